Source: an optimization exercise on an open RTL-to-GDS flow (aim: small area, a short achievable clock period and few clock cycles). Production flows keep margins and buffers that such runs may drop. Only simulation tests tie the RTL to the original design; equivalence was not proved. The runs stand in the order in which they began. Some may have run side by side, so a run need not build on the results above it, and the first need not be the original design. Some runs may be left out. An edit can pass the tests and still lose a function that they never use. Power and IR drop assume default switching activity.

<file path="design.v">
module alu #(
    parameter DATA_WIDTH = 32
)(
    input  logic [DATA_WIDTH-1:0]    aluOp1_i,       
    input  logic [DATA_WIDTH-1:0]    aluOp2_i,       
    input  logic [3:0]               aluCtrl_i,      
    output logic [DATA_WIDTH-1:0]    sum_o,          
    output logic                     eq_o            
);
always_comb 
    case (aluCtrl_i)
        4'b0000: sum_o = aluOp1_i + aluOp2_i;               
        4'b0001: sum_o = aluOp1_i - aluOp2_i;               
        4'b0010: sum_o = aluOp1_i & aluOp2_i;               
        4'b0011: sum_o = aluOp1_i | aluOp2_i;               
        4'b0100: sum_o = aluOp1_i << aluOp2_i[4:0];         
        4'b0101: sum_o = ($signed(aluOp1_i) < $signed(aluOp2_i)) ? {{DATA_WIDTH-1{1'b0}}, 1'b1} : {DATA_WIDTH{1'b0}};   
        4'b0110: sum_o = aluOp1_i >> aluOp2_i[4:0];         
        4'b0111: sum_o = (aluOp1_i < aluOp2_i) ? {{DATA_WIDTH-1{1'b0}}, 1'b1} : {DATA_WIDTH{1'b0}};   
        4'b1000: sum_o = $signed(aluOp1_i) >>> aluOp2_i[4:0];  
        4'b1001: sum_o = aluOp1_i ^ aluOp2_i;               
        default: sum_o = 0;
    endcase    
assign eq_o = (sum_o == 0) ? 1'b1 : 1'b0;            
endmodule
module alu_decoder( 
    input  logic [2:0]    funct3_i,
    input  logic          funct7_i,
    input  logic[1:0]    alu_op,
    input  logic[6:0]     op_i,
    output logic[3:0]     alu_control_o    
    );
 always_comb
    case (alu_op)   
        2'b00: alu_control_o = 4'b0000;   
        2'b01: 
            case(funct3_i[2:1])
            2'b00: alu_control_o = 4'b0001;  
            2'b10: alu_control_o = 4'b0101;  
            default: alu_control_o = 4'b0111;  
            endcase
        2'b10:
            case(funct3_i)
              3'b000:
                if (op_i[5]==1 & funct7_i==1) 
                alu_control_o = 4'b0001;   
                else alu_control_o=4'b0000;   
              3'b010: alu_control_o=4'b0101;   
              3'b011: alu_control_o=4'b0111;   
              3'b110: alu_control_o=4'b0011;   
              3'b111: alu_control_o=4'b0010;   
              3'b001: alu_control_o=4'b0100;  
              3'b101: if(funct7_i == 0) alu_control_o = 4'b0110;  
              else alu_control_o = 4'b1000;  
              3'b100: alu_control_o = 4'b1001;  
              default: alu_control_o = 4'b0000; 
            endcase
        default: alu_control_o = 4'b0000;
    endcase
endmodule
module maindecoder(
    input logic [6:0]   op_i,
    input logic [2:0]   funct3_i,
    input logic     zero,
    input logic     lt,
    output logic[1:0]    result_src,
    output logic    mem_write,
    output logic    alu_src,
    output logic    alu_a_pc,
    output logic[2:0]   imm_src,
    output logic    reg_write,
    output logic[1:0]  alu_op,
    output logic    pc_src,
    output logic    branch,
    output logic[1:0]    jump
);
always_comb
case(op_i)
    default: begin
                reg_write = 1'b0;  
                imm_src = 3'b000;
                alu_src = 1'b0;
                alu_a_pc = 1'b0;
                mem_write = 1'b0;
                result_src = 2'b00;
                branch = 1'b0;
                alu_op = 2'b00;
                jump = 2'b00;
            end
    7'b0000011: begin 
                reg_write = 1'b1;
                imm_src = 3'b000;
                alu_src = 1'b1;
                alu_a_pc = 1'b0;
                mem_write = 1'b0;
                result_src = 2'b01;
                branch = 1'b0;
                alu_op = 2'b00;
                jump = 2'b00;
    end
    7'b0010011: begin 
                reg_write = 1'b1;
                imm_src = 3'b000;
                alu_src = 1'b1;
                alu_a_pc = 1'b0;
                mem_write = 1'b0;
                result_src = 2'b00;
                branch = 1'b0;
                alu_op = 2'b10;
                jump = 2'b00;
    end
    7'b0100011: begin  
                reg_write = 1'b0;
                imm_src = 3'b001;
                alu_src = 1'b1;
                alu_a_pc = 1'b0;
                mem_write = 1'b1;
                result_src = 2'b00;
                branch = 1'b0;
                alu_op = 2'b00;
                jump = 2'b00;
    end 
    7'b0110011: begin  
                reg_write = 1'b1;
                imm_src = 3'b000;
                alu_src = 1'b0;
                alu_a_pc = 1'b0;
                mem_write = 1'b0;
                result_src = 2'b00;
                branch = 1'b0;
                alu_op = 2'b10;
                jump = 2'b00;
    end 
    7'b1100011: begin  
                reg_write = 1'b0;
                imm_src = 3'b010;
                alu_src = 1'b0;
                alu_a_pc = 1'b0;
                mem_write = 1'b0;
                result_src = 2'b00;
                branch = 1'b1;
                alu_op = 2'b01;
                jump = 2'b00;
    end 
    7'b0110111: begin 
                reg_write = 1'b1;
                imm_src = 3'b100;
                alu_src = 1'b1; 
                alu_a_pc = 1'b0;
                mem_write = 1'b0; 
                result_src = 2'b11; 
                branch = 1'b0; 
                alu_op = 2'b00;
                jump = 2'b00;
    end 
    7'b0010111: begin 
                reg_write = 1'b1;
                imm_src = 3'b100;
                alu_src = 1'b1; 
                alu_a_pc = 1'b1;
                mem_write = 1'b0; 
                result_src = 2'b00; 
                branch = 1'b0; 
                alu_op = 2'b00;
                jump = 2'b00;
    end 
    7'b1101111: begin  
                reg_write = 1'b1;
                imm_src = 3'b011;
                alu_src = 1'b0;  
                alu_a_pc = 1'b0;
                mem_write = 1'b0;  
                result_src = 2'b10;  
                branch = 1'b0;  
                alu_op = 2'b00; 
                jump = 2'b01;
    end
    7'b1100111: begin  
                reg_write = 1'b1;
                imm_src = 3'b000;
                alu_src = 1'b1;
                alu_a_pc = 1'b0;
                mem_write = 1'b0;
                result_src = 2'b10; 
                branch = 1'b0;  
                alu_op = 2'b00;
                jump = 2'b10;
    end 
endcase
assign pc_src = branch & (funct3_i[0] ^ (funct3_i[2] ? lt : zero));
endmodule
module controlunit(
    input logic [31:0] instr,
    input logic zero,
    input logic lt,
    output logic [1:0] result_src,
    output logic mem_write,
    output logic alu_src,
    output logic alu_a_pc,
    output logic[2:0] imm_src,
    output logic reg_write,
    output logic  pc_src,
    output logic[3:0]  alu_control_o,
    output logic[1:0]  jump
);
logic [6:0] op_i;
logic [2:0] funct3_i;
logic funct7_i;
assign op_i = instr[6:0];
assign funct3_i = instr[14:12];
assign funct7_i = instr[30];
logic [1:0] alu_op;
logic branch;
maindecoder maindecoder(
    .op_i(op_i),
    .funct3_i(funct3_i),
    .zero(zero),
    .lt(lt),
    .branch(branch),
    .jump(jump),
    .result_src(result_src),
    .mem_write(mem_write),
    .alu_src(alu_src),
    .alu_a_pc(alu_a_pc),
    .imm_src(imm_src),
    .reg_write(reg_write),
    .alu_op(alu_op),
    .pc_src(pc_src)
);
alu_decoder aludecoder
(
    .op_i(op_i),
    .funct3_i(funct3_i),
    .funct7_i(funct7_i),
    .alu_op(alu_op),
    .alu_control_o(alu_control_o)
);
endmodule
module sign_extend #(
    parameter DATA_WIDTH = 32
)(
    input   [DATA_WIDTH-1:7] instr,
    input   [2:0]       imm_src,
    output reg [DATA_WIDTH-1:0] imm_ext 
);
    always_comb begin  
        case (imm_src)
            3'b000 : imm_ext = {{20{instr[31]}}, instr[31:20]};  
            3'b001 : imm_ext = {{20{instr[31]}}, instr[31:25], instr[11:7]};  
            3'b010 : imm_ext = {{20{instr[31]}}, instr[7], instr[30:25], instr[11:8], 1'b0};  
            3'b011 : imm_ext = {{12{instr[31]}}, instr[19:12], instr[20], instr[30:21], 1'b0};  
            3'b100 : imm_ext = {instr[31:12], 12'b0};  
            default : imm_ext = {{20{instr[31]}}, instr[31:20]}; 
        endcase
    end
endmodule 
module reg_file #(
    parameter ADDR_WDTH = 5,
    parameter DATA_WDTH = 32
)(
    input                     clk_i,
    input [ADDR_WDTH - 1 : 0] ad1_i,
    input [ADDR_WDTH - 1 : 0] ad2_i,
    input [ADDR_WDTH - 1 : 0] ad3_i,
    input                     we3_i,
    input [DATA_WDTH - 1 : 0] wd3_i,
    output [DATA_WDTH - 1 : 0]rd1_o,
    output [DATA_WDTH - 1 : 0]rd2_o
);
    logic [DATA_WDTH-1:0] reg_data [32];     
    always_ff @ (posedge clk_i) begin
        if (we3_i) reg_data[ad3_i] <= wd3_i;
    end
    assign rd1_o = (ad1_i != 0) ? reg_data[ad1_i] : {DATA_WDTH{1'b0}};
    assign rd2_o = (ad2_i != 0) ? reg_data[ad2_i] : {DATA_WDTH{1'b0}};
endmodule
module alu_top #(
    parameter ADDR_WIDTH = 5,
    parameter DATA_WIDTH = 32
)(
    input logic                     clk_i,            
    input logic [ADDR_WIDTH-1:0]    rs1_i,            
    input logic [ADDR_WIDTH-1:0]    rs2_i,            
    input logic [ADDR_WIDTH-1:0]    rd_i,             
    input logic                     reg_write_i,      
    input logic [DATA_WIDTH-1:0]    imm_op_i,         
    input logic                     alu_src_i,        
    input logic                     alu_a_pc_i,       
    input logic [3:0]               alu_ctrl_i,       
    input logic [1:0]               result_src_i,     
    input logic [DATA_WIDTH-1:0]    pc_i,             
    input logic [DATA_WIDTH-1:0]    pc_plus4_i,       
    input logic [DATA_WIDTH-1:0]    read_data_i,      
    output logic [DATA_WIDTH-1:0]   alu_result_o,     
    output logic [DATA_WIDTH-1:0]   write_data_o,     
    output logic                    eq_o              
);
logic [DATA_WIDTH-1:0] alu_op1;    
logic [DATA_WIDTH-1:0] alu_op2;    
logic [DATA_WIDTH-1:0] reg_op1;    
logic [DATA_WIDTH-1:0] reg_op2;    
logic [DATA_WIDTH-1:0] result;     
reg_file regfile (
    .clk_i (clk_i),
    .ad1_i (rs1_i),
    .ad2_i (rs2_i),
    .ad3_i (rd_i),
    .we3_i (reg_write_i),  
    .wd3_i (result),  
    .rd1_o (reg_op1),
    .rd2_o (reg_op2)
);
assign alu_op1 = alu_a_pc_i ? pc_i : reg_op1;  
assign alu_op2 = alu_src_i ? imm_op_i : reg_op2;  
assign write_data_o = reg_op2;
alu alu (
    .aluOp1_i (alu_op1),
    .aluOp2_i (alu_op2),
    .aluCtrl_i (alu_ctrl_i),
    .sum_o (alu_result_o),
    .eq_o (eq_o)
);
always_comb
    case (result_src_i)
        2'b00: result = alu_result_o;
        2'b01: result = read_data_i;
        2'b10: result = pc_plus4_i;
        default: result = imm_op_i;
    endcase
endmodule
module pc_reg #(
    parameter PC_WIDTH = 32
)(
    input  logic         clk,
    input  logic         rst,
    input  logic [PC_WIDTH-1:0]  next_pc,
    output logic [PC_WIDTH-1:0]  pc
);
always_ff @ (posedge clk, posedge rst) begin
    if (rst) pc<= {PC_WIDTH{1'b0}};
    else pc<= next_pc;
end
endmodule
module pc_top #(
    parameter PC_WIDTH = 32
)(
    input logic [31:0] imm_op,
    input logic clk,
    input logic rst,
    input logic pc_src,
    input logic [1:0] jump,
    input logic [PC_WIDTH-1:0] jalr_pc,  
    output logic [PC_WIDTH-1:0] pc_plus4,
    output logic [PC_WIDTH-1:0] pc_target,
    output logic [PC_WIDTH-1:0] pc
);
logic [PC_WIDTH-1:0] next_pc;
logic pc_jump;  
assign pc_jump = jump[0] | pc_src;
assign pc_plus4 = pc + 32'h4;
assign pc_target = pc + imm_op;
always_comb begin
    if (jump[1]) next_pc = {jalr_pc[PC_WIDTH-1:1], 1'b0};  
    else begin
        next_pc = pc_jump ? pc_target : pc_plus4 ; 
    end
end
pc_reg pc_reg (
    .next_pc(next_pc),
    .clk(clk),
    .rst(rst),
    .pc(pc)
);
endmodule
module top #(
    parameter ADDR_WIDTH = 5,   
              DATA_WIDTH = 32
)(
    input  logic                  clk,      
    input  logic                  rst,
    output logic [DATA_WIDTH-1:0] imem_addr_o,
    input  logic [DATA_WIDTH-1:0] imem_data_i,
    output logic [DATA_WIDTH-1:0] dmem_addr_o,
    output logic [DATA_WIDTH-1:0] dmem_wdata_o,
    output logic                  dmem_we_o,
    input  logic [DATA_WIDTH-1:0] dmem_rdata_i
);
    logic [ADDR_WIDTH-1:0] rs1; 
    logic [ADDR_WIDTH-1:0] rs2; 
    logic [ADDR_WIDTH-1:0] rd;
    logic reg_write;  
    logic alu_src; 
    logic alu_a_pc;
    logic eq; 
    logic pc_src; 
    logic [1:0] result_src;
    logic mem_write;
    logic [1:0] jump;
    logic [DATA_WIDTH-1:0] alu_out;
    logic [DATA_WIDTH-1:0] write_data;
    logic [3:0] alu_ctrl;
    logic [DATA_WIDTH-1:0] imm_op;
    logic [2:0] imm_src;
    logic [DATA_WIDTH-1:0] pc;
    logic [DATA_WIDTH-1:0] pc_plus4;
    logic [DATA_WIDTH-1:0] pc_target;
    logic [DATA_WIDTH-1:0] instr;
    assign instr = imem_data_i;
    assign imem_addr_o = pc;
    assign rs1 = instr[19:15];
    assign rs2 = instr[24:20];
    assign rd  = instr[11:7];
    assign dmem_addr_o  = alu_out;
    assign dmem_wdata_o = write_data;
    assign dmem_we_o    = mem_write;
    alu_top #(.ADDR_WIDTH(ADDR_WIDTH), .DATA_WIDTH(DATA_WIDTH)) alu_regfile (
        .clk_i(clk),
        .rs1_i(rs1),
        .rs2_i(rs2),
        .rd_i(rd),
        .reg_write_i(reg_write),
        .imm_op_i(imm_op),
        .alu_src_i(alu_src),
        .alu_a_pc_i(alu_a_pc),
        .alu_ctrl_i(alu_ctrl),
        .result_src_i(result_src),
        .pc_i(pc),
        .pc_plus4_i(pc_plus4),
        .read_data_i(dmem_rdata_i),
        .alu_result_o(alu_out),
        .write_data_o(write_data),
        .eq_o(eq)
    );
    controlunit control_unit (
        .instr(instr),
        .zero(eq),
        .lt(alu_out[0]),
        .result_src(result_src),
        .mem_write(mem_write),
        .alu_src(alu_src),
        .alu_a_pc(alu_a_pc),
        .imm_src(imm_src),
        .reg_write(reg_write),
        .pc_src(pc_src),
        .alu_control_o(alu_ctrl),
        .jump(jump)
    );
    sign_extend sign_extend (
        .instr(instr[31:7]),
        .imm_src(imm_src),
        .imm_ext(imm_op)
    );
    pc_top pc_module (
        .imm_op(imm_op),
        .clk(clk),
        .rst(rst),
        .pc_src(pc_src),
        .jump(jump),
        .jalr_pc(alu_out),
        .pc_plus4(pc_plus4),
        .pc_target(pc_target),
        .pc(pc)
    );
endmodule
</file>
<file path="run.sh">
#!/bin/bash
# synth_recipe.tcl (not shown) runs the flow's synth.tcl, then flattens the netlist and writes it again
# the make line also repeats each setting of config.mk as NAME=value (left out here)
make -C /OpenROAD-flow-scripts/flow DESIGN_CONFIG=/design/flow/config.mk WORK_HOME=/design/flow/orfs CLKGATE_MAP_FILE= SYNTH_SCRIPT=/design/flow/synth_recipe.tcl finish
</file>
<file path="config.mk">
export PLATFORM = sky130hd
export DESIGN_NAME = top
export DESIGN_NICKNAME = top
export VERILOG_FILES = /design/flow/design.v
export SDC_FILE = /design/flow/constraint.sdc
export NUM_CORES = 4
export LEC_CHECK = 0
export CAP_MARGIN = 20
export CORE_MARGIN = 2
export CORE_UTILIZATION = 40
export SLEW_MARGIN = 20
</file>
<file path="constraint.sdc">
create_clock -name core_clock -period 12.0 [get_ports {clk}]
set_input_delay 2.4000 -clock core_clock [delete_from_list [all_inputs] [get_ports {clk}]]
set_output_delay 2.4000 -clock core_clock [all_outputs]
set_load 0.01 [all_outputs]
</file>
==> results.cfg, run 1 <==
[synthesis]
synth_edf_count = 1024
ys_types = 106
synthFlopType = edfxtp_1
syn_area_sq_um = 61700
ys_seq_area_share_pct = 51.2
async_flop_share_pct = 3.03
synth_cells = 4443
synth_area_leaders = edfxtp_1 50%, mux4_2 18%, mux2i_1 3.7%
synth_top_area_share_pct = 49.9
avgSynthCellArea_sq_um = 13.9
yosys_warnings = 8
synth_seq_cells = 1056
yosysTopAreaCell = edfxtp_1

[timing]
slew_viol_final = 0
setup_viol = 0
max_slew_margin_pct = 20.2
finalHoldViolCount = 0
postLayoutSetupSlackWorst_ns = 0.260
fmax_mhz = 85.2
fin_skew_ns = 0.0522
worst_pin_slew_ns = 1.18
rsz0062_at_grt = false
min_period_over_period_pct = 97.8
fin_crit_ns = 11.74

[grt]
antenna_found_initial = 11
grt_pass1_vias = 45400
track_usage_pct = 33.0
grt_max_degree = 95
grt_pass1_wl_mm = 362
grt_overflow_total = 0

[clock_tree]
htreeDepth = 3
clock-sinks = 1056
cts_root_buf = clkbuf_16
clk_path_buf_depth = 3
cts_buffers = 107
clkTransAtPathRegs_ns = 0.07
cts_tree = built
insertion_delay_ns = 0.77

[worst_hold_path]
min_from = pc_module.pc_reg.pc[1]
min_path_type = reg -> reg

[power_and_ir_drop]
power.share.switching_pct = 34.5
p_clk_share_pct = 28.9
power.density_nw_per_um2 = 168
pwr-share-seq_pct = 39.6
p_int_mw = 7.85
vdd_ir_drop_max_v = 0.000120
p_switching_mw = 4.14
p_leak_nw = 24.4
combPwrFrac_pct = 31.5
power_mw = 12.0

[route]
first_iter_violations = 6629
drc_errors = 0
ant_nets = 0
wire_per_inst_microns = 38.4
num_vias = 46800
routed_wl_mm = 264
dr.pass1.iters = 8
via_per_inst = 6.81

[job]
cap_violations = 0

[floorplan]
dieArea_sq_um = 157000
start_util_pct = 40.2
dieHeight_microns = 397
fp.dieW_microns = 397
coreArea_sq_um = 154000
ios = 163
rows = 144

[place]
hpwl_mm = 178
dp_slack_ns = 0.197
dp.cells = 6661
io_buffers = 162
gp_congestion = 1.02

[final_layout]
mostFrequentLayoutCell = edfxtp_1
fillers = 13500
final_cells = 6864
nets = 4926
drive_above_1_share_pct = 25.3
mostFrequentLayoutCells = 1024 x edfxtp_1, 489 x mux4_2, 321 x buf_4
multi_input_area_sq_um = 28500
largest_register_ffs = 1024
syn2layout_area_growth_pct = 15.7
regArea_sq_um = 31600

[setup_path]
critPathCaptureType = output port
crit_chain = buf_8, buf_12, mux4_2, nor2b_1, a211oi_1, o41ai_2, buf_4, fa_1, a211oi_1, buf_4, o21ai_0, a31oi_1, o21bai_1, a31oi_2, o21ai_0, a311oi_1, o21bai_1, a31o_2, a211o_1, a2111oi_0, nand3b_1, clkdlybuf4s50_1
path_max_fanout = 34
critical_path_arrival_ns = 9.34
path_class = in -> out
worstSetupStartpointType = input pin
worstReg2RegStart = alu_regfile.regfile.reg_data[19][6]
crit_required_ns = 9.60
critical-path-max-stage-delay_ns = 0.57
crit_path_start = imem_data_i[15]
cp_slowest_cell = clkdlybuf4s50_1

[run_status]
status = no timing/DRC/antenna violations
[per-layer routing]
layer  part of all wire (%)  vias up  GRT usage, %
met5                  0.013        -             0
met4                    6.0        4          17.0
met3                     11      672          8.68
met2                     45     3199          50.9
met1                     37    24200          42.9
li1                       -    18700             -
[power by group through the flow]
| stage | Sequential, mW | Clock [mW] | Combinational (mW) |
|---|---|---|---|
| floorplan | 4.76 | 0 | 1.95 |
| global placement | 4.82 | 0 | 3.63 |
| detailed placement | 4.82 | 0 | 3.65 |
| CTS | 4.74 | 3.50 | 3.66 |
| global route | 4.75 | 3.63 | 3.94 |
| finish | 4.75 | 3.47 | 3.77 |
[logic make-up (layout without fill, tap and decap cells)]
| group | Yosys count | after routing | synth area share, % |
|---|---|---|---|
| other cells | 0 | 4 | 0 |
| mux | 779 | 779 | 22.7 |
| simple gates | 865 | 865 | 6.63 |
| xor+xnor | 61 | 61 | 0.866 |
| compound gates | 1054 | 1054 | 12.3 |
| flops | 1056 | 1056 | 51.2 |
| buf+inv | 494 | 867 | 3.56 |
| fa+ha+maj | 134 | 134 | 2.76 |
[worst max-delay path: cells and delay by family]
family / cells / cell delay [ns]
buf+inv: 5 / 1.55
fa+ha+maj: 1 / 0.42
mux: 1 / 0.53
simple gates: 2 / 0.39
compound gates: 13 / 3.91
[path summary, 6_finish.rpt]
check                                     endpoint  slack, ns  cells after the start
min in group asynchronous  pc_module.pc_reg.pc[19]       2.09                      3
max                                 dmem_addr_o[0]       0.26                     22
min                         pc_module.pc_reg.pc[1]       0.74                      2
max in group asynchronous   pc_module.pc_reg.pc[3]       9.45                      3
min reg2reg                 pc_module.pc_reg.pc[1]       0.74                      2
max reg2reg                pc_module.pc_reg.pc[24]       2.89                     30
[what timing repair did]
| item | CTS | global route |
|---|---|---|
| endpoints found under the setup margin | 0 | 5 |
| endpoints found under the hold margin | 0 | 0 |
| setup buffers | 0 | 0 |
| gates resized for setup | 0 | 4 |
| hold buffers | 0 | 0 |
[layout make-up]
| class | count | share of cell area [%] |
|---|---|---|
| timing repair buffer | 506 | 6.32 |
| sequential | 1056 | 44.2 |
| multi-input combinational | 2893 | 40.0 |
| clock buffer | 128 | 3.95 |
| clock inverter | 71 | 1.09 |
| tap | 2044 | 3.58 |
| antenna | 4 | 0.0140 |
| inverter | 162 | 0.854 |
[synthesized netlist by cell type, types with 66 or more instances]
cell	instances
edfxtp_1	1024
mux4_2	489
nand2_1	258
nor2_1	249
mux2i_1	228
a21oi_1	217
clkbuf_1	168
inv_1	148
ha_1	131
o21ai_0	127
a22oi_1	83
nor3_1	74
a211oi_1	72
buf_1	66
nand3_1	66
[metrics by stage]
stage               utilization [%]  instance area [sq um]  TNS, ns  hold WS, ns
finish                         46.5                  71300        0        0.743
global route                   46.5                  71300        0        0.769
CTS                            46.4                  71300        0        0.749
detailed placement             44.1                  67700        0        0.743
global placement               44.1                  67700   -0.343        0.733
floorplan                         -                  61700        0        0.667
Testbench counts, summed over its fixed seeds: cycles 23,777.
==> run 2, diff against run 1 <==
==> design.v (replaced) <==
module alu (
    input  logic [31:0] a_i,
    input  logic [31:0] b_i,
    input  logic [2:0]  f3_i,         
    input  logic        sub_i,        
    input  logic        sra_i,        
    input  logic        cmp_signed_i,
    output logic [31:0] sum_o,        
    output logic [31:0] res_o,
    output logic        eq_o,
    output logic        lt_o
);
    logic [32:0] aext, bext, sum33;
    assign aext  = {cmp_signed_i & a_i[31], a_i};
    assign bext  = {cmp_signed_i & b_i[31], b_i};
    assign sum33 = aext + (sub_i ? ~bext : bext) + {32'd0, sub_i};
    assign sum_o = sum33[31:0];
    assign lt_o  = sum33[32];
    assign eq_o  = (a_i == b_i);
    logic [31:0] sh_in, sh_out, a_rev, sh_rev;
    logic        left;
    assign left = ~f3_i[2];
    always_comb
        for (int i = 0; i < 32; i++) begin
            a_rev[i]  = a_i[31-i];
            sh_rev[i] = sh_out[31-i];
        end
    assign sh_in = left ? a_rev : a_i;
    logic signed [32:0] sh_ext;
    assign sh_ext = $signed({sra_i & f3_i[2] & a_i[31], sh_in}) >>> b_i[4:0];
    assign sh_out = sh_ext[31:0];
    always_comb
        case (f3_i)
            3'b000:  res_o = sum_o;
            3'b001:  res_o = sh_rev;
            3'b010,
            3'b011:  res_o = {31'd0, lt_o};
            3'b100:  res_o = a_i ^ b_i;
            3'b101:  res_o = sh_out;
            3'b110:  res_o = a_i | b_i;
            default: res_o = a_i & b_i;
        endcase
endmodule
module reg_file (
    input  logic        clk_i,
    input  logic [4:0]  ad1_i,
    input  logic [4:0]  ad2_i,
    input  logic [4:0]  ad3_i,
    input  logic        we3_i,
    input  logic [31:0] wd3_i,
    output logic [31:0] rd1_o,
    output logic [31:0] rd2_o
);
    logic [31:0] regs [1:31];
    always_ff @(posedge clk_i)
        if (we3_i) regs[ad3_i] <= wd3_i;
    assign rd1_o = (ad1_i != 5'd0) ? regs[ad1_i] : 32'd0;
    assign rd2_o = (ad2_i != 5'd0) ? regs[ad2_i] : 32'd0;
endmodule
module top #(
    parameter ADDR_WIDTH = 5,
              DATA_WIDTH = 32
)(
    input  logic                  clk,
    input  logic                  rst,
    output logic [DATA_WIDTH-1:0] imem_addr_o,
    input  logic [DATA_WIDTH-1:0] imem_data_i,
    output logic [DATA_WIDTH-1:0] dmem_addr_o,
    output logic [DATA_WIDTH-1:0] dmem_wdata_o,
    output logic                  dmem_we_o,
    input  logic [DATA_WIDTH-1:0] dmem_rdata_i
);
    logic [31:0] pc_f;
    logic [31:0] instr_d, pc_d;
    logic        valid_d;
    logic [31:0] a_e, b_e, t_e;
    logic [4:0]  rd_e;
    logic [2:0]  f3_e;
    logic        we_e, load_e, store_e, br_e, jalr_e, pred_e;
    logic        sub_e, sra_e, cmps_e, selt_e;
    logic        fa_m_e, fa_w_e, fb_m_e, fb_w_e, ft_m_e, ft_w_e;
    logic [31:0] res_m, sd_m;
    logic [4:0]  rd_m;
    logic        we_m, load_m, store_m;
    logic [31:0] wd_w;
    logic [4:0]  rd_w;
    logic        we_w;
    logic [6:0] op_d;
    logic [4:0] rd_d, rs1_d, rs2_d;
    logic [2:0] f3_d;
    assign op_d  = instr_d[6:0];
    assign rd_d  = instr_d[11:7];
    assign f3_d  = instr_d[14:12];
    assign rs1_d = instr_d[19:15];
    assign rs2_d = instr_d[24:20];
    logic is_lui, is_auipc, is_jal, is_jalr, is_br, is_load, is_store, is_opimm, is_op;
    assign is_br    =  op_d[6] & ~op_d[2];
    assign is_jalr  =  op_d[6] &  op_d[2] & ~op_d[3];
    assign is_jal   =  op_d[6] &  op_d[3];
    assign is_lui   = ~op_d[6] &  op_d[2] &  op_d[5];
    assign is_auipc = ~op_d[6] &  op_d[2] & ~op_d[5];
    assign is_op    = ~op_d[6] & ~op_d[2] &  op_d[4] &  op_d[5];
    assign is_opimm = ~op_d[6] & ~op_d[2] &  op_d[4] & ~op_d[5];
    assign is_store = ~op_d[6] & ~op_d[2] & ~op_d[4] &  op_d[5];
    assign is_load  = ~op_d[6] & ~op_d[2] & ~op_d[4] & ~op_d[5];
    logic uses1_d, uses2_d, we_d;
    assign uses1_d = ~(is_lui | is_auipc | is_jal);
    assign uses2_d = is_op | is_br | is_store;
    assign we_d    = ~(is_br | is_store) & (rd_d != 5'd0);
    logic [31:0] imm_i, imm_s, imm_b, imm_u, imm_j;
    assign imm_i = {{20{instr_d[31]}}, instr_d[31:20]};
    assign imm_s = {{20{instr_d[31]}}, instr_d[31:25], instr_d[11:7]};
    assign imm_b = {{20{instr_d[31]}}, instr_d[7], instr_d[30:25], instr_d[11:8], 1'b0};
    assign imm_u = {instr_d[31:12], 12'b0};
    assign imm_j = {{12{instr_d[31]}}, instr_d[19:12], instr_d[20], instr_d[30:21], 1'b0};
    logic [31:0] pc_imm, pc_4, rel_imm;
    assign rel_imm = is_br ? imm_b : (is_jal ? imm_j : imm_u);
    assign pc_imm  = pc_d + rel_imm;
    assign pc_4    = pc_d + 32'd4;
    logic [31:0] rf1, rf2, rv1, rv2;
    reg_file regfile (
        .clk_i (clk),
        .ad1_i (rs1_d),
        .ad2_i (rs2_d),
        .ad3_i (rd_w),
        .we3_i (we_w),
        .wd3_i (wd_w),
        .rd1_o (rf1),
        .rd2_o (rf2)
    );
    assign rv1 = (we_w && rd_w == rs1_d) ? wd_w : rf1;
    assign rv2 = (we_w && rd_w == rs2_d) ? wd_w : rf2;
    logic back_d, stall, id_redirect, ex_redirect;
    logic [31:0] ex_target;
    assign back_d      = is_br & instr_d[31];
    assign stall       = valid_d & load_e &
                         ((uses1_d & rs1_d == rd_e) | (uses2_d & rs2_d == rd_e));
    assign id_redirect = valid_d & (is_jal | back_d);
    assign imem_addr_o = pc_f;
    always_ff @(posedge clk, posedge rst)
        if (rst) begin
            pc_f    <= 32'd0;
            valid_d <= 1'b0;
        end else if (ex_redirect) begin
            pc_f    <= ex_target;
            valid_d <= 1'b0;
        end else if (!stall) begin
            pc_f    <= id_redirect ? pc_imm : pc_f + 32'd4;
            valid_d <= ~id_redirect;
        end
    always_ff @(posedge clk)
        if (!stall) begin
            instr_d <= imem_data_i;
            pc_d    <= pc_f;
        end
    logic issue;
    assign issue = valid_d & ~stall & ~ex_redirect;
    always_ff @(posedge clk, posedge rst)
        if (rst) begin
            we_e    <= 1'b0;
            load_e  <= 1'b0;
            store_e <= 1'b0;
            br_e    <= 1'b0;
            jalr_e  <= 1'b0;
        end else begin
            we_e    <= issue & we_d;
            load_e  <= issue & is_load & (rd_d != 5'd0);
            store_e <= issue & is_store;
            br_e    <= issue & is_br;
            jalr_e  <= issue & is_jalr;
        end
    always_ff @(posedge clk) begin
        rd_e   <= rd_d;
        pred_e <= instr_d[31];
        a_e    <= rv1;
        b_e    <= (is_op | is_br) ? rv2 : (is_store ? imm_s : imm_i);
        if (is_store)                 t_e <= rv2;
        else if (is_lui)              t_e <= imm_u;
        else if (is_jal | is_jalr | back_d) t_e <= pc_4;
        else                          t_e <= pc_imm;
        f3_e   <= (is_op | is_opimm) ? f3_d : 3'b000;
        sub_e  <= is_br | ((is_op | is_opimm) & f3_d[2:1] == 2'b01) |
                  (is_op & f3_d == 3'b000 & instr_d[30]);
        sra_e  <= instr_d[30];
        cmps_e <= is_br ? ~f3_d[1] : ~f3_d[0];
        selt_e <= is_lui | is_auipc | is_jal | is_jalr;
        if (is_br) f3_e <= f3_d;
        fa_m_e <= we_e & (rs1_d == rd_e);
        fa_w_e <= we_m & (rs1_d == rd_m);
        fb_m_e <= (is_op | is_br) & we_e & (rs2_d == rd_e);
        fb_w_e <= (is_op | is_br) & we_m & (rs2_d == rd_m);
        ft_m_e <= is_store & we_e & (rs2_d == rd_e);
        ft_w_e <= is_store & we_m & (rs2_d == rd_m);
    end
    logic [31:0] a, b, t, sum, alu_res;
    logic eq, lt, taken;
    assign a = fa_m_e ? res_m : (fa_w_e ? wd_w : a_e);
    assign b = fb_m_e ? res_m : (fb_w_e ? wd_w : b_e);
    assign t = ft_m_e ? res_m : (ft_w_e ? wd_w : t_e);
    alu alu (
        .a_i          (a),
        .b_i          (b),
        .f3_i         (f3_e),
        .sub_i        (sub_e),
        .sra_i        (sra_e),
        .cmp_signed_i (cmps_e),
        .sum_o        (sum),
        .res_o        (alu_res),
        .eq_o         (eq),
        .lt_o         (lt)
    );
    assign taken       = f3_e[0] ^ (f3_e[2] ? lt : eq);
    assign ex_redirect = jalr_e | (br_e & (taken ^ pred_e));
    assign ex_target   = jalr_e ? {sum[31:1], 1'b0} : t_e;
    always_ff @(posedge clk, posedge rst)
        if (rst) begin
            we_m    <= 1'b0;
            store_m <= 1'b0;
        end else begin
            we_m    <= we_e;
            store_m <= store_e;
        end
    always_ff @(posedge clk) begin
        res_m  <= selt_e ? t_e : alu_res;
        sd_m   <= t;
        rd_m   <= rd_e;
        load_m <= load_e;
    end
    assign dmem_addr_o  = res_m;
    assign dmem_wdata_o = sd_m;
    assign dmem_we_o    = store_m;
    always_ff @(posedge clk, posedge rst)
        if (rst) we_w <= 1'b0;
        else     we_w <= we_m;
    always_ff @(posedge clk) begin
        wd_w <= load_m ? dmem_rdata_i : res_m;
        rd_w <= rd_m;
    end
endmodule
==> run 2 against run 1 <==
  * Still clean on timing, DRC and antenna
  * Routed wire length decreased by 3.0%
  * Register-to-register slack improved by 3.1 ns
  * Clock power increased by 25%
  * Clock-buffer cell count increased by 61
  * Sequential power increased by 37%
  * Design area increased by 11%
  * Synthesized area increased by 14%
  * Clock skew increased by 0.0073 ns
  * Die area increased by 14%
  * Setup slack improved by 5.7 ns
  * Global-route usage decreased by 4.9 points
  * Critical path type is now reg -> reg
  * Largest power group unchanged
  * Highest routed layer unchanged
==> results.cfg, run 2 <==
[timing]
max_slew_margin_pct = 14.4
min_period_over_period_pct = 49.9
worst_pin_slew_ns = 1.27
slew_viol_final = 0
setup-tns-final_ns = 0
setup_viol = 0
finalHoldViolCount = 0
fmax_mhz = 167
rsz0062_at_grt = false
fin_skew_ns = 0.0595
fin_crit_ns = 5.99

[synthesis]
synth_edf_count = 1054
async_flop_share_pct = 3.09
synth.most_common_cell = edfxtp_1
synth_top_area_share_pct = 45.1
synth_cells = 5134
ys_types = 91
ys_top_cells_by_count = 1054 x edfxtp_1, 577 x mux4_2, 364 x nand2_1
yosys_warnings = 3
synthFlopType = edfxtp_1
ys_seq_area_share_pct = 53.2
synth_area_leaders = edfxtp_1 45%, mux4_2 19%, dfxtp_1 6.6%
avgSynthCellArea_sq_um = 13.7
synth_seq_cells = 1327
syn_area_sq_um = 70200
yosysTopAreaCell = edfxtp_1

[setup_path]
crit_required_ns = 12.65
critPathCaptureType = register
r2r-end = res_m[20]
ff2ff_path_depth = 16
worstReg2RegStart = fb_m_e
path_max_fanout = 50
worstSetupStartpointType = register
path_class = reg -> reg
reg2reg_slack_ns = 6.01
critical_path_arrival_ns = 6.64

[power_and_ir_drop]
power_mw = 15.0
power.density_nw_per_um2 = 190
vdd_ir_drop_max_v = 0.000135
p_leak_nw = 26.6

[floorplan]
dieArea_sq_um = 179000
fp.dieW_microns = 423
rows = 153
start_util_pct = 40.3
ios = 163
dieHeight_microns = 423
coreArea_sq_um = 174000

[worst_hold_path]
min_path_type = reg -> reg
holdPathEnd = rd_m[3]
min_from = rd_e[3]
worstHoldPathCells = 0

[route]
drc_errors = 0
via_per_inst = 6.46
first_iter_violations = 6445
ant_nets = 0
wire_per_inst_microns = 33.6
dr.pass1.iters = 6
routed_wl_mm = 256
num_vias = 49200

[place]
io_buffers = 160
gp_congestion = 1.01
dp.cells = 7365
hpwl_mm = 166

[clock_tree]
postCtsSetupRepairBufs = 0
insertion_delay_ns = 0.79
htreeDepth = 4
clock-sinks = 1327
clk_path_buf_depth = 3
cts_resized = 0
cts_tree = built
cts_root_buf = clkbuf_16
cts_buffers = 142
clkTransAtPathRegs_ns = 0.06
holdBufCountCts = 0

[final_layout]
nets = 5379
final_cells = 7619
drive_above_1_share_pct = 20.5
mostFrequentLayoutCell = edfxtp_1
utilization_pct = 45.4
syn2layout_area_growth_pct = 12.7
largest_register_ffs = 992
multi_input_area_sq_um = 31200
fillers = 15400
mostFrequentLayoutCells = 1054 x edfxtp_1, 577 x mux4_2, 364 x nand2_1
regArea_sq_um = 37400
largest-register = regfile.regs

[grt]
grt_pass1_wl_mm = 359
track_usage_pct = 28.1
grt_overflow_total = 0
grt_pass1_vias = 47700
antenna_found_initial = 18
grt_max_degree = 128

[job]
cap_violations = 0

[run_status]
status = no timing/DRC/antenna violations
[run 2: cell count changes after synthesis, sizes merged, moves of 100 or more]
cell	change
a21oi	+100
clkbuf	+100
dfxtp	+232
nand2	+105
nor2	+106
o21ai	+114
[run 2: cell families after synthesis]
logic type | count (synthesis) | synth area share, %
AOI/OAI and AO/OA | 1055 | 9.49
xor gates and xnor gates | 160 | 2.02
adders and majority gates | 129 | 2.32
buffers and inverters | 493 | 2.78
DFF | 1327 | 53.2
muxes | 918 | 23.5
and+or+nand+nor | 1052 | 6.67
[run 2: per-layer routing]
| layer | up-vias | global-route usage [%] | wire length, microns |
|---|---|---|---|
| li1 | 20400 | - | - |
| met1 | 25500 | 37.2 | 98600 |
| met2 | 2703 | 44.0 | 118000 |
| met3 | 599 | 5.42 | 23800 |
| met4 | 6 | 14.3 | 15100 |
| met5 | - | 0 | 40 |
[run 2: layout make-up]
type / count / area share, %
Timing Repair Buffer: 299 / 3.44
Sequential cell: 1327 / 47.3
Inverter: 100 / 0.479
Antenna cell: 1 / 0.00316
Clock buffer: 189 / 4.90
Tap cell: 2325 / 3.68
Clock inverter: 64 / 0.799
Multi-Input combinational cell: 3314 / 39.4
[run 2: worst max-delay path by stage]
stage / cells after the start / end / slack, ns / startpoint
after floorplan: 19 / pc_f[3] / 7.41 / fb_w_e
after global placement: 16 / res_m[20] / 6.28 / fb_m_e
after detailed placement: 17 / pc_f[3] / 6.31 / fb_m_e
after CTS: 16 / res_m[20] / 6.22 / fb_m_e
after global routing: 16 / res_m[16] / 5.84 / fb_m_e
final: 16 / res_m[20] / 6.01 / fb_m_e
[run 2: stage by stage]
step / hold WS [ns] / area, sq um / worst slack (ns)
final: 0.398 / 79100 / 6.01
after global routing: 0.407 / 79100 / 5.84
after CTS: 0.398 / 79100 / 6.22
after detailed placement: 0.385 / 74600 / 6.31
after global placement: 0.388 / 74600 / 6.28
after floorplan: 0.331 / 70200 / 7.41
[run 2: worst max-delay path, cell delays in order, from the launching register on]
cell	delay, ns
dfxtp_2	0.51
buf_4	0.53
nor2b_1	0.35
a21oi_4	0.04
buf_4	0.26
inv_4	0.52
a21oi_1	0.20
fa_1	0.50
nand2b_1	0.19
a211o_1	0.32
a2111oi_0	0.70
or2_2	0.28
a31oi_1	0.13
o21bai_1	0.21
xor2_1	0.61
a211oi_1	0.16
a21oi_1	0.23
[run 2: power breakdown]
group / switching, mW / internal [mW] / total [mW]
clock network: 1.89 / 2.46 / 4.34
registers: 0.714 / 5.81 / 6.52
logic: 2.66 / 1.49 / 4.15
Testbench counts for the RTL of run 2, summed over its fixed seeds: cycles 29,488.
==> run 3, diff against run 2 <==
--- a/design.v
+++ b/design.v
@@ -43,19 +43,23 @@
 endmodule
 module reg_file (
     input  logic        clk_i,
-    input  logic [4:0]  ad1_i,
-    input  logic [4:0]  ad2_i,
-    input  logic [4:0]  ad3_i,
+    input  logic [4:0]  ad1_i, ad2_i, ad3_i,
     input  logic        we3_i,
     input  logic [31:0] wd3_i,
-    output logic [31:0] rd1_o,
-    output logic [31:0] rd2_o
+    output logic [31:0] rd1_o, rd2_o
 );
     logic [31:0] regs [1:31];
     always_ff @(posedge clk_i)
         if (we3_i) regs[ad3_i] <= wd3_i;
-    assign rd1_o = (ad1_i != 5'd0) ? regs[ad1_i] : 32'd0;
-    assign rd2_o = (ad2_i != 5'd0) ? regs[ad2_i] : 32'd0;
+    logic [31:1] s1, s2;
+    always_comb begin
+        rd1_o = '0; rd2_o = '0;
+        for (int i = 1; i < 32; i++) begin
+            s1[i] = (ad1_i == i); s2[i] = (ad2_i == i);
+            rd1_o = rd1_o | ({32{s1[i]}} & regs[i]);
+            rd2_o = rd2_o | ({32{s2[i]}} & regs[i]);
+        end
+    end
 endmodule
 module top #(
     parameter ADDR_WIDTH = 5,
@@ -70,8 +74,9 @@
     output logic                  dmem_we_o,
     input  logic [DATA_WIDTH-1:0] dmem_rdata_i
 );
-    logic [31:0] pc_f;
-    logic [31:0] instr_d, pc_d;
+    logic [11:2] pc_f;
+    logic [31:0] instr_d;
+    logic [11:2] pc_d;
     logic        valid_d;
     logic [31:0] a_e, b_e, t_e;
     logic [4:0]  rd_e;
@@ -113,10 +118,11 @@
     assign imm_b = {{20{instr_d[31]}}, instr_d[7], instr_d[30:25], instr_d[11:8], 1'b0};
     assign imm_u = {instr_d[31:12], 12'b0};
     assign imm_j = {{12{instr_d[31]}}, instr_d[19:12], instr_d[20], instr_d[30:21], 1'b0};
-    logic [31:0] pc_imm, pc_4, rel_imm;
-    assign rel_imm = is_br ? imm_b : (is_jal ? imm_j : imm_u);
+    logic [11:2] pc_imm, rel_imm;
+    logic [12:2] pc_4;
+    assign rel_imm = is_br ? imm_b[11:2] : imm_j[11:2];
     assign pc_imm  = pc_d + rel_imm;
-    assign pc_4    = pc_d + 32'd4;
+    assign pc_4    = {1'b0, pc_d} + 11'd1;
     logic [31:0] rf1, rf2, rv1, rv2;
     reg_file regfile (
         .clk_i (clk),
@@ -131,28 +137,27 @@
     assign rv1 = (we_w && rd_w == rs1_d) ? wd_w : rf1;
     assign rv2 = (we_w && rd_w == rs2_d) ? wd_w : rf2;
     logic back_d, stall, id_redirect, ex_redirect;
-    logic [31:0] ex_target;
+    logic [11:2] ex_target;
     assign back_d      = is_br & instr_d[31];
     assign stall       = valid_d & load_e &
                          ((uses1_d & rs1_d == rd_e) | (uses2_d & rs2_d == rd_e));
     assign id_redirect = valid_d & (is_jal | back_d);
-    assign imem_addr_o = pc_f;
+    assign imem_addr_o = {20'd0, pc_f, 2'b00};
     always_ff @(posedge clk, posedge rst)
         if (rst) begin
-            pc_f    <= 32'd0;
+            pc_f    <= 10'd0;
             valid_d <= 1'b0;
-        end else if (ex_redirect) begin
-            pc_f    <= ex_target;
-            valid_d <= 1'b0;
-        end else if (!stall) begin
-            pc_f    <= id_redirect ? pc_imm : pc_f + 32'd4;
-            valid_d <= ~id_redirect;
-        end
-    always_ff @(posedge clk)
-        if (!stall) begin
-            instr_d <= imem_data_i;
-            pc_d    <= pc_f;
-        end
+        end else begin
+            if (ex_redirect)      pc_f <= ex_target;
+            else if (stall)       pc_f <= pc_d;
+            else if (id_redirect) pc_f <= pc_imm;
+            else                  pc_f <= pc_f + 10'd1;
+            valid_d <= ~(ex_redirect | stall | id_redirect);
+        end
+    always_ff @(posedge clk) begin
+        instr_d <= imem_data_i;
+        pc_d    <= pc_f;
+    end
     logic issue;
     assign issue = valid_d & ~stall & ~ex_redirect;
     always_ff @(posedge clk, posedge rst)
@@ -176,8 +181,9 @@
         b_e    <= (is_op | is_br) ? rv2 : (is_store ? imm_s : imm_i);
         if (is_store)                 t_e <= rv2;
         else if (is_lui)              t_e <= imm_u;
-        else if (is_jal | is_jalr | back_d) t_e <= pc_4;
-        else                          t_e <= pc_imm;
+        else if (is_auipc)            t_e <= {imm_u[31:12], pc_d, 2'b00};
+        else if (is_jal | is_jalr | back_d) t_e <= {19'd0, pc_4, 2'b00};
+        else                          t_e <= {20'd0, pc_imm, 2'b00};
         f3_e   <= (is_op | is_opimm) ? f3_d : 3'b000;
         sub_e  <= is_br | ((is_op | is_opimm) & f3_d[2:1] == 2'b01) |
                   (is_op & f3_d == 3'b000 & instr_d[30]);
@@ -211,7 +217,7 @@
     );
     assign taken       = f3_e[0] ^ (f3_e[2] ? lt : eq);
     assign ex_redirect = jalr_e | (br_e & (taken ^ pred_e));
-    assign ex_target   = jalr_e ? {sum[31:1], 1'b0} : t_e;
+    assign ex_target   = jalr_e ? sum[11:2] : t_e[11:2];
     always_ff @(posedge clk, posedge rst)
         if (rst) begin
             we_m    <= 1'b0;
==> run 3 against run 2 <==
  * First-iteration DRC count increased by 96%
  * Largest cell class unchanged
  * Still clean
  * Critical endpoint is now pc_f[9]
  * Die area decreased by 14%
  * Global-route usage increased by 9.8 points
==> results.cfg, run 3 <==
[run_status]
status = no timing/DRC/antenna violations

[route]
dr.pass1.iters = 13
num_vias = 52900
ant_nets = 0
via_per_inst = 7.38
first_iter_violations = 12600
wire_per_inst_microns = 41.8
routed_wl_mm = 299
drc_errors = 0

[timing]
fmax_mhz = 171
hold_ws_ns = 0.352
fin_skew_ns = 0.0364
rsz0062_at_grt = false
fin_crit_ns = 5.86
min_period_over_period_pct = 48.9
worst_pin_slew_ns = 1.29
finalHoldViolCount = 0
setup-tns-final_ns = 0
max_slew_margin_pct = 13.3
postLayoutSetupSlackWorst_ns = 6.14
slew_viol_final = 0
setup_viol = 0

[clock_tree]
clock-sinks = 1273
clkTransAtPathRegs_ns = 0.06
cts_root_buf = clkbuf_16
cts_resized = 0
cts_tree = built
clk_path_buf_depth = 3
postCtsSetupRepairBufs = 0
holdBufCountCts = 0
cts_buffers = 135
htreeDepth = 4
insertion_delay_ns = 0.80

[final_layout]
design_area_sq_um = 69300
largest_register_ffs = 992
mostFrequentLayoutCell = edfxtp_1
drive_above_1_share_pct = 12.6
mostFrequentLayoutCells = 992 x edfxtp_1, 411 x a22oi_1, 265 x a221oi_1, 265 x a22o_1, 252 x dfxtp_1
nets = 5207
final_cells = 7167
syn2layout_area_growth_pct = 15.2
largest-register = regfile.regs

[floorplan]
dieArea_sq_um = 154000
ios = 163
coreArea_sq_um = 150000
dieHeight_microns = 392
rows = 142
fp.dieW_microns = 392
start_util_pct = 40.2

[synthesis]
ys_seq_area_share_pct = 59.0
synth.most_common_cell = edfxtp_1
async_flop_share_pct = 1.49
synth_edf_count = 992
ys_top_cells_by_count = 992 x edfxtp_1, 411 x a22oi_1, 317 x nor2_1
synth_seq_cells = 1273
synth_area_leaders = edfxtp_1 50%, dfxtp_1 8.7%, a22oi_1 5.1%
synth_top_area_share_pct = 49.5
avgSynthCellArea_sq_um = 12.2
synth_cells = 4934
ys_types = 84
yosys_warnings = 3
yosysTopAreaCell = edfxtp_1
syn_area_sq_um = 60200
synthFlopType = edfxtp_1

[setup_path]
crit_family = compound AO/OA/AOI/OAI gates
cp_slowest_cell = buf_4
critPathCaptureType = register
crit_required_ns = 12.63
path_max_fanout = 48
cp_num_buf_inv = 4
crit_chain = buf_4, mux2i_1, o21a_2, buf_4, xnor2_1, inv_1, fa_1, nand2b_1, a21oi_1, o21bai_1, o21ai_0, buf_4, a32oi_1, mux2i_1, a21oi_1, a2111oi_0, o31ai_1
crit_top_cell = buf_4
path_class = reg -> reg
worstSetupStartpointType = register
critical-path-max-stage-delay_ns = 0.60
critical_path_arrival_ns = 6.50

[place]
gp_congestion = 1.03
io_buffers = 138
placed_area_sq_um = 64800
dp.cells = 6911
hpwl_mm = 172
dp_slack_ns = 6.44

[grt]
antenna_found_initial = 11
track_usage_pct = 37.8
grt_pass1_vias = 49100
grt_pass1_wl_mm = 401
grt_max_degree = 70
grt_overflow_total = 0

[job]
cap_violations = 0

[power_and_ir_drop]
power.density_nw_per_um2 = 180
vdd_ir_drop_max_v = 0.000128
p_leak_nw = 23.2

[worst_hold_path]
min_path_type = reg -> reg
-- run 3: cell count changes in the layout (fill, tap and decap cells not counted), moves of 104 or more --
cell,before,now
mux4_2,577,26
a22oi_1,8,411
a22o_1,7,265
a221oi_1,17,265
nand2_1,364,219
nand4_1,21,148
o21ai_0,239,133
nor2_1,325,221
-- run 3: logic make-up after synthesis --
family / count (synthesis) / share of synthesized area (%)
compound gates: 1639 / 20.4
xor+xnor: 102 / 1.48
fa+ha+maj: 108 / 2.27
buf+inv: 492 / 3.35
flops: 1273 / 59.0
mux: 264 / 5.07
other cells: 1 / 0.00623
simple gates: 1055 / 8.39
-- run 3: where the power goes --
| part | internal (mW) | switching (mW) |
|---|---|---|
| clock | 2.35 | 1.92 |
| combinational | 0.882 | 1.81 |
| sequential | 5.21 | 0.280 |
| total | 8.45 | 4.01 |
-- run 3: layout make-up --
type / count / area, sq um
diodes: 9 / 22.5
repair buffers: 340 / 2910
inverters: 93 / 357
fillers: 13500 / 80300
clock buffers: 160 / 3550
flip-flops and latches: 1273 / 35500
clock inverters: 86 / 910
well taps: 2016 / 2520
multi-input cells: 3190 / 23500
-- run 3: routing by layer --
metal  global-route usage, %  wire (microns)
met3                    15.1           49600
met1                    49.4          106000
met2                    51.8          118000
met4                    24.2           24800
met5                       0             138
-- run 3: final timing paths --
| check | startpoint | end | slack, ns | cells past startpoint |
|---|---|---|---|---|
| worst max-delay path | fb_w_e | pc_f[9] | 6.14 | 17 |
| worst min-delay path | store_e | store_m | 0.35 | 0 |
| worst max register to register | fb_w_e | pc_f[9] | 6.14 | 17 |
| worst min register to register | store_e | store_m | 0.35 | 0 |
| max in group asynchronous | rst | br_e | 9.36 | 2 |
| min in group asynchronous | rst | pc_f[3] | 2.11 | 2 |
-- run 3: stage by stage --
| step | utilization (%) | power (mW) |
|---|---|---|
| floorplan | - | 6.91 |
| global placement | 43.3 | 8.12 |
| detailed placement | 43.3 | 8.14 |
| CTS | 46.3 | 12.3 |
| global route | 46.3 | 12.7 |
| finish | 46.3 | 12.5 |
Testbench counts for the RTL of run 3, summed over its fixed seeds: cycles 29,556.
==> run 4, diff against run 3 <==
==> flow/run.sh (new file) <==
#!/bin/bash
set -e
export SETUP_SLACK_MARGIN=${MARGIN:-8}
bash standard.sh > standard.log 2>&1
==> standard.sh (new file) <==
#!/bin/bash
# synth_recipe.tcl (not shown) runs the flow's synth.tcl, then flattens the netlist and writes it again
# the make line also repeats each setting of config.mk as NAME=value (left out here)
make -C /OpenROAD-flow-scripts/flow DESIGN_CONFIG=/design/flow/config.mk WORK_HOME=/design/flow/orfs CLKGATE_MAP_FILE= SYNTH_SCRIPT=/design/flow/synth_recipe.tcl "${@:-finish}"
removed: run.sh
==> run 4 against run 3 <==
  * Still clean
  * Critical path depth is 1 higher
  * Register-to-register slack gained 1.6 ns
  * Worst hold slack about the same
  * Setup slack gained 1.6 ns
  * Highest routed layer unchanged
  * Power up 3.4%
  * Clock-buffer cell count up 5
  * Largest cell class unchanged
  * Routed wire length is 2.5% higher
  * Final cell count rose by 1.3%
==> results.cfg, run 4 <==
[run_status]
status = no timing/DRC/antenna violations

[job]
cap_violations = 0

[place]
io_buffers = 138
hpwl_mm = 171
placed_area_sq_um = 64700
gp_congestion = 1.01

[grt]
track_usage_pct = 38.6
grt_use_met2_pct = 52.5
grt_max_degree = 65
antenna_found_initial = 12
grt_overflow_total = 0
grt-busiest-layer = met2
grt_pass1_wl_mm = 407
grt_pass1_vias = 49400
met3_usage_pct = 15.3
grt_use_met1_pct = 50.4

[clock_tree]
clk_path_buf_depth = 3
insertion_delay_ns = 0.86
cts_buffers = 137
cts_tree = built
cts_root_buf = clkbuf_16
htreeDepth = 4
clkTransAtPathRegs_ns = 0.06
clock-sinks = 1273

[synthesis]
synthFlopType = edfxtp_1
synth_area_leaders = edfxtp_1 50%, dfxtp_1 8.7%, a22oi_1 5.1%
synth.most_common_cell = edfxtp_1
ys_types = 84
yosys_warnings = 3
synth_top_area_share_pct = 49.5
synth_seq_cells = 1273
yosysTopAreaCell = edfxtp_1
avgSynthCellArea_sq_um = 12.2
ys_seq_area_share_pct = 59.0
synth_cells = 4934
syn_area_sq_um = 60200
async_flop_share_pct = 1.49
ys_top_cells_by_count = 992 x edfxtp_1, 411 x a22oi_1, 317 x nor2_1
synth_edf_count = 992

[timing]
setup-tns-final_ns = 0
rsz0062_at_grt = true
worst_pin_slew_ns = 1.42
fmax_mhz = 237
fin_skew_ns = 0.0545
setup_viol = 0
min_period_over_period_pct = 35.2
finalHoldViolCount = 0
fin_crit_ns = 4.23
slew_viol_final = 0
max_slew_margin_pct = 4.45

[floorplan]
ios = 163
start_util_pct = 40.2
coreArea_sq_um = 150000
dieHeight_microns = 392
rows = 142
dieArea_sq_um = 154000
fp.dieW_microns = 392

[power_and_ir_drop]
p_leak_nw = 24.2
vdd_ir_drop_max_v = 0.000148
power.density_nw_per_um2 = 179

[route]
first_iter_violations = 12900
routed_wl_mm = 307
ant_nets = 0
dr.pass1.iters = 12
wire_per_inst_microns = 42.3
drc_errors = 0
num_vias = 53600
via_per_inst = 7.39

[final_layout]
largest_register_ffs = 992
largest-register = regfile.regs
mostFrequentLayoutCells = 992 x edfxtp_1, 409 x a22oi_1, 265 x a22o_1
syn2layout_area_growth_pct = 19.3
drive_above_1_share_pct = 18.5
fillers = 13300
design_area_sq_um = 71800
mostFrequentLayoutCell = edfxtp_1
nets = 5295

[setup_path]
path_max_fanout = 8
path_class = reg -> reg
critPathCaptureType = register
crit_required_ns = 12.72
critical_path_arrival_ns = 4.94
worstSetupStartpointType = register

[worst_hold_path]
min_path_type = reg -> reg
[run 4: cell counts after synthesis]
Identical to the previous run, type by type.
[run 4: critical path, stage by stage (launching register included)]
cell and delay [ns]:
dfxtp_4 0.46, buf_16 0.20, mux2i_1 0.25, nor2_1 0.08, a21oi_2 0.25, xnor2_2 0.17
ha_4 0.25, a21o_1 0.26, a21o_1 0.25, a21oi_4 0.21, o211ai_1 0.13, buf_4 0.16
a32oi_4 0.20, buf_12 0.16, mux2i_4 0.32, a21o_4 0.22, nand4_1 0.15, buf_4 0.19
nor4b_4 0.20
[run 4: layer usage]
layer	wire length, microns	vias to the layer above	part of all wire [%]
met3	51800	1522	17
met5	464	-	0.15
met2	120000	5778	39
li1	-	20300	-
met4	26500	20	8.6
met1	108000	26000	35
[run 4: per-stage QoR]
| stage | util [%] | std cells | hold slack (ns) | setup slack [ns] | power, mW |
|---|---|---|---|---|---|
| 2_1_floorplan | - | 4955 | 0.331 | 8.00 | 6.91 |
| 3_3_place_gp | 43.2 | 6894 | 0.336 | 6.17 | 8.10 |
| 3_5_place_dp | 43.2 | 6895 | 0.342 | 6.17 | 8.11 |
| 4_1_cts | 47.3 | 7202 | 0.356 | 7.85 | 12.5 |
| 5_1_grt | 48.0 | 7254 | 0.364 | 7.73 | 13.2 |
| 6_report | 48.0 | 7259 | 0.352 | 7.77 | 12.9 |
[run 4: logic make-up after synthesis]
family | Yosys count | synth area share, %
mux | 264 | 5.07
fa+ha+maj | 108 | 2.27
buf+inv | 492 | 3.35
compound gates | 1639 | 20.4
other cells | 1 | 0.00623
flops | 1273 | 59.0
simple gates | 1055 | 8.39
xor+xnor | 102 | 1.48
[run 4: area by class of cell]
| cell class | instances | area (sq um) | area share [%] |
|---|---|---|---|
| clock inverters | 91 | 1020 | 1.42 |
| repair buffers | 424 | 3980 | 5.54 |
| well taps | 2016 | 2520 | 3.51 |
| diodes | 5 | 12.5 | 0.0174 |
| inverters | 93 | 385 | 0.537 |
| clock buffers | 165 | 3610 | 5.04 |
| flip-flops and latches | 1273 | 35700 | 49.7 |
| multi-input cells | 3192 | 24600 | 34.3 |
[run 4: report_power, final]
| group | internal (mW) | switching, mW | total (mW) |
|---|---|---|---|
| Combinational | 1.01 | 1.91 | 2.92 |
| Clock | 2.44 | 1.95 | 4.39 |
| Sequential | 5.23 | 0.335 | 5.56 |
[run 4: path summary, 6_finish.rpt]
path                          from       to  slack, ns  cells after the start
max                         fb_w_e   load_e       7.77                     18
min                        store_e  store_m       0.35                      0
max reg2reg                 fb_w_e   load_e       7.77                     18
min reg2reg                store_e  store_m       0.35                      0
max in group asynchronous      rst  pc_f[2]       9.39                      2
min in group asynchronous      rst     we_e       2.04                      2
[run 4: repair_timing]
action / in CTS / in global routing
endpoints found under the setup margin: 181 / 56
resized for setup: 331 / 112
setup buffers: 40 / 50
gates cloned: 11 / 2
endpoints found under the hold margin: 0 / 0
pin swaps: 21 / 55
hold buffers: 0 / 0
==> run 5, diff against run 4 <==
--- a/design.v
+++ b/design.v
@@ -1,22 +1,23 @@
 module alu (
     input  logic [31:0] a_i,
-    input  logic [31:0] b_i,
+    input  logic [31:0] b_i,          
+    input  logic [4:0]  shamt_i,      
     input  logic [2:0]  f3_i,         
     input  logic        sub_i,        
     input  logic        sra_i,        
     input  logic        cmp_signed_i,
     output logic [31:0] sum_o,        
     output logic [31:0] res_o,
-    output logic        eq_o,
+    output logic        eq_o,         
     output logic        lt_o
 );
     logic [32:0] aext, bext, sum33;
     assign aext  = {cmp_signed_i & a_i[31], a_i};
-    assign bext  = {cmp_signed_i & b_i[31], b_i};
-    assign sum33 = aext + (sub_i ? ~bext : bext) + {32'd0, sub_i};
+    assign bext  = {~cmp_signed_i | b_i[31], b_i};
+    assign sum33 = aext + bext + {32'd0, sub_i};
     assign sum_o = sum33[31:0];
     assign lt_o  = sum33[32];
-    assign eq_o  = (a_i == b_i);
+    assign eq_o  = &(a_i ^ b_i);
     logic [31:0] sh_in, sh_out, a_rev, sh_rev;
     logic        left;
     assign left = ~f3_i[2];
@@ -27,7 +28,7 @@
         end
     assign sh_in = left ? a_rev : a_i;
     logic signed [32:0] sh_ext;
-    assign sh_ext = $signed({sra_i & f3_i[2] & a_i[31], sh_in}) >>> b_i[4:0];
+    assign sh_ext = $signed({sra_i & f3_i[2] & a_i[31], sh_in}) >>> shamt_i;
     assign sh_out = sh_ext[31:0];
     always_comb
         case (f3_i)
@@ -77,13 +78,12 @@
     logic [11:2] pc_f;
     logic [31:0] instr_d;
     logic [11:2] pc_d;
-    logic        valid_d;
+    logic        valid_d, fused_d;
     logic [31:0] a_e, b_e, t_e;
-    logic [4:0]  rd_e;
+    logic [4:0]  rd_e, shamt_e;
     logic [2:0]  f3_e;
     logic        we_e, load_e, store_e, br_e, jalr_e, pred_e;
     logic        sub_e, sra_e, cmps_e, selt_e;
-    logic        fa_m_e, fa_w_e, fb_m_e, fb_w_e, ft_m_e, ft_w_e;
     logic [31:0] res_m, sd_m;
     logic [4:0]  rd_m;
     logic        we_m, load_m, store_m;
@@ -118,12 +118,11 @@
     assign imm_b = {{20{instr_d[31]}}, instr_d[7], instr_d[30:25], instr_d[11:8], 1'b0};
     assign imm_u = {instr_d[31:12], 12'b0};
     assign imm_j = {{12{instr_d[31]}}, instr_d[19:12], instr_d[20], instr_d[30:21], 1'b0};
-    logic [11:2] pc_imm, rel_imm;
+    logic [11:2] pc_imm;
     logic [12:2] pc_4;
-    assign rel_imm = is_br ? imm_b[11:2] : imm_j[11:2];
-    assign pc_imm  = pc_d + rel_imm;
+    assign pc_imm  = pc_d + imm_b[11:2];
     assign pc_4    = {1'b0, pc_d} + 11'd1;
-    logic [31:0] rf1, rf2, rv1, rv2;
+    logic [31:0] rf1, rf2;
     reg_file regfile (
         .clk_i (clk),
         .ad1_i (rs1_d),
@@ -134,15 +133,38 @@
         .rd1_o (rf1),
         .rd2_o (rf2)
     );
-    assign rv1 = (we_w && rd_w == rs1_d) ? wd_w : rf1;
-    assign rv2 = (we_w && rd_w == rs2_d) ? wd_w : rf2;
-    logic back_d, stall, id_redirect, ex_redirect;
+    logic [31:0] ex_res, mem_val;
+    logic        e1, m1, w1, e2, m2, w2;
+    assign e1 = we_e & (rs1_d == rd_e);
+    assign m1 = we_m & (rs1_d == rd_m);
+    assign w1 = we_w & (rs1_d == rd_w);
+    assign e2 = we_e & (rs2_d == rd_e);
+    assign m2 = we_m & (rs2_d == rd_m);
+    assign w2 = we_w & (rs2_d == rd_w);
+    logic [31:0] old1, old2, src1, src2;
+    assign old1 = m1 ? mem_val : (w1 ? wd_w : rf1);
+    assign old2 = m2 ? mem_val : (w2 ? wd_w : rf2);
+    assign src1 = e1 ? ex_res : old1;
+    assign src2 = e2 ? ex_res : old2;
+    logic sub_d;
+    assign sub_d = is_br | ((is_op | is_opimm) & f3_d[2:1] == 2'b01) |
+                   (is_op & f3_d == 3'b000 & instr_d[30]);
+    logic back_d, stall, ex_redirect;
     logic [11:2] ex_target;
     assign back_d      = is_br & instr_d[31];
     assign stall       = valid_d & load_e &
                          ((uses1_d & rs1_d == rd_e) | (uses2_d & rs2_d == rd_e));
-    assign id_redirect = valid_d & (is_jal | back_d);
     assign imem_addr_o = {20'd0, pc_f, 2'b00};
+    logic [31:0] iw;
+    logic        if_jal, if_fuse, if_redirect;
+    logic [11:2] if_target, fuse_target;
+    assign iw          = imem_data_i;
+    assign if_jal      = iw[6] & iw[3];
+    assign if_redirect = if_jal | (iw[6] & ~iw[2] & iw[31]);
+    assign if_target   = pc_f + (if_jal ? {iw[20], iw[30:22]} : {iw[7], iw[30:25], iw[11:9]});
+    assign if_fuse     = valid_d & is_auipc & (rd_d != 5'd0) &
+                         iw[6] & iw[2] & ~iw[3] & (iw[19:15] == rd_d);
+    assign fuse_target = pc_d + iw[31:22];
     always_ff @(posedge clk, posedge rst)
         if (rst) begin
             pc_f    <= 10'd0;
@@ -150,13 +172,15 @@
         end else begin
             if (ex_redirect)      pc_f <= ex_target;
             else if (stall)       pc_f <= pc_d;
-            else if (id_redirect) pc_f <= pc_imm;
+            else if (if_fuse)     pc_f <= fuse_target;
+            else if (if_redirect) pc_f <= if_target;
             else                  pc_f <= pc_f + 10'd1;
-            valid_d <= ~(ex_redirect | stall | id_redirect);
+            valid_d <= ~(ex_redirect | stall);
         end
     always_ff @(posedge clk) begin
         instr_d <= imem_data_i;
         pc_d    <= pc_f;
+        fused_d <= if_fuse;
     end
     logic issue;
     assign issue = valid_d & ~stall & ~ex_redirect;
@@ -172,40 +196,31 @@
             load_e  <= issue & is_load & (rd_d != 5'd0);
             store_e <= issue & is_store;
             br_e    <= issue & is_br;
-            jalr_e  <= issue & is_jalr;
+            jalr_e  <= issue & is_jalr & ~fused_d;
         end
     always_ff @(posedge clk) begin
         rd_e   <= rd_d;
         pred_e <= instr_d[31];
-        a_e    <= rv1;
-        b_e    <= (is_op | is_br) ? rv2 : (is_store ? imm_s : imm_i);
-        if (is_store)                 t_e <= rv2;
-        else if (is_lui)              t_e <= imm_u;
-        else if (is_auipc)            t_e <= {imm_u[31:12], pc_d, 2'b00};
+        a_e    <= src1;
+        b_e    <= {32{sub_d}} ^ ((is_op | is_br) ? src2 : (is_store ? imm_s : imm_i));
+        if (is_store)                       t_e <= src2;
+        else if (is_lui)                    t_e <= imm_u;
+        else if (is_auipc)                  t_e <= {imm_u[31:12], pc_d, 2'b00};
         else if (is_jal | is_jalr | back_d) t_e <= {19'd0, pc_4, 2'b00};
-        else                          t_e <= {20'd0, pc_imm, 2'b00};
-        f3_e   <= (is_op | is_opimm) ? f3_d : 3'b000;
-        sub_e  <= is_br | ((is_op | is_opimm) & f3_d[2:1] == 2'b01) |
-                  (is_op & f3_d == 3'b000 & instr_d[30]);
+        else                                t_e <= {20'd0, pc_imm, 2'b00};
+        f3_e   <= (is_op | is_opimm | is_br) ? f3_d : 3'b000;
+        sub_e  <= sub_d;
+        shamt_e <= is_op ? src2[4:0] : instr_d[24:20];
         sra_e  <= instr_d[30];
         cmps_e <= is_br ? ~f3_d[1] : ~f3_d[0];
         selt_e <= is_lui | is_auipc | is_jal | is_jalr;
-        if (is_br) f3_e <= f3_d;
-        fa_m_e <= we_e & (rs1_d == rd_e);
-        fa_w_e <= we_m & (rs1_d == rd_m);
-        fb_m_e <= (is_op | is_br) & we_e & (rs2_d == rd_e);
-        fb_w_e <= (is_op | is_br) & we_m & (rs2_d == rd_m);
-        ft_m_e <= is_store & we_e & (rs2_d == rd_e);
-        ft_w_e <= is_store & we_m & (rs2_d == rd_m);
-    end
-    logic [31:0] a, b, t, sum, alu_res;
+    end
+    logic [31:0] sum, alu_res;
     logic eq, lt, taken;
-    assign a = fa_m_e ? res_m : (fa_w_e ? wd_w : a_e);
-    assign b = fb_m_e ? res_m : (fb_w_e ? wd_w : b_e);
-    assign t = ft_m_e ? res_m : (ft_w_e ? wd_w : t_e);
     alu alu (
-        .a_i          (a),
-        .b_i          (b),
+        .a_i          (a_e),
+        .b_i          (b_e),
+        .shamt_i      (shamt_e),
         .f3_i         (f3_e),
         .sub_i        (sub_e),
         .sra_i        (sra_e),
@@ -215,6 +230,7 @@
         .eq_o         (eq),
         .lt_o         (lt)
     );
+    assign ex_res      = selt_e ? t_e : alu_res;
     assign taken       = f3_e[0] ^ (f3_e[2] ? lt : eq);
     assign ex_redirect = jalr_e | (br_e & (taken ^ pred_e));
     assign ex_target   = jalr_e ? sum[11:2] : t_e[11:2];
@@ -227,19 +243,20 @@
             store_m <= store_e;
         end
     always_ff @(posedge clk) begin
-        res_m  <= selt_e ? t_e : alu_res;
-        sd_m   <= t;
+        res_m  <= ex_res;
+        sd_m   <= t_e;
         rd_m   <= rd_e;
         load_m <= load_e;
     end
     assign dmem_addr_o  = res_m;
     assign dmem_wdata_o = sd_m;
     assign dmem_we_o    = store_m;
+    assign mem_val      = load_m ? dmem_rdata_i : res_m;
     always_ff @(posedge clk, posedge rst)
         if (rst) we_w <= 1'b0;
         else     we_w <= we_m;
     always_ff @(posedge clk) begin
-        wd_w <= load_m ? dmem_rdata_i : res_m;
+        wd_w <= mem_val;
         rd_w <= rd_m;
     end
 endmodule
==> flow/run.sh (replaced) <==
#!/bin/bash
set -e
export SETUP_SLACK_MARGIN=8
bash standard.sh > standard.log 2>&1
==> run 5 against run 4 <==
  * Final cell count is 2.8% higher
  * Via count is 1.7% higher
  * Design area is 0.30% lower
  * Utilization is 0.93 points lower
  * Global-route usage is 0.44 points lower
  * Critical endpoint is now pc_f[8]
  * Maximum frequency is 2.7% higher
  * Setup slack better by 0.11 ns
  * Die area is 1.9% higher
  * Worst hold slack better by 0.0058 ns
  * Still clean
  * Sequential share of layout area hardly changed
==> results.cfg, run 5 <==
[route]
wire_per_inst_microns = 41.7
drc_errors = 0
dr.pass1.iters = 14
via_per_inst = 7.30
first_iter_violations = 12300
routed_wl_mm = 311
num_vias = 54500
ant_nets = 0

[grt]
track_usage_pct = 38.1
grt_pass1_wl_mm = 414
grt_pass1_vias = 50200
antenna_found_initial = 20
grt_max_degree = 65
grt_overflow_total = 0

[synthesis]
ys_seq_area_share_pct = 57.9
synth_area_leaders = edfxtp_1 49%, a22oi_1 10%, dfxtp_1 8.6%
yosysTopAreaCell = edfxtp_1
ys_top_cells_by_count = 992 x edfxtp_1, 848 x a22oi_1, 397 x nand2_1
ys_types = 91
synth_cells = 5207
synth.most_common_cell = edfxtp_1
synth_edf_count = 992
yosys_warnings = 3
avgSynthCellArea_sq_um = 11.8
synth_top_area_share_pct = 48.6
syn_area_sq_um = 61300
async_flop_share_pct = 1.49
synth_seq_cells = 1273
synthFlopType = edfxtp_1

[power_and_ir_drop]
power.share.switching_pct = 32.0
pwr-share-seq_pct = 45.0
p_leak_nw = 25.5
p_int_mw = 8.76
p_switching_mw = 4.12
power.density_nw_per_um2 = 180
combPwrFrac_pct = 20.9
p_clk_share_pct = 34.1
vdd_ir_drop_max_v = 0.000157

[floorplan]
fp.dieW_microns = 395
dieArea_sq_um = 156000
coreArea_sq_um = 152000
ios = 163
start_util_pct = 40.3
dieHeight_microns = 395
rows = 143

[timing]
min_period_over_period_pct = 34.3
rsz0062_at_grt = true
fin_crit_ns = 4.12
postLayoutSetupSlackWorst_ns = 7.88
finalHoldViolCount = 0
setup_viol = 0
fmax_mhz = 243
slew_viol_final = 0
max_slew_margin_pct = 16.5
setup-tns-final_ns = 0
worst_pin_slew_ns = 1.24
fin_skew_ns = 0.0520

[setup_path]
cp_slowest_cell = fa_2
crit_chain = buf_12, nor2b_4, nor3b_2, o21ai_1, ha_2, inv_2, fa_2, nor2b_2, o21ai_2, a21oi_2, o21a_1, nor2_1, xnor2_1, nand2_1, a31oi_2, mux2i_1, a21oi_1
critPathCaptureType = register
worstReg2RegStart = instr_d[19]
critical-path-max-stage-delay_ns = 0.37
crit_path_start = imem_data_i[31]
path_class = in -> reg
cp_num_buf_inv = 2
path_max_fanout = 3
crit_family = compound AO/OA/AOI/OAI gates
worstSetupStartpointType = input pin
critical_path_arrival_ns = 4.84
crit_required_ns = 12.72

[final_layout]
fillers = 13800
syn2layout_area_growth_pct = 16.7
final_cells = 7462
nets = 5478
drive_above_1_share_pct = 15.8
design_area_sq_um = 71600
utilization_pct = 47.1
largest-register = regfile.regs
mostFrequentLayoutCell = edfxtp_1
mostFrequentLayoutCells = 992 x edfxtp_1, 846 x a22oi_1, 394 x nand2_1
largest_register_ffs = 992

[clock_tree]
insertion_delay_ns = 0.80
cts_buffers = 135
htreeDepth = 4
cts_root_buf = clkbuf_16
cts_tree = built
clk_path_buf_depth = 3
clock-sinks = 1273
holdBufCountCts = 0
clkTransAtPathRegs_ns = 0.06

[place]
dp_slack_ns = 6.32
dp.cells = 7139
hpwl_mm = 176
placed_area_sq_um = 65300
io_buffers = 138
gp_congestion = 1.00

[run_status]
status = no timing/DRC/antenna violations

[worst_hold_path]
min_path_type = reg -> reg
min_from = t_e[15]

[job]
cap_violations = 0
## run 5: metrics by stage
step,hold WS [ns],power [mW]
CTS,0.362,12.6
floorplan,0.323,7.06
detailed placement,0.344,8.28
global placement,0.341,8.27
finish,0.358,12.9
global route,0.365,13.2
## run 5: kinds of logic after synthesis
kind of cell               synth area share, %
AOI/OAI and AO/OA                         19.1
DFF                                       57.9
muxes                                     5.33
adders and majority gates                 2.04
buffers and inverters                     3.71
and+or+nand+nor                           10.4
other                                  0.00612
xor gates and xnor gates                  1.56
## run 5: final timing paths
kind                       cells past startpoint        to  slack, ns
min reg2reg                                    0  sd_m[15]       0.36
min in group asynchronous                      2  pc_f[10]       2.05
max                                           17   pc_f[8]       7.88
max reg2reg                                   11    a_e[1]       7.90
max in group asynchronous                      2   pc_f[5]       9.39
min                                            0  sd_m[15]       0.36
## run 5: layer usage
metal  vias to the layer above  track usage (%)  share of wire, %
met2                      5838             54.3                41
li1                      20700                -                 -
met1                     26200             45.7                33
met5                         -             1.54              0.22
met3                      1737             16.9                17
met4                        40             27.1               9.4
## run 5: area by class of cell
class / instances / area [sq um] / area share [%]
sequential: 1273 / 35600 / 49.7
tap: 2030 / 2540 / 3.55
antenna: 5 / 12.5 / 0.0175
timing repair inverter: 1 / 5.00 / 0.00699
inverter: 126 / 484 / 0.677
timing repair buffer: 366 / 3430 / 4.79
clock buffer: 180 / 3720 / 5.20
clock inverter: 69 / 842 / 1.18
multi-input combinational: 3412 / 25000 / 34.9
## run 5: repair_timing
action | CTS | global route
setup endpoints to repair | 218 | 71
setup buffers | 39 | 22
gates resized for setup | 273 | 116
pin swaps | 39 | 30
gates cloned | 3 | 4
## run 5: power groups by stage
stage	clock network, mW	logic, mW	registers (mW)
2_1_floorplan	0	1.43	5.63
3_5_place_dp	0	2.44	5.84
5_1_grt	4.55	2.80	5.81
6_report	4.39	2.69	5.79
3_3_place_gp	0	2.44	5.83
4_1_cts	4.37	2.49	5.75
Testbench counts for the RTL of run 5, summed over its fixed seeds: cycles 26,771.
==> run 6, diff against run 5 <==
--- a/design.v
+++ b/design.v
@@ -1,11 +1,13 @@
 module alu (
     input  logic [31:0] a_i,
     input  logic [31:0] b_i,          
+    input  logic [31:0] t_i,          
     input  logic [4:0]  shamt_i,      
-    input  logic [2:0]  f3_i,         
     input  logic        sub_i,        
-    input  logic        sra_i,        
+    input  logic        shl_i,        
+    input  logic        fill_i,       
     input  logic        cmp_signed_i,
+    input  logic [7:0]  sel_i,        
     output logic [31:0] sum_o,        
     output logic [31:0] res_o,
     output logic        eq_o,         
@@ -19,28 +21,23 @@
     assign lt_o  = sum33[32];
     assign eq_o  = &(a_i ^ b_i);
     logic [31:0] sh_in, sh_out, a_rev, sh_rev;
-    logic        left;
-    assign left = ~f3_i[2];
     always_comb
         for (int i = 0; i < 32; i++) begin
             a_rev[i]  = a_i[31-i];
             sh_rev[i] = sh_out[31-i];
         end
-    assign sh_in = left ? a_rev : a_i;
+    assign sh_in = shl_i ? a_rev : a_i;
     logic signed [32:0] sh_ext;
-    assign sh_ext = $signed({sra_i & f3_i[2] & a_i[31], sh_in}) >>> shamt_i;
+    assign sh_ext = $signed({fill_i & a_i[31], sh_in}) >>> shamt_i;
     assign sh_out = sh_ext[31:0];
-    always_comb
-        case (f3_i)
-            3'b000:  res_o = sum_o;
-            3'b001:  res_o = sh_rev;
-            3'b010,
-            3'b011:  res_o = {31'd0, lt_o};
-            3'b100:  res_o = a_i ^ b_i;
-            3'b101:  res_o = sh_out;
-            3'b110:  res_o = a_i | b_i;
-            default: res_o = a_i & b_i;
-        endcase
+    assign res_o = ({32{sel_i[0]}} & sum_o)
+                 | ({32{sel_i[1]}} & sh_rev)
+                 | {31'd0, sel_i[2] & lt_o}
+                 | ({32{sel_i[3]}} & (a_i ^ b_i))
+                 | ({32{sel_i[4]}} & sh_out)
+                 | ({32{sel_i[5]}} & (a_i | b_i))
+                 | ({32{sel_i[6]}} & (a_i & b_i))
+                 | ({32{sel_i[7]}} & t_i);
 endmodule
 module reg_file (
     input  logic        clk_i,
@@ -83,13 +80,11 @@
     logic [4:0]  rd_e, shamt_e;
     logic [2:0]  f3_e;
     logic        we_e, load_e, store_e, br_e, jalr_e, pred_e;
-    logic        sub_e, sra_e, cmps_e, selt_e;
+    logic        sub_e, shl_e, fill_e, cmps_e;
+    logic [7:0]  sel_e;
     logic [31:0] res_m, sd_m;
     logic [4:0]  rd_m;
     logic        we_m, load_m, store_m;
-    logic [31:0] wd_w;
-    logic [4:0]  rd_w;
-    logic        we_w;
     logic [6:0] op_d;
     logic [4:0] rd_d, rs1_d, rs2_d;
     logic [2:0] f3_d;
@@ -127,23 +122,21 @@
         .clk_i (clk),
         .ad1_i (rs1_d),
         .ad2_i (rs2_d),
-        .ad3_i (rd_w),
-        .we3_i (we_w),
-        .wd3_i (wd_w),
+        .ad3_i (rd_m),
+        .we3_i (we_m),
+        .wd3_i (mem_val),
         .rd1_o (rf1),
         .rd2_o (rf2)
     );
     logic [31:0] ex_res, mem_val;
-    logic        e1, m1, w1, e2, m2, w2;
+    logic        e1, m1, e2, m2;
     assign e1 = we_e & (rs1_d == rd_e);
     assign m1 = we_m & (rs1_d == rd_m);
-    assign w1 = we_w & (rs1_d == rd_w);
     assign e2 = we_e & (rs2_d == rd_e);
     assign m2 = we_m & (rs2_d == rd_m);
-    assign w2 = we_w & (rs2_d == rd_w);
     logic [31:0] old1, old2, src1, src2;
-    assign old1 = m1 ? mem_val : (w1 ? wd_w : rf1);
-    assign old2 = m2 ? mem_val : (w2 ? wd_w : rf2);
+    assign old1 = m1 ? mem_val : rf1;
+    assign old2 = m2 ? mem_val : rf2;
     assign src1 = e1 ? ex_res : old1;
     assign src2 = e2 ? ex_res : old2;
     logic sub_d;
@@ -157,11 +150,12 @@
     assign imem_addr_o = {20'd0, pc_f, 2'b00};
     logic [31:0] iw;
     logic        if_jal, if_fuse, if_redirect;
-    logic [11:2] if_target, fuse_target;
+    logic [11:2] jal_target, br_target, fuse_target;
     assign iw          = imem_data_i;
     assign if_jal      = iw[6] & iw[3];
     assign if_redirect = if_jal | (iw[6] & ~iw[2] & iw[31]);
-    assign if_target   = pc_f + (if_jal ? {iw[20], iw[30:22]} : {iw[7], iw[30:25], iw[11:9]});
+    assign jal_target  = pc_f + {iw[20], iw[30:22]};
+    assign br_target   = pc_f + {iw[7], iw[30:25], iw[11:9]};
     assign if_fuse     = valid_d & is_auipc & (rd_d != 5'd0) &
                          iw[6] & iw[2] & ~iw[3] & (iw[19:15] == rd_d);
     assign fuse_target = pc_d + iw[31:22];
@@ -173,7 +167,7 @@
             if (ex_redirect)      pc_f <= ex_target;
             else if (stall)       pc_f <= pc_d;
             else if (if_fuse)     pc_f <= fuse_target;
-            else if (if_redirect) pc_f <= if_target;
+            else if (if_redirect) pc_f <= if_jal ? jal_target : br_target;
             else                  pc_f <= pc_f + 10'd1;
             valid_d <= ~(ex_redirect | stall);
         end
@@ -208,12 +202,20 @@
         else if (is_auipc)                  t_e <= {imm_u[31:12], pc_d, 2'b00};
         else if (is_jal | is_jalr | back_d) t_e <= {19'd0, pc_4, 2'b00};
         else                                t_e <= {20'd0, pc_imm, 2'b00};
-        f3_e   <= (is_op | is_opimm | is_br) ? f3_d : 3'b000;
+        f3_e   <= f3_d;
         sub_e  <= sub_d;
         shamt_e <= is_op ? src2[4:0] : instr_d[24:20];
-        sra_e  <= instr_d[30];
+        shl_e  <= f3_d == 3'b001;
+        fill_e <= instr_d[30] & f3_d == 3'b101;
         cmps_e <= is_br ? ~f3_d[1] : ~f3_d[0];
-        selt_e <= is_lui | is_auipc | is_jal | is_jalr;
+        sel_e  <= {is_lui | is_auipc | is_jal | is_jalr,
+                   (is_op | is_opimm) & f3_d == 3'b111,
+                   (is_op | is_opimm) & f3_d == 3'b110,
+                   (is_op | is_opimm) & f3_d == 3'b101,
+                   (is_op | is_opimm) & f3_d == 3'b100,
+                   (is_op | is_opimm) & f3_d[2:1] == 2'b01,
+                   (is_op | is_opimm) & f3_d == 3'b001,
+                   ((is_op | is_opimm) & f3_d == 3'b000) | is_load | is_store};
     end
     logic [31:0] sum, alu_res;
     logic eq, lt, taken;
@@ -221,16 +223,18 @@
         .a_i          (a_e),
         .b_i          (b_e),
         .shamt_i      (shamt_e),
-        .f3_i         (f3_e),
+        .t_i          (t_e),
         .sub_i        (sub_e),
-        .sra_i        (sra_e),
+        .shl_i        (shl_e),
+        .fill_i       (fill_e),
         .cmp_signed_i (cmps_e),
+        .sel_i        (sel_e),
         .sum_o        (sum),
         .res_o        (alu_res),
         .eq_o         (eq),
         .lt_o         (lt)
     );
-    assign ex_res      = selt_e ? t_e : alu_res;
+    assign ex_res      = alu_res;
     assign taken       = f3_e[0] ^ (f3_e[2] ? lt : eq);
     assign ex_redirect = jalr_e | (br_e & (taken ^ pred_e));
     assign ex_target   = jalr_e ? sum[11:2] : t_e[11:2];
@@ -252,11 +256,4 @@
     assign dmem_wdata_o = sd_m;
     assign dmem_we_o    = store_m;
     assign mem_val      = load_m ? dmem_rdata_i : res_m;
-    always_ff @(posedge clk, posedge rst)
-        if (rst) we_w <= 1'b0;
-        else     we_w <= we_m;
-    always_ff @(posedge clk) begin
-        wd_w <= mem_val;
-        rd_w <= rd_m;
-    end
 endmodule
==> flow/run.sh (replaced) <==
#!/bin/bash
set -e
export SETUP_SLACK_MARGIN=8.4
bash standard.sh > standard.log 2>&1
--- a/config.mk
+++ b/config.mk
@@ -7,5 +7,5 @@
 export LEC_CHECK = 0
 export CAP_MARGIN = 20
 export CORE_MARGIN = 2
-export CORE_UTILIZATION = 40
+export CORE_UTILIZATION = 45
 export SLEW_MARGIN = 20
==> run 6 against run 5 <==
  * Utilization rose by 6.5 points
  * Final cell count fell by 3.8%
  * Sequential power fell by 5.5%
  * Maximum frequency fell by 1.4%
  * Design area fell by 0.48%
  * Still clean
  * Sequential share of layout area fell by 0.49 points
  * Worst hold slack got worse by 0.0050 ns
  * Routed wire length fell by 0.75%
  * Critical path depth fell by 4
  * Largest cell class unchanged
  * Via count rose by 0.50%
==> results.cfg, run 6 <==
[grt]
grt_overflow_total = 0
met3_usage_pct = 19.2
antenna_found_initial = 21
grt_pass1_wl_mm = 404
grt_max_degree = 66
grt_pass1_vias = 49500
grt_use_met2_pct = 61.2
grt-busiest-layer = met2
track_usage_pct = 43.0
grt_use_met1_pct = 52.2

[route]
wire_per_inst_microns = 43.0
via_per_inst = 7.63
ant_nets = 0
drc_errors = 0
routed_wl_mm = 309
num_vias = 54800
dr.pass1.iters = 15
first_iter_violations = 12800

[power_and_ir_drop]
p_switching_mw = 4.14
power.density_nw_per_um2 = 180
power.share.switching_pct = 32.4
pwr-share-seq_pct = 42.7
p_leak_nw = 25.5
combPwrFrac_pct = 24.6
p_clk_share_pct = 32.6
vdd_ir_drop_max_v = 0.000128
p_int_mw = 8.66
power_mw = 12.8

[timing]
worst_pin_slew_ns = 1.22
setup-tns-final_ns = 0
finalHoldViolCount = 0
fin_skew_ns = 0.0341
postLayoutSetupSlackWorst_ns = 7.82
setup_viol = 0
fmax_mhz = 239
rsz0062_at_grt = true
min_period_over_period_pct = 34.8
fin_crit_ns = 4.18
slew_viol_final = 0
max_slew_margin_pct = 19.0

[floorplan]
start_util_pct = 45.2
dieHeight_microns = 369
coreArea_sq_um = 133000
dieArea_sq_um = 136000
ios = 163
rows = 134
fp.dieW_microns = 369

[worst_hold_path]
worstHoldPathCells = 0
min_path_type = reg -> reg
holdPathEnd = store_m
min_from = store_e

[final_layout]
mostFrequentLayoutCell = edfxtp_1
drive_above_1_share_pct = 20.5
fillers = 11200
utilization_pct = 53.6
largest-register = regfile.regs
nets = 5443
design_area_sq_um = 71200
largest_register_ffs = 992
mostFrequentLayoutCells = 992 x edfxtp_1, 789 x a22oi_1, 461 x nand2_1
syn2layout_area_growth_pct = 18.6

[synthesis]
ys_top_cells_by_count = 992 x edfxtp_1, 789 x a22oi_1, 465 x nand2_1
synth.most_common_cell = edfxtp_1
yosys_warnings = 3
synth_area_leaders = edfxtp_1 50%, a22oi_1 9.9%, dfxtp_1 7.7%
ys_types = 101
syn_area_sq_um = 60100
synth_edf_count = 992
ys_seq_area_share_pct = 58.1
synth_seq_cells = 1242
synth_top_area_share_pct = 49.6
async_flop_share_pct = 1.45
avgSynthCellArea_sq_um = 11.9
yosysTopAreaCell = edfxtp_1
synthFlopType = edfxtp_1
synth_cells = 5064

[place]
hpwl_mm = 166
gp_congestion = 0.988
placed_area_sq_um = 64000
io_buffers = 138
dp_slack_ns = 6.38

[clock_tree]
cts_tree = built
clkTransAtPathRegs_ns = 0.06
cts_buffers = 134
holdBufCountCts = 0
clock-sinks = 1242
htreeDepth = 4
insertion_delay_ns = 0.81
clk_path_buf_depth = 3
cts_root_buf = clkbuf_16

[job]
cap_violations = 0

[setup_path]
critPathCaptureType = register
path_max_fanout = 3
worstSetupStartpointType = input pin
critical_path_arrival_ns = 4.88
r2r-end = a_e[21]
crit_required_ns = 12.71
path_class = in -> reg
reg2reg_slack_ns = 8.29
worstReg2RegStart = instr_d[17]
ff2ff_path_depth = 9

[run_status]
status = no timing/DRC/antenna violations
-- run 6: cell families after synthesis --
group | Yosys count | share of synthesized area (%)
compound gates | 1547 | 19.0
xor+xnor | 91 | 1.33
fa+ha+maj | 97 | 2.08
buf+inv | 530 | 3.65
flops | 1242 | 58.1
mux | 205 | 5.17
other cells | 1 | 0.00624
simple gates | 1351 | 10.6
-- run 6: worst max-delay path by stage --
stage / startpoint / endpoint / slack (ns) / cells past startpoint
floorplan: imem_data_i[31] / pc_f[10] / 7.40 / 15
global placement: imem_data_i[31] / pc_f[11] / 6.34 / 16
detailed placement: imem_data_i[31] / pc_f[11] / 6.38 / 16
CTS: imem_data_i[31] / pc_f[10] / 7.94 / 16
global route: imem_data_i[22] / pc_f[10] / 7.70 / 13
finish: imem_data_i[22] / pc_f[10] / 7.82 / 13
-- run 6: layout make-up --
class | count | area, sq um | area share, %
Sequential cell | 1242 | 35100 | 49.2
Multi-Input combinational cell | 3328 | 25200 | 35.3
Timing Repair Buffer | 440 | 3850 | 5.40
Clock buffer | 176 | 3660 | 5.13
Tap cell | 1768 | 2210 | 3.11
Clock inverter | 68 | 707 | 0.992
Inverter | 133 | 510 | 0.717
Antenna cell | 21 | 52.6 | 0.0738
Timing Repair inverter | 1 | 7.51 | 0.0105
-- run 6: power groups by stage --
stage,clock network (mW),registers [mW],logic (mW)
floorplan,0,5.38,1.53
CTS,4.17,5.45,2.75
global route,4.34,5.47,3.26
finish,4.18,5.47,3.15
detailed placement,0,5.53,2.55
global placement,0,5.53,2.53
-- run 6: repair_timing --
item / CTS / global route
cloned: 6 / 13
pin swaps: 74 / 43
setup endpoints to repair: 221 / 176
setup buffers: 86 / 57
resized for setup: 648 / 169
-- run 6: routing by layer --
| layer | up-vias | share of wire, % |
|---|---|---|
| met1 | 26300 | 33 |
| met3 | 1795 | 18 |
| met5 | - | 0.20 |
| met4 | 26 | 9.1 |
| met2 | 6142 | 40 |
| li1 | 20500 | - |
-- run 6: critical path, cell delays in order --
cell	delay, ns
clkdlybuf4s15_2	0.24
ha_1	0.18
inv_1	0.06
fa_1	0.40
nor2b_1	0.13
o21ai_0	0.14
a21oi_1	0.31
nor3_1	0.10
o21a_1	0.21
xnor2_1	0.13
nand2_1	0.07
a311o_1	0.37
a31oi_1	0.15
-- run 6: metrics by stage --
stage               hold WS, ns  cells
global placement          0.333   6750
floorplan                 0.329   5085
CTS                       0.355   7086
global route              0.360   7157
finish                    0.353   7177
detailed placement        0.342   6750
Testbench counts for the RTL of run 6, summed over its fixed seeds: cycles 26,771.
==> run 7, diff against run 6 <==
--- a/design.v
+++ b/design.v
@@ -144,31 +144,42 @@
                    (is_op & f3_d == 3'b000 & instr_d[30]);
     logic back_d, stall, ex_redirect;
     logic [11:2] ex_target;
-    assign back_d      = is_br & instr_d[31];
+    assign back_d      = is_br & (instr_d[31] | f3_d == 3'b001);    
     assign stall       = valid_d & load_e &
                          ((uses1_d & rs1_d == rd_e) | (uses2_d & rs2_d == rd_e));
     assign imem_addr_o = {20'd0, pc_f, 2'b00};
     logic [31:0] iw;
-    logic        if_jal, if_fuse, if_redirect;
+    logic        if_jal, if_br, if_fuse;
     logic [11:2] jal_target, br_target, fuse_target;
     assign iw          = imem_data_i;
     assign if_jal      = iw[6] & iw[3];
-    assign if_redirect = if_jal | (iw[6] & ~iw[2] & iw[31]);
+    assign if_br       = iw[6] & ~iw[2] & (iw[31] | iw[14:12] == 3'b001);
     assign jal_target  = pc_f + {iw[20], iw[30:22]};
     assign br_target   = pc_f + {iw[7], iw[30:25], iw[11:9]};
     assign if_fuse     = valid_d & is_auipc & (rd_d != 5'd0) &
                          iw[6] & iw[2] & ~iw[3] & (iw[19:15] == rd_d);
     assign fuse_target = pc_d + iw[31:22];
+    logic        s_ex, s_st, s_keep, s_fu, s_j, s_b, s_inc;
+    logic [11:2] pc_next;
+    assign s_ex   = ex_redirect;
+    assign s_st   = ~ex_redirect & stall;
+    assign s_keep = ~ex_redirect & ~stall;
+    assign s_fu   = s_keep & if_fuse;
+    assign s_j    = s_keep & if_jal;
+    assign s_b    = s_keep & if_br;
+    assign s_inc  = s_keep & ~if_fuse & ~if_jal & ~if_br;
+    assign pc_next = ({10{s_ex}}  & ex_target)
+                   | ({10{s_st}}  & pc_d)
+                   | ({10{s_fu}}  & fuse_target)
+                   | ({10{s_j}}   & jal_target)
+                   | ({10{s_b}}   & br_target)
+                   | ({10{s_inc}} & (pc_f + 10'd1));
     always_ff @(posedge clk, posedge rst)
         if (rst) begin
             pc_f    <= 10'd0;
             valid_d <= 1'b0;
         end else begin
-            if (ex_redirect)      pc_f <= ex_target;
-            else if (stall)       pc_f <= pc_d;
-            else if (if_fuse)     pc_f <= fuse_target;
-            else if (if_redirect) pc_f <= if_jal ? jal_target : br_target;
-            else                  pc_f <= pc_f + 10'd1;
+            pc_f    <= pc_next;
             valid_d <= ~(ex_redirect | stall);
         end
     always_ff @(posedge clk) begin
@@ -194,7 +205,7 @@
         end
     always_ff @(posedge clk) begin
         rd_e   <= rd_d;
-        pred_e <= instr_d[31];
+        pred_e <= back_d;
         a_e    <= src1;
         b_e    <= {32{sub_d}} ^ ((is_op | is_br) ? src2 : (is_store ? imm_s : imm_i));
         if (is_store)                       t_e <= src2;
==> run 7 against run 6 <==
  * Still clean on timing, DRC and antenna
  * Final cell count down 5.4%
  * Design area down 2.2%
  * Die area down 3.0%
  * Global-route usage up 0.18 points
  * Non-clock buffer count down 9
  * First-iteration DRC count down 11%
  * Routed wire length down 4.2%
  * Maximum frequency up 8.9%
  * Utilization up 0.85 points
  * Worst hold slack better by 0.012 ns
  * Largest power group unchanged
  * Highest routed layer unchanged
==> results.cfg, run 7 <==
[clock_tree]
cts_buffers = 130
holdBufCountCts = 0
clkTransAtPathRegs_ns = 0.06
clk_path_buf_depth = 3
cts_tree = built
insertion_delay_ns = 0.78
htreeDepth = 4
cts_root_buf = clkbuf_16
clock-sinks = 1242

[final_layout]
largest-register = regfile.regs
utilization_pct = 54.4
regArea_sq_um = 35100
mostFrequentLayoutCell = edfxtp_1
syn2layout_area_growth_pct = 19.7
multi_input_area_sq_um = 23600
drive_above_1_share_pct = 21.5
largest_register_ffs = 992
design_area_sq_um = 69700
fillers = 10600
mostFrequentLayoutCells = 992 x edfxtp_1, 719 x a22oi_1, 259 x nand2_1
nets = 5120

[synthesis]
avgSynthCellArea_sq_um = 12.3
synth_edf_count = 992
ys_top_cells_by_count = 992 x edfxtp_1, 722 x a22oi_1, 289 x clkbuf_1
synthFlopType = edfxtp_1
synth_cells = 4727
ys_types = 80
yosysTopAreaCell = edfxtp_1
synth_seq_cells = 1242
synth_area_leaders = edfxtp_1 51%, a22oi_1 9.3%, dfxtp_1 8.0%
ys_seq_area_share_pct = 59.9
syn_area_sq_um = 58200
yosys_warnings = 3
async_flop_share_pct = 1.45
synth.most_common_cell = edfxtp_1
synth_top_area_share_pct = 51.2

[timing]
max_slew_margin_pct = 20.4
finalHoldViolCount = 0
hold_ws_ns = 0.365
setup-tns-final_ns = 0
slew_viol_final = 0
min_period_over_period_pct = 31.9
fin_crit_ns = 3.83
worst_pin_slew_ns = 1.19
setup_viol = 0
rsz0062_at_grt = true
fmax_mhz = 261
fin_skew_ns = 0.0301

[grt]
grt_max_degree = 59
grt_overflow_total = 0
grt_pass1_vias = 47500
antenna_found_initial = 16
grt_pass1_wl_mm = 390
track_usage_pct = 43.1

[worst_hold_path]
min_path_type = reg -> reg

[place]
placed_area_sq_um = 62300
gp_congestion = 0.985
hpwl_mm = 162
io_buffers = 138

[route]
dr.pass1.iters = 12
ant_nets = 0
wire_per_inst_microns = 43.6
drc_errors = 0
via_per_inst = 7.64
num_vias = 51800
routed_wl_mm = 296
first_iter_violations = 11400

[job]
cap_violations = 0

[setup_path]
crit_family = compound AO/OA/AOI/OAI gates
crit_chain = inv_1, ha_1, nand2_1, o21a_1, a31oi_4, buf_12, o2111ai_4, a211o_4, and4b_4, a222oi_1, nand4_1
critical_path_arrival_ns = 4.46
worstSetupStartpointType = register
reg2reg_slack_ns = 8.17
cp_slowest_cell = ha_1
cp_num_buf_inv = 2
crit_required_ns = 12.63
path_class = reg -> reg
path_max_fanout = 8
critPathCaptureType = register
critical-path-max-stage-delay_ns = 0.56

[power_and_ir_drop]
power.density_nw_per_um2 = 182
p_leak_nw = 24.4
vdd_ir_drop_max_v = 0.000117

[floorplan]
dieArea_sq_um = 132000
start_util_pct = 45.5
coreArea_sq_um = 128000
ios = 163
dieHeight_microns = 364
fp.dieW_microns = 364
rows = 131

[run_status]
status = no timing/DRC/antenna violations
## run 7: worst register-to-register path, stage by stage (launching register included)
cell,delay [ns]
dfxtp_2,0.53
inv_1,0.09
ha_1,0.56
nand2_1,0.28
o21a_1,0.37
a31oi_4,0.26
buf_12,0.16
o2111ai_4,0.16
a211o_4,0.43
and4b_4,0.24
a222oi_1,0.45
nand4_1,0.15
## run 7: final timing paths
check | start | to | cells after the start
worst max-delay path | a_e[13] | pc_f[2] | 11
worst max register to register | a_e[13] | pc_f[2] | 11
worst min-delay path | t_e[14] | sd_m[14] | 0
min in group asynchronous | rst | store_m | 2
worst min register to register | t_e[14] | sd_m[14] | 0
max in group asynchronous | rst | pc_f[11] | 2
## run 7: per-layer routing
metal / vias up / share of wire [%] / GRT usage, %
met5: - / 0.16 / 0.871
met1: 24900 / 32 / 51.0
met2: 5684 / 41 / 62.0
met4: 27 / 9.6 / 31.3
met3: 1756 / 17 / 19.5
li1: 19400 / - / -
## run 7: layout make-up
cell class / instances / share of cell area (%)
sequential: 1242 / 50.4
multi-input combinational: 3021 / 33.9
timing repair buffer: 431 / 5.78
clock buffer: 170 / 5.23
tap: 1729 / 3.11
clock inverter: 59 / 0.939
inverter: 126 / 0.679
antenna: 11 / 0.0395
## run 7: through the flow
step                      setup slack [ns]  total power [mW]  instances
after floorplan                       7.75              6.86       4748
after global placement                6.66              7.95       6398
after detailed placement              6.64              7.97       6398
after CTS                             8.19              12.3       6717
after global routing                  8.20              12.9       6778
final                                 8.17              12.6       6789
## run 7: power breakdown
| part | internal [mW] | leakage, nW | switching, mW |
|---|---|---|---|
| clock | 2.42 | 2.09 | 1.74 |
| combinational | 1.13 | 11.1 | 1.92 |
| sequential | 5.16 | 11.3 | 0.287 |
## run 7: cell families (layout without fill, tap and decap cells)
group / count (synthesis) / count (layout) / share of synthesized area, %
adders and majority gates: 102 / 102 / 2.27
other: 1 / 33 / 0.00644
and+or+nand+nor: 1017 / 1018 / 8.25
AOI/OAI and AO/OA: 1561 / 1561 / 19.8
xor gates and xnor gates: 117 / 117 / 1.76
muxes: 195 / 201 / 4.53
DFF: 1242 / 1242 / 59.9
buffers and inverters: 492 / 786 / 3.44
## run 7: what timing repair did
action,4_1_cts,5_1_grt
pin swaps,73,84
gates resized for setup,701,188
setup endpoints to repair,213,151
buffers inserted,84,54
cloned,6,7
Testbench counts for the RTL of run 7, summed over its fixed seeds: cycles 26,215.
==> run 8, diff against run 7 <==
==> flow/run.sh (replaced) <==
#!/bin/bash
set -e
export SETUP_SLACK_MARGIN=8.3
export CTS_ARGS="-sink_clustering_enable -repair_clock_nets -dont_use_dummy_load -sink_clustering_size 20 -sink_clustering_max_diameter 60 -buf_list sky130_fd_sc_hd__clkbuf_16"
bash standard.sh > standard.log 2>&1
==> run 8 against run 7 <==
  * Critical path type is now reg -> out
  * Synthesized area unchanged
  * Clock power decreased by 29%
  * Utilization decreased by 2.0 points
  * Still clean on timing, DRC and antenna
==> results.cfg, run 8 <==
[grt]
track_usage_pct = 42.5
grt_overflow_total = 0
antenna_found_initial = 13
grt_pass1_wl_mm = 386
grt_max_degree = 62
grt_pass1_vias = 46800

[route]
routed_wl_mm = 291
via_per_inst = 7.69
first_iter_violations = 11500
num_vias = 51000
wire_per_inst_microns = 43.8
drc_errors = 0
dr.pass1.iters = 12
ant_nets = 0

[final_layout]
syn2layout_area_growth_pct = 15.3
fillers = 10900
regArea_sq_um = 35000
largest_register_ffs = 992
largest-register = regfile.regs
nets = 5066
mostFrequentLayoutCell = edfxtp_1
design_area_sq_um = 67100
multi_input_area_sq_um = 23400
mostFrequentLayoutCells = 992 x edfxtp_1, 721 x a22oi_1, 260 x nand2_1
drive_above_1_share_pct = 18.2

[timing]
fin_crit_ns = 3.92
fin_skew_ns = 0.0811
min_period_over_period_pct = 32.7
slew_viol_final = 0
max_slew_margin_pct = 19.3
fmax_mhz = 255
worst_pin_slew_ns = 1.21
setup_viol = 0
setup-tns-final_ns = 0
finalHoldViolCount = 0
rsz0062_at_grt = true

[floorplan]
coreArea_sq_um = 128000
ios = 163
rows = 131
start_util_pct = 45.5
fp.dieW_microns = 364
dieArea_sq_um = 132000
dieHeight_microns = 364

[clock_tree]
htreeDepth = 3
clk_path_buf_depth = 3
insertion_delay_ns = 0.74
holdBufCountCts = 0
cts_root_buf = clkbuf_16
clkTransAtPathRegs_ns = 0.08
cts_tree = built
cts_buffers = 101
clock-sinks = 1242

[place]
gp_congestion = 1.02
placed_area_sq_um = 62200
io_buffers = 138
hpwl_mm = 163

[setup_path]
path_max_fanout = 3
worstSetupStartpointType = register
crit_cells = 1
crit_family = flip-flops
path_class = reg -> out
critical_path_arrival_ns = 1.52
critical-path-max-stage-delay_ns = 0.56
cp_num_buf_inv = 1
critPathCaptureType = output port
reg2reg_slack_ns = 8.12
ff2ff_path_depth = 11
cp_slowest_cell = dfxtp_2
crit_chain = clkdlybuf4s15_2
crit_required_ns = 9.60

[synthesis]
synthFlopType = edfxtp_1
synth_seq_cells = 1242
synth_area_leaders = edfxtp_1 51%, a22oi_1 9.3%, dfxtp_1 8.0%
synth.most_common_cell = edfxtp_1
avgSynthCellArea_sq_um = 12.3
ys_top_cells_by_count = 992 x edfxtp_1, 722 x a22oi_1, 289 x clkbuf_1
ys_seq_area_share_pct = 59.9
synth_cells = 4727
synth_edf_count = 992
yosysTopAreaCell = edfxtp_1
syn_area_sq_um = 58200
ys_types = 80
yosys_warnings = 3
synth_top_area_share_pct = 51.2
async_flop_share_pct = 1.45

[power_and_ir_drop]
power.density_nw_per_um2 = 168
p_leak_nw = 23.3
power_mw = 11.3
vdd_ir_drop_max_v = 0.0000928

[job]
cap_violations = 0

[worst_hold_path]
min_path_type = reg -> reg
worstHoldPathCells = 0

[run_status]
status = no timing/DRC/antenna violations
## run 8: cell types whose count changed in the layout (fill, tap and decap cells not counted), moves of 20 or more
| cell | before | now |
|---|---|---|
| buf_6 | 102 | 31 |
| clkbuf_1 | 27 | 0 |
| clkbuf_16 | 142 | 103 |
| clkinv_1 | 21 | 1 |
| dfxtp_1 | 132 | 174 |
| dfxtp_2 | 71 | 31 |
## run 8: metal layers
layer	track usage, %	vias to the layer above	part of all wire [%]
met5	1.23	-	0.15
met1	50.7	24600	32
li1	-	19200	-
met3	18.6	1641	17
met2	61.6	5609	41
met4	29.8	16	9.4
## run 8: cells by family after synthesis
logic type | count (synthesis) | share of synthesized area (%)
AOI/OAI and AO/OA | 1561 | 19.8
DFF | 1242 | 59.9
and+or+nand+nor | 1017 | 8.25
buffers and inverters | 492 | 3.44
muxes | 195 | 4.53
xor gates and xnor gates | 117 | 1.76
adders and majority gates | 102 | 2.27
other | 1 | 0.00644
## run 8: per-stage QoR
stage          worst slack (ns)  instances  utilization (%)  hold WS (ns)
2_1_floorplan              7.75       4748                -         0.331
3_3_place_gp               6.90       6397             48.6         0.345
3_5_place_dp               6.91       6397             48.6         0.344
4_1_cts                    8.11       6579             51.7         0.357
5_1_grt                    8.11       6625             52.4         0.362
6_report                   8.08       6638             52.4         0.356
## run 8: worst paths after layout
path | startpoint | to
min in group asynchronous | rst | store_m
worst min register to register | store_e | store_m
worst max register to register | a_e[16] | pc_f[2]
worst max-delay path | res_m[3] | dmem_addr_o[3]
worst min-delay path | store_e | store_m
max in group asynchronous | rst | pc_f[5]
## run 8: area by class of cell
cell class | instances | area share, %
clock buffer | 101 | 3.77
tap | 1729 | 3.22
antenna | 13 | 0.0485
sequential | 1242 | 52.2
multi-input combinational | 3018 | 34.8
inverter | 126 | 0.705
timing repair buffer | 409 | 5.21
## run 8: repair_timing
action / in CTS / in global routing
cloned: 3 / 4
resized for setup: 447 / 187
hold endpoints to repair: 0 / 0
endpoints found under the setup margin: 210 / 111
pin swaps: 66 / 64
setup buffers: 78 / 42
## run 8: where the power goes
part / leakage [nW] / switching, mW / internal (mW)
sequential: 11.3 / 0.274 / 5.15
combinational: 10.8 / 1.87 / 1.04
clock: 1.24 / 1.49 / 1.47
==> run 9, diff against run 8 <==
==> flow/run.sh (replaced) <==
#!/bin/bash
set -e
export SETUP_SLACK_MARGIN=8.2
export CTS_ARGS="-sink_clustering_enable -repair_clock_nets -dont_use_dummy_load -sink_clustering_size 20 -sink_clustering_max_diameter 60 -buf_list sky130_fd_sc_hd__clkbuf_16"
bash standard.sh > standard.log 2>&1
==> run 9 against run 8 <==
  * Die area is the same
  * Largest power group unchanged
  * Worst hold slack gained 0.00095 ns
  * Clock-buffer cell count grew 3
  * Clock power grew 2%
  * Routed wire length shrank 0.94%
  * Via count shrank 0.79%
  * Maximum frequency is essentially flat
==> results.cfg, run 9 <==
[synthesis]
synth_cells = 4727
ys_types = 80
async_flop_share_pct = 1.45
synth_edf_count = 992
ys_top_cells_by_count = 992 x edfxtp_1, 722 x a22oi_1, 289 x clkbuf_1
yosysTopAreaCell = edfxtp_1
synth_top_area_share_pct = 51.2
syn_area_sq_um = 58200
synth.most_common_cell = edfxtp_1
synth_area_leaders = edfxtp_1 51%, a22oi_1 9.3%, dfxtp_1 8.0%
synth_seq_cells = 1242
avgSynthCellArea_sq_um = 12.3
ys_seq_area_share_pct = 59.9
synthFlopType = edfxtp_1
yosys_warnings = 3

[setup_path]
ff2ff_path_depth = 13
path_class = reg -> reg
cp_slowest_cell = or3_1
worstSetupStartpointType = register
crit_chain = buf_4, or3_1, nor2_4, buf_4, buf_4, a222oi_1, nand3_1, nor2_1, nand3_1, o211ai_1, o21ai_1, o21ai_1, xnor2_1
critical-path-max-stage-delay_ns = 0.54
critPathCaptureType = register
path_max_fanout = 18
crit_required_ns = 12.52
critical_path_arrival_ns = 4.45
crit_top_cell = buf_4

[final_layout]
design_area_sq_um = 66700
drive_above_1_share_pct = 15.9
mostFrequentLayoutCells = 992 x edfxtp_1, 719 x a22oi_1, 262 x nand2_1
largest_register_ffs = 992
mostFrequentLayoutCell = edfxtp_1
utilization_pct = 52.1
syn2layout_area_growth_pct = 14.5
final_cells = 6614
largest-register = regfile.regs
nets = 5033

[power_and_ir_drop]
p_switching_mw = 3.60
combPwrFrac_pct = 25.2
p_clk_share_pct = 26.8
power.density_nw_per_um2 = 169
pwr-share-seq_pct = 48.0
vdd_ir_drop_max_v = 0.000112
p_leak_nw = 23.2
power.share.switching_pct = 32.0
p_int_mw = 7.66
power_mw = 11.3

[route]
num_vias = 50600
routed_wl_mm = 288
via_per_inst = 7.66
ant_nets = 0
wire_per_inst_microns = 43.5
first_iter_violations = 11300
dr.pass1.iters = 12
drc_errors = 0

[grt]
grt_max_degree = 66
track_usage_pct = 42.2
grt_pass1_wl_mm = 383
grt_overflow_total = 0
grt_pass1_vias = 46800
antenna_found_initial = 20

[timing]
setup_viol = 0
finalHoldViolCount = 0
worst_pin_slew_ns = 1.19
rsz0062_at_grt = true
setup-tns-final_ns = 0
fmax_mhz = 255
slew_viol_final = 0
fin_crit_ns = 3.93
postLayoutSetupSlackWorst_ns = 8.07
hold_ws_ns = 0.357
max_slew_margin_pct = 20.4
fin_skew_ns = 0.0986
min_period_over_period_pct = 32.7

[clock_tree]
htreeDepth = 3
cts_buffers = 104
clock-sinks = 1242
clk_path_buf_depth = 3
cts_tree = built
cts_root_buf = clkbuf_16
insertion_delay_ns = 0.74
clkTransAtPathRegs_ns = 0.06

[place]
io_buffers = 138
gp_congestion = 0.992
dp.cells = 6398
dp_slack_ns = 6.69
placed_area_sq_um = 62200
hpwl_mm = 163

[worst_hold_path]
worstHoldPathCells = 0
min_path_type = reg -> reg

[floorplan]
coreArea_sq_um = 128000
ios = 163
dieHeight_microns = 364
fp.dieW_microns = 364
rows = 131
dieArea_sq_um = 132000
start_util_pct = 45.5

[run_status]
status = no timing/DRC/antenna violations

[job]
cap_violations = 0
## run 9: cell counts after synthesis
No cell type changed its count.
## run 9: routing by layer
| metal | up-vias | GRT usage (%) | wire (microns) |
|---|---|---|---|
| met3 | 1614 | 18.6 | 49100 |
| li1 | 19200 | - | - |
| met4 | 20 | 30.7 | 26600 |
| met5 | - | 1.92 | 512 |
| met1 | 24400 | 50.3 | 93600 |
| met2 | 5466 | 60.4 | 118000 |
## run 9: layout make-up
class / instances / area, sq um
Sequential cell: 1242 / 35000
Tap cell: 1729 / 2160
Inverter: 126 / 473
Timing Repair Buffer: 375 / 3240
Clock buffer: 104 / 2600
Antenna cell: 22 / 55.1
Fill cell: 10900 / 61300
Multi-Input combinational cell: 3016 / 23100
## run 9: power groups by stage
stage / sequential (mW) / clock, mW / combinational, mW
global route: 5.41 / 3.16 / 2.96
global placement: 5.51 / 0 / 2.43
detailed placement: 5.50 / 0 / 2.44
finish: 5.40 / 3.02 / 2.84
floorplan: 5.39 / 0 / 1.47
CTS: 5.40 / 3.00 / 2.61
## run 9: kinds of logic (layout without fill, tap and decap cells)
kind of cell	Yosys count	count (layout)	synth area share (%)
adders and majority gates	102	102	2.27
AOI/OAI and AO/OA	1561	1561	19.8
and+or+nand+nor	1017	1017	8.25
other	1	44	0.00644
buffers and inverters	492	605	3.44
muxes	195	197	4.53
DFF	1242	1242	59.9
xor gates and xnor gates	117	117	1.76
## run 9: final timing paths
check | endpoint | from | slack, ns
setup / recovery | b_e[14] | instr_d[23] | 8.07
hold / removal | sd_m[23] | t_e[23] | 0.36
setup reg to reg | b_e[14] | instr_d[23] | 8.07
hold reg to reg | sd_m[23] | t_e[23] | 0.36
max in group asynchronous | pc_f[4] | rst | 9.26
min in group asynchronous | store_m | rst | 2.16
## run 9: critical path: cells and delay by family, from the launching register on
kind                      cells  cell delay (ns)
and+or+nand+nor               5             1.11
DFF                           1             0.29
AOI/OAI and AO/OA             4             0.89
buffers and inverters         3             1.24
xor gates and xnor gates      1             0.18
## run 9: repair_timing
item,in CTS,in global routing
gates cloned,2,1
resized for setup,304,130
hold endpoints to repair,0,0
pin swaps,46,53
buffers inserted,61,24
hold buffers,0,0
endpoints found under the setup margin,197,63
==> run 10, diff against run 9 <==
==> flow/run.sh (replaced) <==
#!/bin/bash
set -e
export SETUP_SLACK_MARGIN=8.3
export CTS_ARGS="-sink_clustering_enable -repair_clock_nets -dont_use_dummy_load -sink_clustering_size 25 -sink_clustering_max_diameter 80 -buf_list sky130_fd_sc_hd__clkbuf_16"
bash standard.sh > standard.log 2>&1
==> run 10 against run 9 <==
  * Largest cell class unchanged
  * Still clean on timing, DRC and antenna
  * Sequential power about the same
  * Routed wire length grew 1.6%
  * Register-to-register slack about the same
==> results.cfg, run 10 <==
[final_layout]
utilization_pct = 52.1
largest-register = regfile.regs
largest_register_ffs = 992
mostFrequentLayoutCell = edfxtp_1
mostFrequentLayoutCells = 992 x edfxtp_1, 721 x a22oi_1, 260 x nand2_1
syn2layout_area_growth_pct = 14.7
nets = 5062
drive_above_1_share_pct = 18.3

[timing]
setup_viol = 0
worst_pin_slew_ns = 1.19
fin_crit_ns = 3.95
fin_skew_ns = 0.117
rsz0062_at_grt = true
finalHoldViolCount = 0
setup-tns-final_ns = 0
min_period_over_period_pct = 32.9
max_slew_margin_pct = 20.6
fmax_mhz = 253
slew_viol_final = 0
hold_ws_ns = 0.359

[clock_tree]
cts_tree = built
clk_path_buf_depth = 3
clkTransAtPathRegs_ns = 0.08
cts_root_buf = clkbuf_16
cts_buffers = 70
insertion_delay_ns = 0.72
holdBufCountCts = 0
htreeDepth = 3
clock-sinks = 1242

[route]
via_per_inst = 7.73
dr.pass1.iters = 14
routed_wl_mm = 293
first_iter_violations = 11600
ant_nets = 0
num_vias = 51300
wire_per_inst_microns = 44.1
drc_errors = 0

[floorplan]
start_util_pct = 45.5
dieHeight_microns = 364
coreArea_sq_um = 128000
ios = 163
fp.dieW_microns = 364
rows = 131
dieArea_sq_um = 132000

[setup_path]
critPathCaptureType = register
critical_path_arrival_ns = 4.45
path_max_fanout = 33
crit_required_ns = 12.50
path_class = in -> reg
worstSetupStartpointType = input pin

[place]
gp_congestion = 1.02
io_buffers = 138
hpwl_mm = 163

[power_and_ir_drop]
power.density_nw_per_um2 = 163
pwr-share-seq_pct = 49.9
power.share.switching_pct = 33.1
p_clk_share_pct = 22.6
combPwrFrac_pct = 27.5
p_int_mw = 7.27
p_leak_nw = 23.1
p_switching_mw = 3.59
vdd_ir_drop_max_v = 0.0000849

[synthesis]
synth_cells = 4727
async_flop_share_pct = 1.45
yosys_warnings = 3
ys_types = 80
synth_top_area_share_pct = 51.2
synth.most_common_cell = edfxtp_1
yosysTopAreaCell = edfxtp_1
ys_top_cells_by_count = 992 x edfxtp_1, 722 x a22oi_1, 289 x clkbuf_1
ys_seq_area_share_pct = 59.9
synthFlopType = edfxtp_1
synth_edf_count = 992
syn_area_sq_um = 58200
synth_seq_cells = 1242
avgSynthCellArea_sq_um = 12.3
synth_area_leaders = edfxtp_1 51%, a22oi_1 9.3%, dfxtp_1 8.0%

[grt]
grt_pass1_vias = 46700
grt_max_degree = 62
grt_overflow_total = 0
grt_pass1_wl_mm = 387
antenna_found_initial = 18
track_usage_pct = 42.6

[job]
cap_violations = 0

[worst_hold_path]
min_path_type = reg -> reg

[run_status]
status = no timing/DRC/antenna violations
## run 10: critical path: stages
cell and delay, ns:
clkdlybuf4s50_1 0.46, mux2_4 0.39, o21ai_0 0.30, mux2i_2 0.50
o21ai_0 0.20, xnor2_1 0.18
## run 10: logic make-up after synthesis
group / Yosys count / synth area share (%)
mux: 195 / 4.53
simple gates: 1017 / 8.25
flops: 1242 / 59.9
buf+inv: 492 / 3.44
other cells: 1 / 0.00644
xor+xnor: 117 / 1.76
compound gates: 1561 / 19.8
fa+ha+maj: 102 / 2.27
## run 10: final timing paths
check | startpoint | slack, ns | depth (start not counted) | to
setup / recovery | dmem_rdata_i[13] | 8.05 | 6 | b_e[13]
setup reg to reg | instr_d[23] | 8.06 | 13 | b_e[13]
hold reg to reg | t_e[14] | 0.36 | 0 | sd_m[14]
hold / removal | t_e[14] | 0.36 | 0 | sd_m[14]
max in group asynchronous | rst | 9.24 | 2 | pc_f[11]
min in group asynchronous | rst | 2.16 | 2 | valid_d
## run 10: final cells by class
type / instances / area [sq um]
antenna: 19 / 47.5
timing repair buffer: 434 / 3740
fill: 10900 / 61300
multi-input combinational: 3020 / 23500
sequential: 1242 / 35000
clock buffer: 70 / 1750
inverter: 126 / 473
tap: 1729 / 2160
## run 10: metrics by stage
stage          power (mW)  cell area [sq um]  setup WS, ns  std cells
2_1_floorplan        6.86              58400          7.75       4748
3_3_place_gp         7.95              62200          6.90       6397
3_5_place_dp         7.96              62200          6.91       6397
4_1_cts              10.5              65600          8.10       6553
5_1_grt              11.1              66700          8.08       6622
6_report             10.9              66800          8.05       6640
## run 10: timing repair
item	in CTS	in global routing
resized for setup	465	164
pin swaps	73	83
setup buffers	83	62
gates cloned	3	6
endpoints found under the setup margin	212	101
## run 10: power by group through the flow
stage               Sequential [mW]  Combinational, mW  Clock [mW]
global route                   5.43               3.12        2.58
CTS                            5.39               2.71        2.44
floorplan                      5.39               1.47           0
finish                         5.42               2.99        2.45
global placement               5.51               2.44           0
detailed placement             5.51               2.45           0
## run 10: metal layers
layer  vias to the layer above  wire length (microns)  share of wire, %  track usage, %
met2                      5643                 119000                41            61.4
met1                     24800                  95200                33            51.4
met4                        16                  28200               9.6            30.1
li1                      19200                      -                 -               -
met3                      1707                  49500                17            18.3
met5                         -                    218             0.075           0.182
==> run 11, diff against run 10 <==
==> flow/run.sh (replaced) <==
#!/bin/bash
set -e
export SETUP_SLACK_MARGIN=8.35
export CTS_ARGS="-sink_clustering_enable -repair_clock_nets -dont_use_dummy_load -sink_clustering_size 20 -sink_clustering_max_diameter 60 -buf_list sky130_fd_sc_hd__clkbuf_16"
bash standard.sh > standard.log 2>&1
--- a/config.mk
+++ b/config.mk
@@ -7,5 +7,5 @@
 export LEC_CHECK = 0
 export CAP_MARGIN = 20
 export CORE_MARGIN = 2
-export CORE_UTILIZATION = 45
+export CORE_UTILIZATION = 50
 export SLEW_MARGIN = 20
==> run 11 against run 10 <==
  * Still clean
  * Design area increased by 1.3%
  * Non-clock buffer count decreased by 3
  * Synthesized area unchanged
  * Worst hold slack got worse by 0.0034 ns
  * Sequential share of layout area decreased by 0.65 points
  * Clock power increased by 24%
==> results.cfg, run 11 <==
[run_status]
status = no timing/DRC/antenna violations

[timing]
fmax_mhz = 258
fin_skew_ns = 0.114
max_slew_margin_pct = 21.2
hold_ws_ns = 0.355
setup_viol = 0
rsz0062_at_grt = true
finalHoldViolCount = 0
setup-tns-final_ns = 0
min_period_over_period_pct = 32.3
fin_crit_ns = 3.87
worst_pin_slew_ns = 1.18
slew_viol_final = 0

[synthesis]
avgSynthCellArea_sq_um = 12.3
synth_seq_cells = 1242
synthFlopType = edfxtp_1
synth_edf_count = 992
synth_area_leaders = edfxtp_1 51%, a22oi_1 9.3%, dfxtp_1 8.0%
synth_top_area_share_pct = 51.2
async_flop_share_pct = 1.45
ys_top_cells_by_count = 992 x edfxtp_1, 722 x a22oi_1, 289 x clkbuf_1
synth_cells = 4727
ys_types = 80
ys_seq_area_share_pct = 59.9
synth.most_common_cell = edfxtp_1
yosysTopAreaCell = edfxtp_1
yosys_warnings = 3
syn_area_sq_um = 58200

[setup_path]
path_class = reg -> out
cp_num_buf_inv = 1
crit_chain = clkdlybuf4s15_2
worstSetupStartpointType = register
cp_slowest_cell = dfxtp_2
crit_required_ns = 9.60
crit_family = flip-flops
critical_path_arrival_ns = 1.47
path_max_fanout = 3
critPathCaptureType = output port
critical-path-max-stage-delay_ns = 0.53

[clock_tree]
cts_tree = built
clock-sinks = 1242
clk_path_buf_depth = 3
cts_buffers = 105
htreeDepth = 3
holdBufCountCts = 0
insertion_delay_ns = 0.76
cts_root_buf = clkbuf_16
clkTransAtPathRegs_ns = 0.06

[power_and_ir_drop]
vdd_ir_drop_max_v = 0.000138
p_leak_nw = 23.6
power.density_nw_per_um2 = 170

[final_layout]
syn2layout_area_growth_pct = 16.1
largest_register_ffs = 992
largest-register = regfile.regs
mostFrequentLayoutCells = 992 x edfxtp_1, 719 x a22oi_1, 258 x nand2_1
nets = 5098
fillers = 9373
multi_input_area_sq_um = 23700
regArea_sq_um = 35000
final_cells = 6462
mostFrequentLayoutCell = edfxtp_1
drive_above_1_share_pct = 19.8

[route]
wire_per_inst_microns = 45.5
routed_wl_mm = 294
first_iter_violations = 11300
via_per_inst = 7.95
ant_nets = 0
drc_errors = 0
dr.pass1.iters = 10
num_vias = 51400

[place]
io_buffers = 138
hpwl_mm = 162
gp_congestion = 0.995
dp.cells = 6200

[floorplan]
ios = 163
start_util_pct = 50.2
dieHeight_microns = 345
rows = 125
dieArea_sq_um = 119000
coreArea_sq_um = 116000
fp.dieW_microns = 345

[job]
cap_violations = 0

[worst_hold_path]
min_path_type = reg -> reg

[grt]
grt_overflow_total = 0
grt_pass1_wl_mm = 385
antenna_found_initial = 17
grt_pass1_vias = 46700
track_usage_pct = 46.9
grt_max_degree = 66
==> run 11: through the flow <==
step / power [mW] / worst slack (ns) / instance area [sq um] / util, %
global placement: 7.95 / 6.65 / 62000 / 53.5
global route: 11.7 / 8.13 / 67600 / 58.3
floorplan: 6.86 / 7.75 / 58400 / -
detailed placement: 7.96 / 6.73 / 62100 / 53.6
finish: 11.5 / 8.13 / 67600 / 58.3
CTS: 11.1 / 8.19 / 66300 / 57.2
==> run 11: power breakdown <==
part / switching, mW / internal [mW]
Clock: 1.53 / 1.53
Sequential: 0.298 / 5.15
Combinational: 1.91 / 1.08
Total: 3.73 / 7.76
==> run 11: worst reg2reg max path, stage by stage, from the launching register on <==
cell	delay, ns
dfxtp_2	0.66
or3b_2	0.63
nor2_4	0.54
buf_4	0.69
a22oi_1	0.20
nand3_1	0.16
nor2_1	0.06
nand4_1	0.10
o22ai_2	0.19
a21oi_1	0.41
==> run 11: final timing paths <==
| path | startpoint | to | slack, ns | cells past startpoint |
|---|---|---|---|---|
| worst max-delay path | res_m[9] | dmem_addr_o[9] | 8.13 | 1 |
| worst min-delay path | t_e[24] | sd_m[24] | 0.36 | 0 |
| worst max register to register | instr_d[16] | a_e[3] | 8.18 | 9 |
| worst min register to register | t_e[24] | sd_m[24] | 0.36 | 0 |
| max in group asynchronous | rst | pc_f[9] | 9.25 | 2 |
| min in group asynchronous | rst | store_e | 2.14 | 2 |
==> run 11: per-layer routing <==
| metal | up-vias | track usage, % | share of wire [%] |
|---|---|---|---|
| met3 | 1705 | 20.1 | 17 |
| li1 | 19300 | - | - |
| met1 | 24700 | 56.8 | 32 |
| met2 | 5713 | 68.0 | 41 |
| met5 | - | 0 | 0.15 |
| met4 | 24 | 31.4 | 9.3 |
==> run 11: logic make-up after synthesis <==
logic type | share of synthesized area [%]
AOI/OAI and AO/OA | 19.8
DFF | 59.9
and+or+nand+nor | 8.25
buffers and inverters | 3.44
muxes | 4.53
xor gates and xnor gates | 1.76
adders and majority gates | 2.27
other | 0.00644
==> run 11: final cells by class <==
type	instances	area share [%]
Timing Repair Buffer	431	5.68
Sequential cell	1242	51.9
Clock buffer	105	3.89
Tap cell	1524	2.82
Inverter	126	0.703
Antenna cell	10	0.0370
Multi-Input combinational cell	3024	35.0
==> run 11: what timing repair did <==
item                                   in CTS  in global routing
endpoints found under the hold margin       0                  0
pin swaps                                  64                 86
cloned                                      6                 10
buffers inserted                           58                 73
setup endpoints to repair                 211                118
resized for setup                         564                199
==> run 12, diff against run 11 <==
==> flow/run.sh (replaced) <==
#!/bin/bash
set -e
export SETUP_SLACK_MARGIN=8.4
export CTS_ARGS="-sink_clustering_enable -repair_clock_nets -dont_use_dummy_load -sink_clustering_size 25 -sink_clustering_max_diameter 80 -buf_list sky130_fd_sc_hd__clkbuf_16"
bash standard.sh > standard.log 2>&1
--- a/config.mk
+++ b/config.mk
@@ -7,5 +7,5 @@
 export LEC_CHECK = 0
 export CAP_MARGIN = 20
 export CORE_MARGIN = 2
-export CORE_UTILIZATION = 50
+export CORE_UTILIZATION = 45
 export SLEW_MARGIN = 20
==> run 12 against run 11 <==
  * Still clean on timing, DRC and antenna
  * Setup slack gained 0.054 ns
  * Critical endpoint is now pc_f[2]
  * Critical path type is now reg -> reg
  * Critical path depth grew 10
  * Clock-buffer cell count shrank 44
==> results.cfg, run 12 <==
[run_status]
status = no timing/DRC/antenna violations

[synthesis]
synth_edf_count = 992
synth_seq_cells = 1242
synth.most_common_cell = edfxtp_1
synth_cells = 4727
synth_area_leaders = edfxtp_1 51%, a22oi_1 9.3%, dfxtp_1 8.0%
yosysTopAreaCell = edfxtp_1
synth_top_area_share_pct = 51.2
ys_seq_area_share_pct = 59.9
async_flop_share_pct = 1.45
ys_top_cells_by_count = 992 x edfxtp_1, 722 x a22oi_1, 289 x clkbuf_1
syn_area_sq_um = 58200
avgSynthCellArea_sq_um = 12.3
yosys_warnings = 3
ys_types = 80
synthFlopType = edfxtp_1

[place]
hpwl_mm = 162
dp.cells = 6398
gp_congestion = 0.985
io_buffers = 138
placed_area_sq_um = 62300

[power_and_ir_drop]
power_mw = 10.8
combPwrFrac_pct = 28.6
vdd_ir_drop_max_v = 0.000120
p_int_mw = 7.20
p_leak_nw = 23.1
p_clk_share_pct = 21.1
p_switching_mw = 3.62
pwr-share-seq_pct = 50.3
power.density_nw_per_um2 = 162
power.share.switching_pct = 33.5

[timing]
worst_pin_slew_ns = 1.22
finalHoldViolCount = 0
fin_skew_ns = 0.0840
fmax_mhz = 262
max_slew_margin_pct = 18.6
slew_viol_final = 0
rsz0062_at_grt = true
fin_crit_ns = 3.82
min_period_over_period_pct = 31.8
setup_viol = 0
setup-tns-final_ns = 0

[floorplan]
dieHeight_microns = 364
fp.dieW_microns = 364
start_util_pct = 45.5
ios = 163
coreArea_sq_um = 128000
dieArea_sq_um = 132000
rows = 131

[route]
num_vias = 51300
routed_wl_mm = 295
first_iter_violations = 11500
dr.pass1.iters = 11
ant_nets = 0
drc_errors = 0
wire_per_inst_microns = 44.5
via_per_inst = 7.73

[final_layout]
nets = 5059
mostFrequentLayoutCells = 992 x edfxtp_1, 719 x a22oi_1, 259 x nand2_1
syn2layout_area_growth_pct = 14.8
largest-register = regfile.regs
mostFrequentLayoutCell = edfxtp_1
final_cells = 6629
drive_above_1_share_pct = 19.8
largest_register_ffs = 992
design_area_sq_um = 66900

[job]
cap_violations = 0

[clock_tree]
htreeDepth = 2
cts_root_buf = clkbuf_16
clkTransAtPathRegs_ns = 0.10
holdBufCountCts = 0
cts_tree = built
cts_buffers = 61
clock-sinks = 1242
insertion_delay_ns = 0.79
clk_path_buf_depth = 3

[grt]
track_usage_pct = 42.6
grt_pass1_vias = 46600
antenna_found_initial = 25
grt_overflow_total = 0
grt_pass1_wl_mm = 387
grt_max_degree = 59

[worst_hold_path]
min_path_type = reg -> reg

[setup_path]
critical_path_arrival_ns = 4.42
crit_required_ns = 12.60
worstSetupStartpointType = register
path_class = reg -> reg
critPathCaptureType = register
path_max_fanout = 8
[run 12: worst paths after layout]
path	from	endpoint	slack [ns]	depth (start not counted)
setup / recovery	a_e[13]	pc_f[2]	8.18	11
hold / removal	t_e[10]	sd_m[10]	0.37	0
setup reg to reg	a_e[13]	pc_f[2]	8.18	11
hold reg to reg	t_e[10]	sd_m[10]	0.37	0
max in group asynchronous	rst	pc_f[11]	9.27	2
min in group asynchronous	rst	store_e	2.13	2
[run 12: area by class of cell]
class                      instances  area (sq um)
inverter                         126           473
sequential                      1242         35100
timing repair buffer             435          3850
fill                           10900         61200
clock buffer                      61          1530
antenna                           11          27.5
tap                             1729          2160
multi-input combinational       3025         23700
[run 12: kinds of logic after synthesis]
family,synth area share [%]
AO/OA/AOI/OAI,19.8
buffers and inverters,3.44
AND/OR/NAND/NOR,8.25
adder cells (fa/ha/maj),2.27
other,0.00644
XOR/XNOR,1.76
multiplexers,4.53
flip-flops,59.9
[run 12: critical path, stage by stage, from the launching register on]
cell and delay (ns):
dfxtp_2 0.54, inv_1 0.08, ha_1 0.56, nand2_1 0.29
o21a_1 0.35, a31oi_4 0.24, buf_12 0.16, o2111ai_4 0.15
a211o_4 0.42, and4b_4 0.24, a222oi_1 0.46, nand4_1 0.16
[run 12: power by group through the flow]
stage | sequential [mW] | combinational, mW | clock [mW]
after floorplan | 5.40 | 1.47 | 0
after global placement | 5.52 | 2.44 | 0
after detailed placement | 5.52 | 2.45 | 0
after CTS | 5.41 | 2.73 | 2.26
after global routing | 5.45 | 3.22 | 2.40
final | 5.44 | 3.09 | 2.28
[run 12: timing repair]
| action | in CTS | in global routing |
|---|---|---|
| setup endpoints to repair | 214 | 112 |
| gates cloned | 4 | 11 |
| pin swaps | 69 | 93 |
| buffers inserted | 84 | 60 |
| resized for setup | 679 | 194 |
[run 12: routing by layer]
metal | vias up | track usage [%] | wire length (microns)
li1 | 19200 | - | -
met1 | 24800 | 51.0 | 94700
met2 | 5583 | 61.9 | 120000
met3 | 1692 | 18.6 | 51400
met4 | 32 | 28.8 | 28700
met5 | - | 0.763 | 513
[run 12: through the flow]
stage | setup slack (ns) | utilization [%] | hold slack (ns)
after floorplan | 7.75 | - | 0.331
after global placement | 6.66 | 48.6 | 0.361
after detailed placement | 6.64 | 48.6 | 0.336
after CTS | 8.22 | 51.1 | 0.362
after global routing | 8.13 | 52.2 | 0.369
final | 8.18 | 52.2 | 0.371
==> run 13, diff against run 12 <==
==> flow/run.sh (replaced) <==
#!/bin/bash
set -e
export SETUP_SLACK_MARGIN=8.3
export CTS_ARGS="-sink_clustering_enable -repair_clock_nets -dont_use_dummy_load -sink_clustering_size 25 -sink_clustering_max_diameter 80 -buf_list sky130_fd_sc_hd__clkbuf_16"
bash standard.sh > standard.log 2>&1
--- a/config.mk
+++ b/config.mk
@@ -7,5 +7,5 @@
 export LEC_CHECK = 0
 export CAP_MARGIN = 20
 export CORE_MARGIN = 2
-export CORE_UTILIZATION = 45
+export CORE_UTILIZATION = 50
 export SLEW_MARGIN = 20
==> run 13 against run 12 <==
  * Synthesized cell count unchanged
  * Still clean on timing, DRC and antenna
  * Routed wire length decreased by 3.8%
  * Clock skew up 0.031 ns
  * Largest power group unchanged
  * Non-clock buffer count decreased by 36
==> results.cfg, run 13 <==
[power_and_ir_drop]
p_leak_nw = 22.7
power.density_nw_per_um2 = 161
combPwrFrac_pct = 27.2
pwr-share-seq_pct = 51.2
p_int_mw = 7.07
power.share.switching_pct = 33.2
p_clk_share_pct = 21.5
vdd_ir_drop_max_v = 0.000137
p_switching_mw = 3.51

[timing]
max_slew_margin_pct = 20.9
slew_viol_final = 0
fin_crit_ns = 3.86
fin_skew_ns = 0.115
setup_viol = 0
fmax_mhz = 259
rsz0062_at_grt = true
min_period_over_period_pct = 32.2
finalHoldViolCount = 0
setup-tns-final_ns = 0
worst_pin_slew_ns = 1.19

[clock_tree]
cts_tree = built
clock-sinks = 1242
holdBufCountCts = 0
cts_root_buf = clkbuf_16
insertion_delay_ns = 0.80
clkTransAtPathRegs_ns = 0.06
htreeDepth = 2
clk_path_buf_depth = 3
cts_buffers = 61

[setup_path]
crit_required_ns = 9.60
crit_path_end = dmem_addr_o[8]
critical-path-max-stage-delay_ns = 0.50
path_max_fanout = 3
crit_cells = 1
reg2reg_slack_ns = 8.16
crit_family = flip-flops
ff2ff_path_depth = 12
path_class = reg -> out
cp_slowest_cell = dfxtp_2
cp_num_buf_inv = 1
crit_path_start = res_m[8]
critPathCaptureType = output port
r2r-end = b_e[6]
worstReg2RegStart = instr_d[22]
worstSetupStartpointType = register
critical_path_arrival_ns = 1.46
crit_chain = clkdlybuf4s15_2

[final_layout]
fillers = 9645
drive_above_1_share_pct = 17.7
nets = 5016
mostFrequentLayoutCell = edfxtp_1
largest-register = regfile.regs
utilization_pct = 56.7
largest_register_ffs = 992
syn2layout_area_growth_pct = 12.8
mostFrequentLayoutCells = 992 x edfxtp_1, 717 x a22oi_1, 261 x nand2_1
final_cells = 6378

[worst_hold_path]
min_path_type = reg -> reg

[route]
wire_per_inst_microns = 44.5
first_iter_violations = 10900
ant_nets = 0
drc_errors = 0
via_per_inst = 7.92
dr.pass1.iters = 12
num_vias = 50500
routed_wl_mm = 284

[grt]
track_usage_pct = 45.5
grt_pass1_vias = 46600
grt_use_met2_pct = 65.9
met3_usage_pct = 19.0
grt_max_degree = 66
grt_pass1_wl_mm = 377
antenna_found_initial = 11
grt-busiest-layer = met2
grt_overflow_total = 0
grt_use_met1_pct = 55.2

[synthesis]
synth_edf_count = 992
synthFlopType = edfxtp_1
ys_top_cells_by_count = 992 x edfxtp_1, 722 x a22oi_1, 289 x clkbuf_1
synth_cells = 4727
synth.most_common_cell = edfxtp_1
ys_seq_area_share_pct = 59.9
syn_area_sq_um = 58200
ys_types = 80
synth_top_area_share_pct = 51.2
avgSynthCellArea_sq_um = 12.3
synth_area_leaders = edfxtp_1 51%, a22oi_1 9.3%, dfxtp_1 8.0%
yosysTopAreaCell = edfxtp_1
async_flop_share_pct = 1.45
yosys_warnings = 3
synth_seq_cells = 1242

[floorplan]
start_util_pct = 50.2
rows = 125
dieHeight_microns = 345
coreArea_sq_um = 116000
fp.dieW_microns = 345
ios = 163
dieArea_sq_um = 119000

[place]
io_buffers = 138
gp_congestion = 0.983
hpwl_mm = 160
dp.cells = 6188

[job]
cap_violations = 0

[run_status]
status = no timing/DRC/antenna violations
run 13: cell counts after synthesis:
No cell type changed its count.
run 13: worst min-delay path by stage:
stage                 start        to  cells after the start
global placement    store_e   store_m                      0
global route        t_e[13]  sd_m[13]                      0
floorplan            t_e[0]   sd_m[0]                      0
detailed placement  store_e   store_m                      0
finish              t_e[13]  sd_m[13]                      0
CTS                 t_e[13]  sd_m[13]                      0
run 13: what timing repair did:
action                                  in CTS  in global routing
setup buffers                               83                 32
gates resized for setup                    470                180
hold endpoints to repair                     0                  0
pin swaps                                   62                 53
endpoints found under the setup margin     205                127
gates cloned                                 1                  5
run 13: logic make-up after synthesis:
family | share of synthesized area (%)
AO/OA/AOI/OAI | 19.8
flip-flops | 59.9
AND/OR/NAND/NOR | 8.25
buffers and inverters | 3.44
multiplexers | 4.53
XOR/XNOR | 1.76
adder cells (fa/ha/maj) | 2.27
other | 0.00644
run 13: area by class of cell:
cell class	count	area, sq um	area share, %
sequential	1242	35000	53.3
multi-input combinational	3018	23300	35.5
timing repair buffer	399	3410	5.18
tap	1524	1910	2.90
clock buffer	61	1530	2.32
inverter	126	473	0.720
antenna	8	20.0	0.0305
run 13: per-stage QoR:
| stage | setup slack, ns | instance area, sq um | hold WS (ns) | power [mW] |
|---|---|---|---|---|
| floorplan | 7.75 | 58400 | 0.331 | 6.86 |
| global placement | 6.67 | 61900 | 0.337 | 7.92 |
| detailed placement | 6.88 | 61900 | 0.337 | 7.94 |
| CTS | 8.21 | 64900 | 0.357 | 10.3 |
| global route | 8.12 | 65700 | 0.366 | 10.9 |
| finish | 8.14 | 65700 | 0.358 | 10.6 |
run 13: power by group through the flow:
stage	Combinational, mW	Sequential (mW)	Clock (mW)
2_1_floorplan	1.47	5.39	0
3_3_place_gp	2.41	5.51	0
3_5_place_dp	2.42	5.52	0
4_1_cts	2.62	5.40	2.26
5_1_grt	3.02	5.43	2.41
6_report	2.88	5.42	2.28
run 13: metal layers:
| layer | part of all wire [%] | wire [microns] |
|---|---|---|
| met1 | 32 | 91100 |
| met2 | 41 | 116000 |
| met3 | 17 | 49600 |
| met4 | 9.4 | 26800 |
| met5 | 0.073 | 208 |

-- separate check: timing with driven ports --
How much do the figures lean on ideal ports? The routed layouts below were timed once more, with nothing changed but the port constraints.
Step 1: set_driving_cell puts a clkbuf_16 on clk and a buf_2 on each other input, an assumption about the parent block.
Step 2, shift: input delay + t, output delay - t, t = (earliest + latest rising clock arrival at the registers) / 2. This alone moves slack from input paths to output paths.
a / b / c = no drivers / after step 1 / after step 2; a / b = the first two.
run | t, ns | setup slack, ns | worst setup path at the end | worst register clock-pin slew, ns | pins driven straight from the clock port
run 1 | 0.829 | 0.260 / 0.143 / 0.084 | input to register | 0.07 / 0.07 | 1
run 2 | 0.836 | 6.010 / 6.010 / 6.010 | register to register | 0.08 / 0.08 | 1
run 3 | 0.879 | 6.136 / 6.136 / 6.136 | register to register | 0.07 / 0.07 | 1
run 4 | 0.917 | 7.772 / 7.772 / 7.772 | register to register | 0.07 / 0.07 | 1
run 5 | 0.862 | 7.884 / 7.900 / 7.050 | input to register | 0.08 / 0.08 | 1
run 6 | 0.877 | 7.824 / 7.879 / 7.003 | input to register | 0.07 / 0.07 | 1
run 7 | 0.843 | 8.167 / 8.167 / 7.502 | input to register | 0.07 / 0.07 | 1
run 8 | 0.777 | 8.076 / 8.002 / 7.489 | input to register | 0.09 / 0.09 | 1
run 9 | 0.774 | 8.075 / 8.075 / 7.415 | input to register | 0.08 / 0.08 | 1
run 10 | 0.738 | 8.051 / 8.036 / 7.312 | input to register | 0.11 / 0.11 | 1
run 11 | 0.782 | 8.129 / 8.048 / 7.429 | input to register | 0.09 / 0.09 | 1
run 12 | 0.823 | 8.183 / 8.108 / 7.492 | input to register | 0.11 / 0.11 | 1
run 13 | 0.822 | 8.138 / 8.060 / 7.413 | input to register | 0.11 / 0.11 | 1
After both steps every run listed still meets setup and hold. For run 5, which loses most, drivers alone change the setup slack by +0.016 ns; drivers and shift together by -0.834 ns.
